This design comes from an exercise in tuning for small area, a short achievable clock period and few clock cycles on the open sky130 flow, not from production work.
In this exercise RTL edits were held to simulation tests only and were not proved equivalent to the original.
Runs are listed by start time; runs that overlapped did not see each other's results, and the first one shown may already differ from the original design.
Not every run is shown, and edits may drop behaviour that the tests do not exercise.

**flow/config.mk**
```make
export PLATFORM = sky130hd
export DESIGN_NAME = MSDAP
export DESIGN_NICKNAME = MSDAP
export VERILOG_FILES = /design/flow/design.v
export SDC_FILE = /design/flow/constraint.sdc
export NUM_CORES = 4
export LEC_CHECK = 0
export CAP_MARGIN = 20
export CORE_MARGIN = 2
export CORE_UTILIZATION = 40
export PLACE_DENSITY = 0.6
export SLEW_MARGIN = 20
```
**flow/constraint.sdc**
```tcl
create_clock -name core_clock -period 12.0 [get_ports {Sclk}]
set_input_delay 2.4000 -clock core_clock [delete_from_list [all_inputs] [get_ports {Sclk}]]
set_output_delay 2.4000 -clock core_clock [all_outputs]
set_load 0.01 [all_outputs]
```
**flow/design.v**
```verilog
module msdap_piso (
	input         clk,
	input         clear,
	input         load,
	input  [39:0] dinL,
	input  [39:0] dinR,
	output        free,
	output        OutReady,
	output        OutputL,
	output        OutputR
);
	reg [5:0]  cnt;
	reg [39:0] shL, shR;
	always @(posedge clk) begin
		if (clear) begin
			cnt <= 6'd0;
		end else if (load) begin
			cnt <= 6'd40;
			shL <= dinL;
			shR <= dinR;
		end else if (cnt != 6'd0) begin
			cnt <= cnt - 6'd1;
			shL <= {shL[38:0], 1'b0};
			shR <= {shR[38:0], 1'b0};
		end
	end
	assign free     = (cnt <= 6'd1);
	assign OutReady = (cnt != 6'd0);
	assign OutputL  = shL[39];
	assign OutputR  = shR[39];
endmodule
module msdap_channel (
	input             clk,
	input             rj_we,
	input             co_we,
	input             x_we,
	input      [6:0]  load_addr,
	input      [15:0] din,
	input      [5:0]  wp_next,
	input      [5:0]  wp,
	input      [6:0]  nsamp,
	input             go,
	output reg        done,
	output     [39:0] acc_out
);
	reg [7:0]  rj_mem [0:15];
	reg [6:0]  co_mem [0:127];    
	reg [15:0] x_mem  [0:63];
	reg [3:0]  j;
	reg [7:0]  k;
	reg [6:0]  caddr;
	reg [39:0] acc;
	always @(posedge clk) begin
		if (rj_we)
			rj_mem[load_addr[3:0]] <= din[7:0];
		if (co_we)
			co_mem[load_addr] <= {din[8], din[5:0]};
		if (x_we)
			x_mem[wp_next] <= din;
	end
	wire [7:0]  rj    = rj_mem[j];
	wire [6:0]  coef  = co_mem[caddr];
	wire [5:0]  idx   = coef[5:0];
	wire        neg   = coef[6];
	wire [15:0] x     = x_mem[wp - idx];
	wire        valid = {1'b0, idx} < nsamp;
	wire [39:0] xe    = {{8{x[15]}}, x, 16'h0000};
	wire [39:0] sum   = neg ? acc - xe : acc + xe;
	always @(posedge clk) begin
		if (go) begin
			j     <= 4'd0;
			k     <= 8'd0;
			caddr <= 7'd0;
			acc   <= 40'd0;
			done  <= 1'b0;
		end else if (!done) begin
			if (k == rj) begin
				acc <= {acc[39], acc[39:1]};
				k   <= 8'd0;
				j   <= j + 4'd1;
				if (j == 4'd15)
					done <= 1'b1;
			end else begin
				if (valid)
					acc <= sum;
				k     <= k + 8'd1;
				caddr <= caddr + 7'd1;
			end
		end
	end
	assign acc_out = acc;
endmodule
module MSDAP (
	input         Sclk,
	input         Start,
	input         Reset_n,
	input         Frame,
	input  [15:0] InputL,
	input  [15:0] InputR,
	output        InReady,
	output        OutReady,
	output        OutputL,
	output        OutputR
);
	localparam [2:0] LOAD_RJ = 3'd0, LOAD_CO = 3'd1, IDLE = 3'd2,
	                 COMPUTE = 3'd3, WAIT_OUT = 3'd4;
	reg [2:0] state;
	reg [6:0] load_cnt;
	reg [5:0] wp;
	reg [6:0] nsamp;
	reg       go;
	wire rj_we    = (state == LOAD_RJ) && Frame;
	wire co_we    = (state == LOAD_CO) && Frame;
	wire x_we     = (state == IDLE) && Frame && Reset_n;
	wire data_ph  = (state == IDLE) || (state == COMPUTE) || (state == WAIT_OUT);
	wire soft_rst = data_ph && !Reset_n;
	wire        doneL, doneR;
	wire [39:0] yL, yR;
	wire        piso_free;
	wire        both_done = doneL && doneR;
	wire        load_out  = (state == COMPUTE || state == WAIT_OUT) && both_done && piso_free;
	assign InReady = (state == LOAD_RJ) || (state == LOAD_CO) || (state == IDLE);
	always @(posedge Sclk) begin
		go <= 1'b0;
		if (!Start) begin
			state    <= LOAD_RJ;
			load_cnt <= 7'd0;
			nsamp    <= 7'd0;
		end else if (soft_rst) begin
			state <= IDLE;
			nsamp <= 7'd0;
		end else begin
			case (state)
			LOAD_RJ: if (Frame) begin
				load_cnt <= load_cnt + 7'd1;
				if (load_cnt[3:0] == 4'd15) begin
					state    <= LOAD_CO;
					load_cnt <= 7'd0;
				end
			end
			LOAD_CO: if (Frame) begin
				load_cnt <= load_cnt + 7'd1;
				if (load_cnt == 7'd127)
					state <= IDLE;
			end
			IDLE: if (Frame) begin
				wp    <= wp + 6'd1;
				if (nsamp != 7'd64)
					nsamp <= nsamp + 7'd1;
				go    <= 1'b1;
				state <= COMPUTE;
			end
			COMPUTE, WAIT_OUT: begin
				if (!go && both_done) begin
					if (piso_free)
						state <= IDLE;
					else
						state <= WAIT_OUT;
				end
			end
			default: state <= LOAD_RJ;
			endcase
		end
	end
	msdap_channel chL (
		.clk(Sclk), .rj_we(rj_we), .co_we(co_we), .x_we(x_we),
		.load_addr(load_cnt), .din(InputL), .wp_next(wp + 6'd1),
		.wp(wp), .nsamp(nsamp), .go(go), .done(doneL), .acc_out(yL)
	);
	msdap_channel chR (
		.clk(Sclk), .rj_we(rj_we), .co_we(co_we), .x_we(x_we),
		.load_addr(load_cnt), .din(InputR), .wp_next(wp + 6'd1),
		.wp(wp), .nsamp(nsamp), .go(go), .done(doneR), .acc_out(yR)
	);
	msdap_piso out (
		.clk(Sclk), .clear(!Start || soft_rst), .load(load_out && !go),
		.dinL(yL), .dinR(yR), .free(piso_free),
		.OutReady(OutReady), .OutputL(OutputL), .OutputR(OutputR)
	);
endmodule
```
**flow/run.sh**
```bash
#!/bin/bash
# synth_recipe.tcl (not shown) runs the flow's synth.tcl, then flattens the netlist and writes it again
# the make line also repeats each setting of config.mk as NAME=value (left out here)
make -C /OpenROAD-flow-scripts/flow DESIGN_CONFIG=/design/flow/config.mk WORK_HOME=/design/flow/orfs CLKGATE_MAP_FILE= SYNTH_SCRIPT=/design/flow/synth_recipe.tcl finish
```
==> results.cfg, run 1 <==
[outcome]
status = complete, no violations

[timing]
tightest_slew_ps = 1170
hold_viol_final = 0
fin_tns_setup_ps = 0
min_period_over_period = 0.965
setup_ws_ps = 419
finalSetupViolCount = 0
layout_min_cycle_time_ps = 11580
slew_headroom = 0.216
rsz0062_at_grt = no
finClkSkew_ps = 111
drv_slew = 0
fmax_mhz = 86.3

[clock_tree]
cts_tree = yes
cts_max_path_buffers = 4
htree_levels = 5
cts_setup_buffers = 0
cts.reportedPaths.clkPinSlew_ps = 60
cts-buffers-inserted = 434
root_buffer = clkbuf_16
clkLatencyLatePin_ps = 1040
cts.sinks = 4348
hold_buffers = 0
cts-resized-gates = 0

[placed_design]
port_buffers = 39
dp_cells = 13700
dp_slack_ps = 676
hpwl_um = 257000
gp_congestion = 0.870

[synthesis]
synthCells = 7985
ys_ff_latch = 4348
yosysTopAreaCell = edfxtp_1
ys_seq_area_frac = 0.752
synth_top_area_share = 0.733
syn-num-nets = 8111
synth.top_cells.by_area = edfxtp_1 73%, mux4_2 16%, dfxtp_1 1.9%
synth_most_common_cell = edfxtp_1
ys.flop_type = edfxtp_1
synthArstFlopShare = 0
synth_edf_count = 4182
syn_avg_cell_area_um2 = 21.5
yosys-top-cells-count = 4182 x edfxtp_1, 1217 x mux4_2, 469 x nor2_1
yosys_warnings = 3
syn_area_mm2 = 0.171
synth_cell_types = 85

[worst_setup_path]
worstPathRequired_ps = 12820
crit_fanout = 39
crit_slowest_cell = fa_4
end_kind = flip-flop
max_stage_delay_ps = 1150
worstSetupPathType = reg2reg
arrival_ps = 12400
cpMostUsedCell = mux4_2
crit_path_start_kind = flip-flop

[finish]
ff_latch_area_mm2 = 0.129
syn_to_final_growth_pct = 14.2
fin_cells = 14500
layout-drive-gt1-share = 0.291
multi_input_area_mm2 = 0.0415
fin_nets = 8552
final.fill_count = 35100

[route]
dr.first_iter.drc_count = 10200
vias = 84000
wl_per_cell_um = 30.8
drc_errors = 0
via_per_inst = 5.80
routed_wl_um = 447000
postRouteAntennaNets = 0
first_pass_iters = 6

[floorplan]
core_area_mm2 = 0.427
die_w_um = 659
ioPinCount = 40
start_util = 0.401
fp-row-count = 240
die_y_um = 659
die_area_mm2 = 0.434

[grt]
grt_start_max_net_pins = 130
antenna_found_initial = 25
grt_pass1_wl_um = 632000
grt-ovfl-total = 0
grt_pass1_vias = 84100
track_usage = 0.203

[worst_hold_path]
hold_path.class = reg2reg

[job]
drv_cap = 0
registers in the layout (all words and copies together) (netlist names), 3 cells and up, named ones only:
| signal | cells |
|---|---|
| chL.j | 4 |
| wp | 6 |
| chR.acc | 40 |
| state | 3 |
| chR.co_mem | 896 |
| chR.j | 4 |
| out.cnt | 6 |
| chL.co_mem | 896 |
| chL.x_mem | 1024 |
| chR.caddr | 7 |
| chL.caddr | 7 |
| chR.x_mem | 1024 |
| chL.k | 8 |
| out.shR | 40 |
| chR.k | 8 |
| nsamp | 7 |
| chR.rj_mem | 128 |
| out.shL | 40 |
| chL.rj_mem | 128 |
| chL.acc | 40 |
| load_cnt | 7 |
critical path: cells and delay by family (launching register included):
| family | cells | cell delay, ps |
|---|---|---|
| xor+xnor | 1 | 510 |
| simple gates | 4 | 1090 |
| compound gates | 8 | 1590 |
| buf+inv | 6 | 1760 |
| fa+ha+maj | 2 | 1510 |
| flops | 1 | 760 |
| mux | 9 | 4090 |
metrics by stage:
stage | utilization | hold WS (ps) | area (um^2)
floorplan | - | 460 | 171000
global placement | 0.424 | 474 | 181000
detailed placement | 0.424 | 488 | 181000
CTS | 0.458 | 492 | 196000
global route | 0.458 | 508 | 196000
finish | 0.458 | 499 | 196000
worst paths after layout:
kind	start	endpoint	slack (ps)	depth (start not counted)
worst min register to register	chL.j[3]	chL.done	500	2
worst min-delay path	chL.j[3]	chL.done	500	2
worst max register to register	flip-flop	chR.acc[39]	420	30
worst max-delay path	flip-flop	chR.acc[39]	420	30
area by class of cell:
class	instances	share of cell area
diodes	11	0.000141
clock buffers	526	0.0585
clock inverters	279	0.0147
inverters	46	0.000882
multi-input cells	3192	0.212
flip-flops and latches	4348	0.659
well taps	5687	0.0364
repair buffers	404	0.0184
placed cells by master (no fill, tap or decap), types with 69 or more instances in the layout:
master,count
clkbuf_16,438
nand2_1,199
dfxtp_1,153
xnor2_1,73
ha_1,84
mux2_2,123
buf_4,328
mux2i_1,238
edfxtp_1,4182
nor2_4,79
o21ai_0,69
mux4_2,1217
clkinv_1,98
nand3_1,85
clkinv_2,88
a21oi_1,103
clkbuf_1,72
nor2_1,340
metal layers:
metal / up-vias / GRT usage / part of all wire
li1: 34300 / - / -
met1: 45600 / 0.285 / 0.41
met2: 3536 / 0.332 / 0.49
met3: 648 / 0.0324 / 0.077
met4: 2 / 0.0513 / 0.027
met5: - / 0 / 0.000020
cell families after synthesis:
group,after synthesis,synth area share
DFF,4348,0.752
muxes,1582,0.182
and+or+nand+nor,1012,0.0268
buffers and inverters,445,0.0112
AOI/OAI and AO/OA,378,0.0144
xor gates and xnor gates,130,0.00669
adders and majority gates,90,0.00675
Testbench counts, summed over its fixed seeds: cycles 94,392.
Power of run 1 is not shown: the default activity estimate is doubtful for this run.
--- run 2: outline of the changes from run 1 ---
flow/design.v: 180 -> 2879 lines; modules unchanged: 0
  msdap_piso: edited, 31 -> 21 lines
  msdap_channel: edited, 61 -> 141 lines
  msdap_tree: new, 2638 lines, shown in part
  MSDAP: edited, 88 -> 79 lines
==> module msdap_piso as of run 2 <==
module msdap_piso (
	input        clk,
	input        clear,      
	input        kill,       
	input        ycap,       
	output       pload,      
	output [5:0] ocnt_n,     
	output       yfull_n,
	output reg   OutReady
);
	reg [5:0] ocnt;
	reg       yfull;
	assign pload   = yfull && (ocnt <= 6'd1);
	assign ocnt_n  = clear ? 6'd0 : pload ? 6'd40 : (ocnt != 6'd0) ? ocnt - 6'd1 : 6'd0;
	assign yfull_n = !clear && (ycap || (yfull && !pload));
	always @(posedge clk) begin
		ocnt     <= ocnt_n;
		yfull    <= yfull_n;
		OutReady <= (ocnt_n != 6'd0) && !kill;
	end
endmodule
==> module msdap_channel as of run 2 <==
module msdap_channel (
	input             clk,
	input      [5:0]  t,         
	input      [15:0] din,       
	input             ins,       
	input             wclr,      
	input             tap_go,    
	input             tap_start, 
	input             rst,       
	input             va_n,      
	input             vb_n,      
	input             first,     
	input             cpa,       
	input             pload,     
	output            pend_n,    
	output            obit
);
	reg [15:0] X [0:63];
	integer i;
	always @(posedge clk) begin
		for (i = 0; i < 64; i = i + 1)
			if (!ins)
				X[i] <= X[(i + 1) % 64];
		if (ins && t[5])
			X[0] <= din;
		if (ins && !t[5])
			X[32] <= din;
	end
	wire [15:0] xa_n = ins ? (t[5] ? din : X[0]) : X[1];
	wire [15:0] xb_n = ins ? (t[5] ? X[32] : din) : X[33];
	reg  [4:0] j;         
	reg  [7:0] rc;        
	reg        needr;     
	reg        sdone;     
	reg        pend;
	reg  [5:0] pd;
	reg        ps;
	wire [3:0] rj_idx  = 4'd15 - (j[3:0] - 4'd1);
	wire       rj_here = needr && (t[4:0] == {1'b0, rj_idx});
	wire [7:0] rj_val  = t[5] ? X[32][7:0] : X[0][7:0];
	wire       upd     = pend && !needr && !sdone && (t[4:0] == pd[4:0]);
	wire       upd_b   = t[5] ^ pd[5];
	assign pend_n = tap_go || (pend && !upd && !sdone);
	always @(posedge clk) begin
		if (rst) begin
			pend  <= 1'b0;
			needr <= 1'b0;
			sdone <= 1'b1;
		end else begin
			if (tap_start) begin
				j     <= 5'd1;
				needr <= 1'b1;
				sdone <= 1'b0;
			end else if (rj_here) begin
				if (rj_val != 8'd0) begin
					rc    <= rj_val;
					needr <= 1'b0;
				end else if (j == 5'd16) begin
					needr <= 1'b0;
					sdone <= 1'b1;
				end else
					j <= j + 5'd1;
			end else if (upd) begin
				rc <= rc - 8'd1;
				if (rc == 8'd1) begin
					if (j == 5'd16)
						sdone <= 1'b1;
					else begin
						j     <= j + 5'd1;
						needr <= 1'b1;
					end
				end
			end
			pend <= pend_n;
			if (tap_go) begin
				pd <= din[5:0];
				ps <= din[8];
			end
		end
	end
	reg  [23:0] W [0:63];
	wire [15:0] onehot = 16'd1 << (j[3:0] - 4'd1);
	wire [23:0] dlt    = {8'd0, onehot} ^ {24{ps}};
	wire [23:0] wsum   = (upd_b ? W[32] : W[0]) + dlt + {23'd0, ps};
	always @(posedge clk) begin
		for (i = 0; i < 64; i = i + 1)
			if (i != 31 && i != 63)
				W[i] <= W[i + 1];
		W[63] <= wclr ? 24'd0 : (upd && !upd_b) ? wsum : W[0];
		W[31] <= wclr ? 24'd0 : (upd &&  upd_b) ? wsum : W[32];
	end
	function [23:0] booth;    
		input [15:0] x;
		input        v;
		integer k;
		reg b2, b1, b0;
		begin
			booth = 24'd0;
			for (k = 0; k < 8; k = k + 1) begin
				b2 = x[2*k+1];
				b1 = x[2*k];
				b0 = (k == 0) ? 1'b0 : x[2*k-1];
				booth[16+k] = v & (b1 ^ b0);
				booth[8+k]  = v & ((b2 & ~b1 & ~b0) | (~b2 & b1 & b0));
				booth[k]    = v & b2 & ~(b1 & b0);
			end
		end
	endfunction
	reg [23:0] bda, bdb;
	always @(posedge clk) begin
		bda <= booth(xa_n, va_n);
		bdb <= booth(xb_n, vb_n);
	end
	reg  [39:0] a0, a1, a2;
	wire [39:0] r0, r1, r2;
	wire [39:0] g0 = first ? 40'd0 : a0;
	wire [39:0] g1 = first ? 40'd0 : a1;
	wire [39:0] g2 = first ? 40'd0 : a2;
	msdap_tree tree (
		.ha(W[0]), .hb(W[32]),
		.oa(bda[23:16]), .ta(bda[15:8]), .na(bda[7:0]),
		.ob(bdb[23:16]), .tb(bdb[15:8]), .nb(bdb[7:0]),
		.a0(g0), .a1(g1), .a2(g2), .r0(r0), .r1(r1), .r2(r2)
	);
	reg  [6:0]  nc;
	always @(posedge clk) begin
		a0 <= r0;
		a1 <= r1;
		a2 <= r2;
		nc <= (first ? 7'd0 : nc) + {6'd0, bda[7]} + {6'd0, bdb[7]};
	end
	localparam [39:0] CORR = 40'd0 - (40'd1 << 31) - (40'd1 << 33)
	                         - (40'd1 << 35) - (40'd1 << 37) - (40'd1 << 39);
	reg  [39:0] y, sh;
	always @(posedge clk) begin
		if (cpa)
			y <= a0 + a1 + a2 + {19'd0, nc, 14'd0} + CORR;
		sh <= pload ? y : {sh[38:0], 1'b0};
	end
	assign obit = sh[39];
endmodule
==> module msdap_tree as of run 2, first 139 of 2638 lines <==
module msdap_tree (
	input  [23:0] ha, hb,
	input  [7:0] oa, ta, na, ob, tb, nb,
	input  [39:0] a0,
	input  [39:0] a1,
	input  [39:0] a2,
	output [39:0] r0, output [39:0] r1, output [39:0] r2
);
	wire pp1;
	wire pp2;
	wire pp3;
	wire pp4;
	wire pp5;
	wire pp6;
	wire pp7;
	wire pp8;
	wire pp9;
	wire pp10;
	wire pp11;
	wire pp12;
	wire pp13;
	wire pp14;
	wire pp15;
	wire pp16;
	wire pp17;
	wire pp18;
	wire pp19;
	wire pp20;
	wire pp21;
	wire pp22;
	wire pp23;
	wire pp24;
	wire pp25;
	wire pp26;
	wire pp27;
	wire pp28;
	wire pp29;
	wire pp30;
	wire pp31;
	wire pp32;
	wire pp33;
	wire pp34;
	wire pp35;
	wire pp36;
	wire pp37;
	wire pp38;
	wire pp39;
	wire pp40;
	wire pp41;
	wire pp42;
	wire pp43;
	wire pp44;
	wire pp45;
	wire pp46;
	wire pp47;
	wire pp48;
	wire pp49;
	wire pp50;
	wire pp51;
	wire pp52;
	wire pp53;
	wire pp54;
	wire pp55;
	wire pp56;
	wire pp57;
	wire pp58;
	wire pp59;
	wire pp60;
	wire pp61;
	wire pp62;
	wire pp63;
	wire pp64;
	wire pp65;
	wire pp66;
	wire pp67;
	wire pp68;
	wire pp69;
	wire pp70;
	wire pp71;
	wire pp72;
	wire pp73;
	wire pp74;
	wire pp75;
	wire pp76;
	wire pp77;
	wire pp78;
	wire pp79;
	wire pp80;
	wire pp81;
	wire pp82;
	wire pp83;
	wire pp84;
	wire pp85;
	wire pp86;
	wire pp87;
	wire pp88;
	wire pp89;
	wire pp90;
	wire pp91;
	wire pp92;
	wire pp93;
	wire pp94;
	wire pp95;
	wire pp96;
	wire pp97;
	wire pp98;
	wire pp99;
	wire pp100;
	wire pp101;
	wire pp102;
	wire pp103;
	wire pp104;
	wire pp105;
	wire pp106;
	wire pp107;
	wire pp108;
	wire pp109;
	wire pp110;
	wire pp111;
	wire pp112;
	wire pp113;
	wire pp114;
	wire pp115;
	wire pp116;
	wire pp117;
	wire pp118;
	wire pp119;
	wire pp120;
	wire pp121;
	wire pp122;
	wire pp123;
	wire pp124;
	wire pp125;
	wire pp126;
	wire pp127;
	wire pp128;
	wire pp129;
	wire pp130;
	wire pp131;
==> module MSDAP as of run 2 <==
module MSDAP (
	input         Sclk,
	input         Start,
	input         Reset_n,
	input         Frame,
	input  [15:0] InputL,
	input  [15:0] InputR,
	output        InReady,
	output        OutReady,
	output        OutputL,
	output        OutputR
);
	reg  [15:0] inl, inr;
	reg         rdy;
	reg         fr;           
	reg         dph;          
	reg         st_q, sr_q;   
	reg  [7:0]  wcnt;         
	reg  [5:0]  t;
	reg  [6:0]  nsamp;
	reg         comp;         
	reg         cpa;          
	wire xfer = Frame && rdy;
	wire kill = !Start || (dph && !Reset_n);
	wire clr  = st_q || sr_q;
	wire w_r   = (wcnt < 8'd16);
	wire w_s   = (wcnt == 8'd144);
	wire ins   = fr && (w_r || w_s);
	wire ins_s = fr && w_s;
	wire tap_go    = fr && !w_r && !w_s;
	wire tap_start = fr && (wcnt == 8'd15);
	wire lap_end   = (t[4:0] == 5'd31);
	wire [5:0] t_n     = st_q ? 6'd0 : t + 6'd1;
	wire [7:0] wcnt_n  = st_q ? 8'd0 : (fr && !w_s) ? wcnt + 8'd1 : wcnt;
	wire [6:0] nsamp_n = clr ? 7'd0 : (ins_s && nsamp != 7'd64) ? nsamp + 7'd1 : nsamp;
	wire       comp_n  = !clr && (lap_end ? ins_s : comp);
	wire       pendL_n, pendR_n;
	wire       pload, yfull_n;
	wire [5:0] ocnt_n;
	wire outok = !(yfull_n && comp_n) && (ocnt_n <= 6'd35 || (!yfull_n && !comp_n));
	wire free  = !pendL_n && !pendR_n;
	wire rdy_n = (wcnt_n < 8'd16) ? (t_n[4:0] == 5'd30) :
	             (wcnt_n < 8'd144) ? (free && !xfer) :
	             (t_n[4:0] == 5'd30) && free && outok;
	always @(posedge Sclk) begin
		inl   <= InputL;
		inr   <= InputR;
		fr    <= xfer;
		st_q  <= !Start;
		sr_q  <= Start && dph && !Reset_n;
		rdy   <= rdy_n && !kill && !clr;
		t     <= t_n;
		wcnt  <= wcnt_n;
		nsamp <= nsamp_n;
		comp  <= comp_n;
		cpa   <= !clr && lap_end && comp;
		dph   <= !st_q && (dph || (xfer && wcnt == 8'd143));
	end
	wire va_n = {1'b0, t_n} < nsamp_n;
	wire vb_n = {1'b0, ~t_n[5], t_n[4:0]} < nsamp_n;
	wire wclr = (wcnt == 8'd0);
	msdap_channel chL (
		.clk(Sclk), .t(t), .din(inl), .ins(ins), .wclr(wclr),
		.tap_go(tap_go), .tap_start(tap_start), .rst(st_q),
		.va_n(va_n), .vb_n(vb_n), .first(t[4:0] == 5'd0), .cpa(cpa),
		.pload(pload), .pend_n(pendL_n), .obit(OutputL)
	);
	msdap_channel chR (
		.clk(Sclk), .t(t), .din(inr), .ins(ins), .wclr(wclr),
		.tap_go(tap_go), .tap_start(tap_start), .rst(st_q),
		.va_n(va_n), .vb_n(vb_n), .first(t[4:0] == 5'd0), .cpa(cpa),
		.pload(pload), .pend_n(pendR_n), .obit(OutputR)
	);
	msdap_piso out (
		.clk(Sclk), .clear(clr), .kill(kill), .ycap(cpa),
		.pload(pload), .ocnt_n(ocnt_n), .yfull_n(yfull_n), .OutReady(OutReady)
	);
	assign InReady = rdy;
endmodule
==> run 2 against run 1 <==
Against the previous run:
- fmax increased by 120%
- core utilization is essentially flat
- first-iteration DRC count decreased by 21%
- clock skew is 10 ps higher
- synthesized area is 12% higher
- non-clock buffer count fell by 162
- worst setup slack better by 6400 ps
- highest routed layer unchanged
==> results.cfg, run 2 <==
[timing]
rsz0062_at_grt = no
slew_headroom = 0.158
tightest_slew_ps = 1260
min_period_over_period = 0.432
drv_slew = 0
fin_tns_setup_ps = 0
finalSetupViolCount = 0
finClkSkew_ps = 121
layout_min_cycle_time_ps = 5180
fmax_mhz = 193
hold_viol_final = 0

[grt]
track_usage = 0.162
grt_pass1_wl_um = 592000
grt_start_max_net_pins = 200
grt-ovfl-total = 0
antenna_found_initial = 28
grt_pass1_vias = 93400

[finish]
final.fill_count = 41300
layout_common_cells = 3522 x dfxtp_1, 2168 x edfxtp_1, 926 x fa_1, 904 x inv_1, 775 x nand2_1
fin_nets = 13900
multi_input_area_mm2 = 0.0489
reg_top3 = chL.W: 1536 flops, chR.W: 1536 flops
mostFrequentLayoutCell = dfxtp_1
ff_latch_area_mm2 = 0.137
layout-drive-gt1-share = 0.0943
syn_to_final_growth_pct = 13.9

[synthesis]
synth_cell_types = 84
synth_edf_count = 2168
synth_most_common_cell = dfxtp_1
synth.top_cells.by_area = dfxtp_1 37%, edfxtp_1 34%, fa_1 9.7%
synthCells = 12500
syn_avg_cell_area_um2 = 15.3
yosysTopAreaCell = dfxtp_1
yosys_warnings = 7
yosys-top-cells-count = 3576 x dfxtp_1, 2168 x edfxtp_1, 926 x fa_1
ys_seq_area_frac = 0.715
synthArstFlopShare = 0
ys.flop_type = dfxtp_1
syn-num-nets = 13700
synth_top_area_share = 0.374
ys_ff_latch = 5744
syn_area_mm2 = 0.191

[clock_tree]
htree_levels = 6
hold_buffers = 0
cts.sinks = 5744
clkLatencyLatePin_ps = 1060
cts_setup_buffers = 0
cts-resized-gates = 0
cts_tree = yes
cts.reportedPaths.clkPinSlew_ps = 60
cts-buffers-inserted = 558
root_buffer = clkbuf_16
cts_max_path_buffers = 4

[route]
drc_errors = 0
first_pass_iters = 8
postRouteAntennaNets = 0
dr.first_iter.drc_count = 8009
vias = 93200
routed_wl_um = 395000
wl_per_cell_um = 20.3
via_per_inst = 4.78

[worst_setup_path]
timing.rr.start = t[0]
rr_worst_depth = 11
crit_path_start_kind = flip-flop
rrSetupSlack_ps = 6820
r2r-end = chR.a2[28]
worstPathRequired_ps = 12910
worstSetupStartpoint = t[0]
end_kind = flip-flop
arrival_ps = 6100
crit_fanout = 69
worstSetupPathType = reg2reg
cp-endpoint = chR.a2[28]

[floorplan]
core_area_mm2 = 0.475
die_area_mm2 = 0.484
die_w_um = 695
die_y_um = 695
ioPinCount = 40
fp-row-count = 253
start_util = 0.402

[outcome]
status = complete, no violations

[job]
drv_cap = 0

[worst_hold_path]
hold_path.class = reg2reg
worstHoldStart = chL.W[5][14]

[placed_design]
gp_congestion = 0.865
hpwl_um = 243000
port_buffers = 39
[run 2: cell count changes after synthesis, moves of 722 or more]
cell | previous run | this run
inv_1 | 45 | 905
fa_1 | 4 | 926
mux4_2 | 1217 | 0
dfxtp_1 | 166 | 3576
edfxtp_1 | 4182 | 2168
a22oi_1 | 17 | 739
[run 2: kinds of logic after synthesis]
logic type / synth area share
xor+xnor: 0.0473
buf+inv: 0.0297
compound gates: 0.0492
simple gates: 0.0336
flops: 0.715
fa+ha+maj: 0.116
mux: 0.00949
[run 2: worst min path at each step]
stage	slack, ps	to	depth (start not counted)
global route	260	chL.W[0][11]	0
floorplan	310	chL.W[0][0]	0
global placement	310	chL.W[26][0]	0
CTS	220	chL.W[59][22]	0
detailed placement	310	chL.W[15][18]	0
finish	230	chL.W[4][14]	0
[run 2: critical path, cell delays in order (launching register included)]
cell     delay [ps]
dfxtp_1         730
inv_1           100
ha_1            220
or4b_4          610
buf_4           760
nand2_1         170
fa_1            470
fa_1            470
fa_1            560
inv_1            60
fa_1            420
fa_1            460
[run 2: cell type report]
class                   count  area share
diodes                     20    0.000230
clock buffers             762      0.0721
inverters                 909      0.0157
repair buffers            242     0.00922
clock inverters           239      0.0133
well taps                6375      0.0366
flip-flops and latches   5744       0.628
multi-input cells        5235       0.225
[run 2: per-stage QoR]
stage | setup slack, ps | instance area, um^2 | hold slack [ps] | cells | utilization
2_1_floorplan | 1030 | 191000 | 310 | 12500 | -
3_3_place_gp | 5850 | 199000 | 310 | 18500 | 0.419
3_5_place_dp | 6830 | 199000 | 312 | 18500 | 0.419
4_1_cts | 6790 | 218000 | 223 | 19500 | 0.458
5_1_grt | 6570 | 218000 | 255 | 19500 | 0.458
6_report | 6820 | 218000 | 228 | 19500 | 0.458
[run 2: metal layers]
metal  wire (um)  up-vias  global-route usage
met5          34        -            0.000800
met4       16200        6              0.0639
met1      181000    46500               0.232
met2      167000     3409               0.235
li1            -    42300                   -
met3       32000     1029              0.0421
Testbench counts for the RTL of run 2, summed over its fixed seeds: cycles 26,129.
Power of run 2 is not shown: the default activity estimate is doubtful for this run.
==> run 3, diff against run 2 <==
--- a/flow/design.v
+++ b/flow/design.v
@@ -132,9 +132,11 @@
 		bda <= booth(xa_n, va_n);
 		bdb <= booth(xb_n, vb_n);
 	end
+	localparam [39:0] CORR = 40'd0 - (40'd1 << 31) - (40'd1 << 33)
+	                         - (40'd1 << 35) - (40'd1 << 37) - (40'd1 << 39);
 	reg  [39:0] a0, a1, a2;
 	wire [39:0] r0, r1, r2;
-	wire [39:0] g0 = first ? 40'd0 : a0;
+	wire [39:0] g0 = first ? CORR : a0;
 	wire [39:0] g1 = first ? 40'd0 : a1;
 	wire [39:0] g2 = first ? 40'd0 : a2;
 	msdap_tree tree (
@@ -150,12 +152,12 @@
 		a2 <= r2;
 		nc <= (first ? 7'd0 : nc) + {6'd0, bda[7]} + {6'd0, bdb[7]};
 	end
-	localparam [39:0] CORR = 40'd0 - (40'd1 << 31) - (40'd1 << 33)
-	                         - (40'd1 << 35) - (40'd1 << 37) - (40'd1 << 39);
+	wire [39:0] f0, f1;
+	msdap_fin fin (.nc(nc), .a0(a0), .a1(a1), .a2(a2), .r0(f0), .r1(f1));
 	reg  [39:0] y, sh;
 	always @(posedge clk) begin
 		if (cpa)
-			y <= a0 + a1 + a2 + {19'd0, nc, 14'd0} + CORR;
+			y <= f0 + f1;
 		sh <= pload ? y : {sh[38:0], 1'b0};
 	end
 	assign obit = sh[39];
@@ -166,7 +168,9 @@
 	input  [39:0] a0,
 	input  [39:0] a1,
 	input  [39:0] a2,
-	output [39:0] r0, output [39:0] r1, output [39:0] r2
+	output [39:0] r0,
+	output [39:0] r1,
+	output [39:0] r2
 );
 	wire pp1;
 	wire pp2;
@@ -2798,6 +2802,277 @@
 	assign r1 = {c1312, c1310, c1308, c1306, c1304, c1302, c1300, c1298, c1296, c1294, c1292, c1290, c1288, c1286, c1284, c1282, c1280, c1278, c1276, c1274, c1272, c1270, c1268, c1266, c1264, c1262, c1260, c1258, c1256, c1254, c1252, c1250, c1248, c1246, c1244, c1242, c1240, c1238, c1236, s1079};
 	assign r2 = {s1313, s1311, s1309, s1307, s1305, s1303, s1301, s1299, s1297, s1295, s1293, s1291, s1289, s1287, s1285, s1283, s1281, s1279, s1277, s1275, s1273, s1271, s1269, s1267, s1265, s1263, s1261, s1259, s1257, s1255, s1253, s1251, s1249, s1247, s1245, s1243, s1241, s1239, s1237, s1235};
 endmodule
+module msdap_fin (
+	input  [6:0] nc,
+	input  [39:0] a0,
+	input  [39:0] a1,
+	input  [39:0] a2,
+	output [39:0] r0,
+	output [39:0] r1
+);
+	wire s1;
+	wire c2;
+	wire s3;
+	wire c4;
+	wire s5;
+	wire c6;
+	wire s7;
+	wire c8;
+	wire s9;
+	wire c10;
+	wire s11;
+	wire c12;
+	wire s13;
+	wire c14;
+	wire s15;
+	wire c16;
+	wire s17;
+	wire c18;
+	wire s19;
+	wire c20;
+	wire s21;
+	wire c22;
+	wire s23;
+	wire c24;
+	wire s25;
+	wire c26;
+	wire s27;
+	wire c28;
+	wire s29;
+	wire c30;
+	wire s31;
+	wire c32;
+	wire s33;
+	wire c34;
+	wire s35;
+	wire c36;
+	wire s37;
+	wire c38;
+	wire s39;
+	wire c40;
+	wire s41;
+	wire c42;
+	wire s43;
+	wire c44;
+	wire s45;
+	wire c46;
+	wire s47;
+	wire c48;
+	wire s49;
+	wire c50;
+	wire s51;
+	wire s52;
+	wire c53;
+	wire s54;
+	wire c55;
+	wire s56;
+	wire c57;
+	wire s58;
+	wire c59;
+	wire s60;
+	wire c61;
+	wire s62;
+	wire c63;
+	wire s64;
+	wire c65;
+	wire s66;
+	wire c67;
+	wire s68;
+	wire c69;
+	wire s70;
+	wire c71;
+	wire s72;
+	wire c73;
+	wire s74;
+	wire c75;
+	wire s76;
+	wire c77;
+	wire s78;
+	wire c79;
+	wire s80;
+	wire c81;
+	wire s82;
+	wire c83;
+	wire s84;
+	wire c85;
+	wire s86;
+	wire c87;
+	wire s88;
+	wire c89;
+	wire s90;
+	wire c91;
+	wire s92;
+	wire c93;
+	wire s94;
+	wire c95;
+	wire s96;
+	wire c97;
+	wire s98;
+	wire c99;
+	wire s100;
+	wire c101;
+	wire s102;
+	wire c103;
+	wire s104;
+	wire c105;
+	wire s106;
+	wire c107;
+	wire s108;
+	wire c109;
+	wire s110;
+	wire c111;
+	wire s112;
+	wire c113;
+	wire s114;
+	wire c115;
+	wire s116;
+	wire c117;
+	wire s118;
+	wire c119;
+	wire s120;
+	wire c121;
+	wire s122;
+	wire c123;
+	wire s124;
+	wire c125;
+	wire s126;
+	wire c127;
+	wire s128;
+	wire c129;
+	wire s130;
+	assign s1 = a0[14] ^ a1[14];
+	assign c2 = a0[14] & a1[14];
+	assign s3 = a0[15] ^ a1[15] ^ a2[15];
+	assign c4 = (a0[15] & a1[15]) | (a0[15] & a2[15]) | (a1[15] & a2[15]);
+	assign s5 = a0[16] ^ a1[16] ^ a2[16];
+	assign c6 = (a0[16] & a1[16]) | (a0[16] & a2[16]) | (a1[16] & a2[16]);
+	assign s7 = a0[17] ^ a1[17] ^ a2[17];
+	assign c8 = (a0[17] & a1[17]) | (a0[17] & a2[17]) | (a1[17] & a2[17]);
+	assign s9 = a0[18] ^ a1[18] ^ a2[18];
+	assign c10 = (a0[18] & a1[18]) | (a0[18] & a2[18]) | (a1[18] & a2[18]);
+	assign s11 = a0[19] ^ a1[19] ^ a2[19];
+	assign c12 = (a0[19] & a1[19]) | (a0[19] & a2[19]) | (a1[19] & a2[19]);
+	assign s13 = a0[20] ^ a1[20] ^ a2[20];
+	assign c14 = (a0[20] & a1[20]) | (a0[20] & a2[20]) | (a1[20] & a2[20]);
+	assign s15 = a0[21] ^ a1[21];
+	assign c16 = a0[21] & a1[21];
+	assign s17 = a0[22] ^ a1[22];
+	assign c18 = a0[22] & a1[22];
+	assign s19 = a0[23] ^ a1[23];
+	assign c20 = a0[23] & a1[23];
+	assign s21 = a0[24] ^ a1[24];
+	assign c22 = a0[24] & a1[24];
+	assign s23 = a0[25] ^ a1[25];
+	assign c24 = a0[25] & a1[25];
+	assign s25 = a0[26] ^ a1[26];
+	assign c26 = a0[26] & a1[26];
+	assign s27 = a0[27] ^ a1[27];
+	assign c28 = a0[27] & a1[27];
+	assign s29 = a0[28] ^ a1[28];
+	assign c30 = a0[28] & a1[28];
+	assign s31 = a0[29] ^ a1[29];
+	assign c32 = a0[29] & a1[29];
+	assign s33 = a0[30] ^ a1[30];
+	assign c34 = a0[30] & a1[30];
+	assign s35 = a0[31] ^ a1[31];
+	assign c36 = a0[31] & a1[31];
+	assign s37 = a0[32] ^ a1[32];
+	assign c38 = a0[32] & a1[32];
+	assign s39 = a0[33] ^ a1[33];
+	assign c40 = a0[33] & a1[33];
+	assign s41 = a0[34] ^ a1[34];
+	assign c42 = a0[34] & a1[34];
+	assign s43 = a0[35] ^ a1[35];
+	assign c44 = a0[35] & a1[35];
+	assign s45 = a0[36] ^ a1[36];
+	assign c46 = a0[36] & a1[36];
+	assign s47 = a0[37] ^ a1[37];
+	assign c48 = a0[37] & a1[37];
+	assign s49 = a0[38] ^ a1[38];
+	assign c50 = a0[38] & a1[38];
+	assign s51 = a0[39] ^ a1[39];
+	assign s52 = a0[0] ^ a1[0];
+	assign c53 = a0[0] & a1[0];
+	assign s54 = a0[1] ^ a1[1] ^ a2[1];
+	assign c55 = (a0[1] & a1[1]) | (a0[1] & a2[1]) | (a1[1] & a2[1]);
+	assign s56 = a0[2] ^ a1[2] ^ a2[2];
+	assign c57 = (a0[2] & a1[2]) | (a0[2] & a2[2]) | (a1[2] & a2[2]);
+	assign s58 = a0[3] ^ a1[3] ^ a2[3];
+	assign c59 = (a0[3] & a1[3]) | (a0[3] & a2[3]) | (a1[3] & a2[3]);
+	assign s60 = a0[4] ^ a1[4] ^ a2[4];
+	assign c61 = (a0[4] & a1[4]) | (a0[4] & a2[4]) | (a1[4] & a2[4]);
+	assign s62 = a0[5] ^ a1[5] ^ a2[5];
+	assign c63 = (a0[5] & a1[5]) | (a0[5] & a2[5]) | (a1[5] & a2[5]);
+	assign s64 = a0[6] ^ a1[6] ^ a2[6];
+	assign c65 = (a0[6] & a1[6]) | (a0[6] & a2[6]) | (a1[6] & a2[6]);
+	assign s66 = a0[7] ^ a1[7] ^ a2[7];
+	assign c67 = (a0[7] & a1[7]) | (a0[7] & a2[7]) | (a1[7] & a2[7]);
+	assign s68 = a0[8] ^ a1[8] ^ a2[8];
+	assign c69 = (a0[8] & a1[8]) | (a0[8] & a2[8]) | (a1[8] & a2[8]);
+	assign s70 = a0[9] ^ a1[9] ^ a2[9];
+	assign c71 = (a0[9] & a1[9]) | (a0[9] & a2[9]) | (a1[9] & a2[9]);
+	assign s72 = a0[10] ^ a1[10] ^ a2[10];
+	assign c73 = (a0[10] & a1[10]) | (a0[10] & a2[10]) | (a1[10] & a2[10]);
+	assign s74 = a0[11] ^ a1[11] ^ a2[11];
+	assign c75 = (a0[11] & a1[11]) | (a0[11] & a2[11]) | (a1[11] & a2[11]);
+	assign s76 = a0[12] ^ a1[12] ^ a2[12];
+	assign c77 = (a0[12] & a1[12]) | (a0[12] & a2[12]) | (a1[12] & a2[12]);
+	assign s78 = a0[13] ^ a1[13] ^ a2[13];
+	assign c79 = (a0[13] & a1[13]) | (a0[13] & a2[13]) | (a1[13] & a2[13]);
+	assign s80 = a2[14] ^ nc[0] ^ s1;
+	assign c81 = (a2[14] & nc[0]) | (a2[14] & s1) | (nc[0] & s1);
+	assign s82 = nc[1] ^ c2 ^ s3;
+	assign c83 = (nc[1] & c2) | (nc[1] & s3) | (c2 & s3);
+	assign s84 = nc[2] ^ c4 ^ s5;
+	assign c85 = (nc[2] & c4) | (nc[2] & s5) | (c4 & s5);
+	assign s86 = nc[3] ^ c6 ^ s7;
+	assign c87 = (nc[3] & c6) | (nc[3] & s7) | (c6 & s7);
+	assign s88 = nc[4] ^ c8 ^ s9;
+	assign c89 = (nc[4] & c8) | (nc[4] & s9) | (c8 & s9);
+	assign s90 = nc[5] ^ c10 ^ s11;
+	assign c91 = (nc[5] & c10) | (nc[5] & s11) | (c10 & s11);
+	assign s92 = nc[6] ^ c12 ^ s13;
+	assign c93 = (nc[6] & c12) | (nc[6] & s13) | (c12 & s13);
+	assign s94 = a2[21] ^ c14 ^ s15;
+	assign c95 = (a2[21] & c14) | (a2[21] & s15) | (c14 & s15);
+	assign s96 = a2[22] ^ c16 ^ s17;
+	assign c97 = (a2[22] & c16) | (a2[22] & s17) | (c16 & s17);
+	assign s98 = a2[23] ^ c18 ^ s19;
+	assign c99 = (a2[23] & c18) | (a2[23] & s19) | (c18 & s19);
+	assign s100 = a2[24] ^ c20 ^ s21;
+	assign c101 = (a2[24] & c20) | (a2[24] & s21) | (c20 & s21);
+	assign s102 = a2[25] ^ c22 ^ s23;
+	assign c103 = (a2[25] & c22) | (a2[25] & s23) | (c22 & s23);
+	assign s104 = a2[26] ^ c24 ^ s25;
+	assign c105 = (a2[26] & c24) | (a2[26] & s25) | (c24 & s25);
+	assign s106 = a2[27] ^ c26 ^ s27;
+	assign c107 = (a2[27] & c26) | (a2[27] & s27) | (c26 & s27);
+	assign s108 = a2[28] ^ c28 ^ s29;
+	assign c109 = (a2[28] & c28) | (a2[28] & s29) | (c28 & s29);
+	assign s110 = a2[29] ^ c30 ^ s31;
+	assign c111 = (a2[29] & c30) | (a2[29] & s31) | (c30 & s31);
+	assign s112 = a2[30] ^ c32 ^ s33;
+	assign c113 = (a2[30] & c32) | (a2[30] & s33) | (c32 & s33);
+	assign s114 = a2[31] ^ c34 ^ s35;
+	assign c115 = (a2[31] & c34) | (a2[31] & s35) | (c34 & s35);
+	assign s116 = a2[32] ^ c36 ^ s37;
+	assign c117 = (a2[32] & c36) | (a2[32] & s37) | (c36 & s37);
+	assign s118 = a2[33] ^ c38 ^ s39;
+	assign c119 = (a2[33] & c38) | (a2[33] & s39) | (c38 & s39);
+	assign s120 = a2[34] ^ c40 ^ s41;
+	assign c121 = (a2[34] & c40) | (a2[34] & s41) | (c40 & s41);
+	assign s122 = a2[35] ^ c42 ^ s43;
+	assign c123 = (a2[35] & c42) | (a2[35] & s43) | (c42 & s43);
+	assign s124 = a2[36] ^ c44 ^ s45;
+	assign c125 = (a2[36] & c44) | (a2[36] & s45) | (c44 & s45);
+	assign s126 = a2[37] ^ c46 ^ s47;
+	assign c127 = (a2[37] & c46) | (a2[37] & s47) | (c46 & s47);
+	assign s128 = a2[38] ^ c48 ^ s49;
+	assign c129 = (a2[38] & c48) | (a2[38] & s49) | (c48 & s49);
+	assign s130 = a2[39] ^ c50 ^ s51;
+	assign r0 = {c129, c127, c125, c123, c121, c119, c117, c115, c113, c111, c109, c107, c105, c103, c101, c99, c97, c95, c93, c91, c89, c87, c85, c83, c81, c79, c77, c75, c73, c71, c69, c67, c65, c63, c61, c59, c57, c55, c53, a2[0]};
+	assign r1 = {s130, s128, s126, s124, s122, s120, s118, s116, s114, s112, s110, s108, s106, s104, s102, s100, s98, s96, s94, s92, s90, s88, s86, s84, s82, s80, s78, s76, s74, s72, s70, s68, s66, s64, s62, s60, s58, s56, s54, s52};
+endmodule
 module MSDAP (
 	input         Sclk,
 	input         Start,
@@ -2825,7 +3100,9 @@
 	wire clr  = st_q || sr_q;
 	wire w_r   = (wcnt < 8'd16);
 	wire w_s   = (wcnt == 8'd144);
-	wire ins   = fr && (w_r || w_s);
+	reg  ins;                 
+	reg  rdy_ins;             
+	reg  first;
 	wire ins_s = fr && w_s;
 	wire tap_go    = fr && !w_r && !w_s;
 	wire tap_start = fr && (wcnt == 8'd15);
@@ -2849,6 +3126,9 @@
 		st_q  <= !Start;
 		sr_q  <= Start && dph && !Reset_n;
 		rdy   <= rdy_n && !kill && !clr;
+		rdy_ins <= (wcnt_n < 8'd16) || (wcnt_n >= 8'd144);
+		ins   <= xfer && rdy_ins;
+		first <= (t_n[4:0] == 5'd0);
 		t     <= t_n;
 		wcnt  <= wcnt_n;
 		nsamp <= nsamp_n;
@@ -2862,13 +3142,13 @@
 	msdap_channel chL (
 		.clk(Sclk), .t(t), .din(inl), .ins(ins), .wclr(wclr),
 		.tap_go(tap_go), .tap_start(tap_start), .rst(st_q),
-		.va_n(va_n), .vb_n(vb_n), .first(t[4:0] == 5'd0), .cpa(cpa),
+		.va_n(va_n), .vb_n(vb_n), .first(first), .cpa(cpa),
 		.pload(pload), .pend_n(pendL_n), .obit(OutputL)
 	);
 	msdap_channel chR (
 		.clk(Sclk), .t(t), .din(inr), .ins(ins), .wclr(wclr),
 		.tap_go(tap_go), .tap_start(tap_start), .rst(st_q),
-		.va_n(va_n), .vb_n(vb_n), .first(t[4:0] == 5'd0), .cpa(cpa),
+		.va_n(va_n), .vb_n(vb_n), .first(first), .cpa(cpa),
 		.pload(pload), .pend_n(pendR_n), .obit(OutputR)
 	);
 	msdap_piso out (
==> run 3 against run 2 <==
Against the previous run:
- still clean
- worst setup slack better by 88 ps
- sequential cell count up 3
- global-route usage down 0.75 points
- via count down 1.9%
- count of clock-buffer cells in the layout up 1
- die area up 0.27%
- largest cell class unchanged
- highest routed layer is now met4
==> results.cfg, run 3 <==
[synthesis]
synth_most_common_cell = dfxtp_1
yosys-top-cells-count = 3579 x dfxtp_1, 2168 x edfxtp_1, 984 x inv_1
syn-num-nets = 13600
yosysTopAreaCell = dfxtp_1
ys.flop_type = dfxtp_1
synth_cell_types = 81
ys_seq_area_frac = 0.713
syn_area_mm2 = 0.192
yosys_warnings = 7
synth_top_area_share = 0.374
ys_ff_latch = 5747
synth.top_cells.by_area = dfxtp_1 37%, edfxtp_1 34%, fa_1 9.6%
synth_edf_count = 2168
synthArstFlopShare = 0
synthCells = 12400
syn_avg_cell_area_um2 = 15.5

[timing]
tightest_slew_ps = 1180
min_period_over_period = 0.425
drv_slew = 0
hold_viol_final = 0
slew_headroom = 0.210
fin_tns_setup_ps = 0
finClkSkew_ps = 108
rsz0062_at_grt = no
layout_min_cycle_time_ps = 5100
fmax_mhz = 196
finalSetupViolCount = 0

[finish]
mostFrequentLayoutCell = dfxtp_1
fin_nets = 13800
layout_common_cells = 3541 x dfxtp_1, 2168 x edfxtp_1, 984 x inv_1, 922 x fa_1, 738 x a22oi_1
syn_to_final_growth_pct = 14.1
fin_cells = 19500
layout-drive-gt1-share = 0.104
reg_top3 = chL.W: 1536 flops, chR.W: 1536 flops
final.fill_count = 41600
utilization = 0.458
stdcell_area_mm2 = 0.219

[clock_tree]
root_buffer = clkbuf_16
cts.reportedPaths.clkPinSlew_ps = 60
cts_max_path_buffers = 4
cts_tree = yes
hold_buffers = 0
htree_levels = 6
cts_setup_buffers = 0
cts.sinks = 5747
clkLatencyLatePin_ps = 1060
cts-buffers-inserted = 560
cts-resized-gates = 0

[route]
wl_per_cell_um = 19.4
via_per_inst = 4.70
routed_wl_um = 378000
first_pass_iters = 6
postRouteAntennaNets = 0
vias = 91500
dr.first_iter.drc_count = 8152
drc_errors = 0

[grt]
antenna_found_initial = 19
track_usage = 0.155
grt_pass1_wl_um = 573000
grt-ovfl-total = 0
grt_pass1_vias = 92500
grt_start_max_net_pins = 198

[worst_setup_path]
arrival_ps = 5970
r2r-end = chL.W[63][22]
end_kind = flip-flop
path_cells = inv_1, ha_1, nor2_1, a21oi_1, o21ai_0, nand2_1, xnor2_1, ha_1, nor2b_1, o21ai_1, a21boi_0, o21ai_1, a21oi_1, o21ai_1, a211oi_1, or4_1, nand3_1, a21oi_1
crit_path_start_kind = flip-flop
rr_worst_depth = 18
timing.rr.start = chL.j[0]
rrSetupSlack_ps = 6900
worstPathRequired_ps = 12870
crit_slowest_cell = o21ai_0
worstSetupPathType = reg2reg
max_stage_delay_ps = 840
crit_fanout = 8

[placed_design]
port_buffers = 39
hpwl_um = 235000
dp_cells = 18400
placed_area_mm2 = 0.200
gp_congestion = 0.855

[floorplan]
fp-row-count = 254
die_y_um = 696
ioPinCount = 40
die_w_um = 696
core_area_mm2 = 0.478
die_area_mm2 = 0.485
start_util = 0.401

[worst_hold_path]
min_path_cells = 0
hold_path.class = reg2reg
worstHoldStart = chL.W[11][6]
hold_end = chL.W[10][6]

[outcome]
status = complete, no violations

[job]
drv_cap = 0
-- run 3: metal layers --
layer	GRT usage	vias to the layer above	share of wire
met2	0.231	2866	0.43
met1	0.221	45700	0.46
li1	-	42000	-
met3	0.0352	894	0.074
met5	0	-	0
met4	0.0565	0	0.036
-- run 3: stage by stage --
step                      worst slack, ps  hold WS, ps
after global routing                 6510          289
after detailed placement             7050          312
after CTS                            6940          278
final                                6900          282
after floorplan                      4080          310
after global placement               7040          310
-- run 3: worst max-delay path: cells and delay by family (launching register included) --
family	cells	cell delay, ps
compound gates	9	2280
xor+xnor	1	170
fa+ha+maj	2	630
buf+inv	1	170
flops	1	500
simple gates	5	1140
-- run 3: worst max-delay path by stage --
stage / start / end / slack [ps] / cells after the start
detailed placement: chL.j[0] / chL.W[63][22] / 7050 / 18
finish: chL.j[0] / chL.W[63][22] / 6900 / 18
floorplan: ins / chL.X[10][0] / 4080 / 3
global route: chL.j[0] / chL.W[63][22] / 6510 / 19
CTS: chL.j[0] / chL.W[63][22] / 6940 / 18
global placement: chL.j[0] / chL.W[63][22] / 7040 / 18
-- run 3: layout make-up --
class / instances / area (um^2) / area share
clock buffer: 763 / 15900 / 0.0728
timing repair buffer: 243 / 2020 / 0.00922
clock inverter: 264 / 3140 / 0.0143
multi-input combinational: 5040 / 49100 / 0.224
tap: 6400 / 8010 / 0.0366
sequential: 5747 / 137000 / 0.625
inverter: 989 / 3740 / 0.0171
antenna: 10 / 25.0 / 0.000114
-- run 3: cell families after synthesis --
group / Yosys count / synth area share
buffers and inverters: 1576 / 0.0311
AO/OA/AOI/OAI: 1331 / 0.0481
flip-flops: 5747 / 0.713
AND/OR/NAND/NOR: 1201 / 0.0303
XOR/XNOR: 1027 / 0.0470
adder cells (fa/ha/maj): 1189 / 0.114
multiplexers: 292 / 0.0164
Testbench counts for the RTL of run 3, summed over its fixed seeds: cycles 26,129.
Power of run 3 is not shown: the default activity estimate is doubtful for this run.
==> run 4, diff against run 3 <==
--- a/flow/design.v
+++ b/flow/design.v
@@ -24,6 +24,7 @@
 	input      [5:0]  t,         
 	input      [15:0] din,       
 	input             ins,       
+	input             insb,      
 	input             wclr,      
 	input             tap_go,    
 	input             tap_start, 
@@ -32,6 +33,7 @@
 	input             vb_n,      
 	input             first,     
 	input             cpa,       
+	input             cpa2,      
 	input             pload,     
 	output            pend_n,    
 	output            obit
@@ -47,8 +49,8 @@
 		if (ins && !t[5])
 			X[32] <= din;
 	end
-	wire [15:0] xa_n = ins ? (t[5] ? din : X[0]) : X[1];
-	wire [15:0] xb_n = ins ? (t[5] ? X[32] : din) : X[33];
+	wire [15:0] xa_n = insb ? (t[5] ? din : X[0]) : X[1];
+	wire [15:0] xb_n = insb ? (t[5] ? X[32] : din) : X[33];
 	reg  [4:0] j;         
 	reg  [7:0] rc;        
 	reg        needr;     
@@ -62,48 +64,60 @@
 	wire       upd     = pend && !needr && !sdone && (t[4:0] == pd[4:0]);
 	wire       upd_b   = t[5] ^ pd[5];
 	assign pend_n = tap_go || (pend && !upd && !sdone);
-	always @(posedge clk) begin
+	reg  [4:0] j_n;
+	reg  [7:0] rc_n;
+	reg        needr_n, sdone_n;
+	always @* begin
+		j_n     = j;
+		rc_n    = rc;
+		needr_n = needr;
+		sdone_n = sdone;
 		if (rst) begin
-			pend  <= 1'b0;
-			needr <= 1'b0;
-			sdone <= 1'b1;
-		end else begin
-			if (tap_start) begin
-				j     <= 5'd1;
-				needr <= 1'b1;
-				sdone <= 1'b0;
-			end else if (rj_here) begin
-				if (rj_val != 8'd0) begin
-					rc    <= rj_val;
-					needr <= 1'b0;
-				end else if (j == 5'd16) begin
-					needr <= 1'b0;
-					sdone <= 1'b1;
-				end else
-					j <= j + 5'd1;
-			end else if (upd) begin
-				rc <= rc - 8'd1;
-				if (rc == 8'd1) begin
-					if (j == 5'd16)
-						sdone <= 1'b1;
-					else begin
-						j     <= j + 5'd1;
-						needr <= 1'b1;
-					end
+			needr_n = 1'b0;
+			sdone_n = 1'b1;
+		end else if (tap_start) begin
+			j_n     = 5'd1;
+			needr_n = 1'b1;
+			sdone_n = 1'b0;
+		end else if (rj_here) begin
+			if (rj_val != 8'd0) begin
+				rc_n    = rj_val;
+				needr_n = 1'b0;
+			end else if (j == 5'd16) begin
+				needr_n = 1'b0;
+				sdone_n = 1'b1;
+			end else
+				j_n = j + 5'd1;
+		end else if (upd) begin
+			rc_n = rc - 8'd1;
+			if (rc == 8'd1) begin
+				if (j == 5'd16)
+					sdone_n = 1'b1;
+				else begin
+					j_n     = j + 5'd1;
+					needr_n = 1'b1;
 				end
 			end
-			pend <= pend_n;
-			if (tap_go) begin
-				pd <= din[5:0];
-				ps <= din[8];
-			end
 		end
 	end
+	wire ps_n = tap_go ? din[8] : ps;
+	always @(posedge clk) begin
+		j     <= j_n;
+		rc    <= rc_n;
+		needr <= needr_n;
+		sdone <= sdone_n;
+		pend  <= pend_n && !rst;
+		ps    <= ps_n;
+		if (tap_go)
+			pd <= din[5:0];
+	end
 	reg  [23:0] W [0:63];
-	wire [15:0] onehot = 16'd1 << (j[3:0] - 4'd1);
-	wire [23:0] dlt    = {8'd0, onehot} ^ {24{ps}};
-	wire [23:0] wsum   = (upd_b ? W[32] : W[0]) + dlt + {23'd0, ps};
+	reg  [23:0] dlt;
+	reg         dneg;
+	wire [23:0] wsum   = (upd_b ? W[32] : W[0]) + dlt + {23'd0, dneg};
 	always @(posedge clk) begin
+		dlt  <= {8'd0, 16'd1 << (j_n[3:0] - 4'd1)} ^ {24{ps_n}};
+		dneg <= ps_n;
 		for (i = 0; i < 64; i = i + 1)
 			if (i != 31 && i != 63)
 				W[i] <= W[i + 1];
@@ -155,9 +169,17 @@
 	wire [39:0] f0, f1;
 	msdap_fin fin (.nc(nc), .a0(a0), .a1(a1), .a2(a2), .r0(f0), .r1(f1));
 	reg  [39:0] y, sh;
+	reg  [19:0] h0, h1;
+	reg         hc;
+	wire [20:0] lo = {1'b0, f0[19:0]} + {1'b0, f1[19:0]};
 	always @(posedge clk) begin
+		h0 <= f0[39:20];
+		h1 <= f1[39:20];
+		hc <= lo[20];
 		if (cpa)
-			y <= f0 + f1;
+			y[19:0] <= lo[19:0];
+		if (cpa2)
+			y[39:20] <= h0 + h1 + {19'd0, hc};
 		sh <= pload ? y : {sh[38:0], 1'b0};
 	end
 	assign obit = sh[39];
@@ -3095,6 +3117,7 @@
 	reg  [6:0]  nsamp;
 	reg         comp;         
 	reg         cpa;          
+	reg         cpa2;         
 	wire xfer = Frame && rdy;
 	wire kill = !Start || (dph && !Reset_n);
 	wire clr  = st_q || sr_q;
@@ -3103,7 +3126,9 @@
 	reg  ins;                 
 	reg  rdy_ins;             
 	reg  first;
-	wire ins_s = fr && w_s;
+	reg  rdy_ins_q;
+	wire insb  = fr && rdy_ins_q;     
+	wire ins_s = ins && dph;
 	wire tap_go    = fr && !w_r && !w_s;
 	wire tap_start = fr && (wcnt == 8'd15);
 	wire lap_end   = (t[4:0] == 5'd31);
@@ -3128,6 +3153,8 @@
 		rdy   <= rdy_n && !kill && !clr;
 		rdy_ins <= (wcnt_n < 8'd16) || (wcnt_n >= 8'd144);
 		ins   <= xfer && rdy_ins;
+		rdy_ins_q <= rdy_ins;
+		cpa2  <= cpa && !clr;
 		first <= (t_n[4:0] == 5'd0);
 		t     <= t_n;
 		wcnt  <= wcnt_n;
@@ -3140,19 +3167,19 @@
 	wire vb_n = {1'b0, ~t_n[5], t_n[4:0]} < nsamp_n;
 	wire wclr = (wcnt == 8'd0);
 	msdap_channel chL (
-		.clk(Sclk), .t(t), .din(inl), .ins(ins), .wclr(wclr),
+		.clk(Sclk), .t(t), .din(inl), .ins(ins), .insb(insb), .wclr(wclr),
 		.tap_go(tap_go), .tap_start(tap_start), .rst(st_q),
-		.va_n(va_n), .vb_n(vb_n), .first(first), .cpa(cpa),
+		.va_n(va_n), .vb_n(vb_n), .first(first), .cpa(cpa), .cpa2(cpa2),
 		.pload(pload), .pend_n(pendL_n), .obit(OutputL)
 	);
 	msdap_channel chR (
-		.clk(Sclk), .t(t), .din(inr), .ins(ins), .wclr(wclr),
+		.clk(Sclk), .t(t), .din(inr), .ins(ins), .insb(insb), .wclr(wclr),
 		.tap_go(tap_go), .tap_start(tap_start), .rst(st_q),
-		.va_n(va_n), .vb_n(vb_n), .first(first), .cpa(cpa),
+		.va_n(va_n), .vb_n(vb_n), .first(first), .cpa(cpa), .cpa2(cpa2),
 		.pload(pload), .pend_n(pendR_n), .obit(OutputR)
 	);
 	msdap_piso out (
-		.clk(Sclk), .clear(clr), .kill(kill), .ycap(cpa),
+		.clk(Sclk), .clear(clr), .kill(kill), .ycap(cpa2),
 		.pload(pload), .ocnt_n(ocnt_n), .yfull_n(yfull_n), .OutReady(OutReady)
 	);
 	assign InReady = rdy;
==> run 4 against run 3 <==
Against the previous run:
- highest routed layer is now met5
- first-iteration DRC count is 3.5% lower
- synthesized area is 0.95% higher
- critical path depth is 2 lower
- still clean
- sequential share of layout area is 0.68 points higher
- sequential cell count is 116 higher
- fmax is 3.2% lower
- global-route usage is 0.28 points lower
- routed wire length is 0.23% lower
- register-to-register slack worse by 170 ps
==> results.cfg, run 4 <==
[worst_hold_path]
hold_end = chL.W[0][3]
hold_path.class = reg2reg
worstHoldStart = chL.W[1][3]
min_path_cells = 0

[synthesis]
synthCells = 12400
syn_avg_cell_area_um2 = 15.6
synthArstFlopShare = 0
synth_top_area_share = 0.383
yosys_warnings = 7
syn_area_mm2 = 0.194
yosysTopAreaCell = dfxtp_1
synth.top_cells.by_area = dfxtp_1 38%, edfxtp_1 33%, fa_1 9.6%
ys_ff_latch = 5863
synth_edf_count = 2158
synth_most_common_cell = dfxtp_1
synth_cell_types = 82
yosys-top-cells-count = 3705 x dfxtp_1, 2158 x edfxtp_1, 973 x inv_1
syn-num-nets = 13700
ys_seq_area_frac = 0.718
ys.flop_type = dfxtp_1

[clock_tree]
cts_setup_buffers = 0
clkLatencyLatePin_ps = 1070
cts_max_path_buffers = 4
htree_levels = 6
cts.sinks = 5863
cts-resized-gates = 0
hold_buffers = 0
cts_tree = yes
root_buffer = clkbuf_16
cts.reportedPaths.clkPinSlew_ps = 60
cts-buffers-inserted = 549

[route]
postRouteAntennaNets = 0
drc_errors = 0
dr.first_iter.drc_count = 7868
routed_wl_um = 377000
first_pass_iters = 6
vias = 92100
wl_per_cell_um = 19.3
via_per_inst = 4.72

[placed_design]
hpwl_um = 233000
port_buffers = 39
gp_congestion = 0.842
placed_area_mm2 = 0.202

[floorplan]
die_y_um = 700
core_area_mm2 = 0.482
ioPinCount = 40
fp-row-count = 255
die_w_um = 700
start_util = 0.401
die_area_mm2 = 0.489

[timing]
min_period_over_period = 0.439
hold_viol_final = 0
drv_slew = 0
layout_min_cycle_time_ps = 5270
finClkSkew_ps = 64.5
fin_tns_setup_ps = 0
fmax_mhz = 190
hold_slack_ps = 285
finalSetupViolCount = 0
rsz0062_at_grt = no
tightest_slew_ps = 1270
slew_headroom = 0.156

[grt]
grt-ovfl-total = 0
grt_start_max_net_pins = 208
grt_pass1_vias = 92000
antenna_found_initial = 31
track_usage = 0.152
grt_pass1_wl_um = 569000

[worst_setup_path]
cpMostUsedCell = nand2_1
r2r-end = chL.W[63][16]
timing.rr.start = t[5]
cp.depth = 16
end_kind = flip-flop
crit_path_start_kind = flip-flop
worstPathRequired_ps = 12940
cp_num_buf_inv = 3
arrival_ps = 6210
rrSetupSlack_ps = 6730
crit_fanout = 27
path_delay_family = compound AO/OA/AOI/OAI gates
rr_worst_depth = 16
path_cells = xor2_2, buf_4, clkinv_1, nand2_1, nand2_1, fa_1, inv_1, fa_1, nor2b_1, o31a_1, o32ai_1, o21ai_0, a21boi_0, o21ai_0, mux2i_1, nand2_1
crit_slowest_cell = clkinv_1
max_stage_delay_ps = 650
worstSetupPathType = reg2reg

[finish]
layout_common_cells = 3681 x dfxtp_1, 2158 x edfxtp_1, 972 x inv_1, 928 x fa_1, 736 x a22oi_1
mostFrequentLayoutCell = dfxtp_1
reg_top3 = chL.W: 1536 flops, chR.W: 1536 flops
syn_to_final_growth_pct = 13.6
multi_input_area_mm2 = 0.0487
ff_latch_area_mm2 = 0.139
final.fill_count = 41700
fin_nets = 13900
layout-drive-gt1-share = 0.0998
stdcell_area_mm2 = 0.220

[outcome]
status = complete, no violations

[job]
drv_cap = 0
-- run 4: per-stage QoR --
step           std cells  utilization  setup WS [ps]
3_5_place_dp       18500        0.418           6760
3_3_place_gp       18500        0.418           6570
2_1_floorplan      12400            -         -18650
5_1_grt            19500        0.456           6220
6_report           19500        0.456           6730
4_1_cts            19500        0.456           6740
-- run 4: logic make-up (layout without fill, tap and decap cells) --
kind of cell,count (synthesis),after routing,share of synthesized area
buffers and inverters,1573,2237,0.0306
multiplexers,251,251,0.0141
AO/OA/AOI/OAI,1348,1348,0.0481
adder cells (fa/ha/maj),1185,1185,0.113
XOR/XNOR,1011,1011,0.0458
other,0,14,0
flip-flops,5863,5863,0.718
AND/OR/NAND/NOR,1206,1206,0.0307
-- run 4: routing by layer --
metal / vias up / part of all wire / track usage
met5: - / 0.000034 / 0
met2: 3000 / 0.43 / 0.225
met1: 46000 / 0.46 / 0.219
met4: 2 / 0.040 / 0.0610
li1: 42200 / - / -
met3: 904 / 0.070 / 0.0305
-- run 4: worst max path at each step --
stage	to	slack, ps	start
6_report	chL.W[63][16]	6730	t[5]
5_1_grt	chL.W[63][16]	6220	t[5]
4_1_cts	chL.W[63][16]	6740	t[5]
3_5_place_dp	chL.W[63][16]	6760	t[5]
3_3_place_gp	chL.W[31][16]	6570	t[5]
2_1_floorplan	chL.X[10][0]	-18650	ins
-- run 4: final cells by class --
cell class	count	share of cell area
sequential	5863	0.632
multi-input combinational	5001	0.222
clock buffer	743	0.0694
tap	6425	0.0366
inverter	985	0.0168
clock inverter	247	0.0134
timing repair buffer	262	0.00976
antenna	14	0.000159
Testbench counts for the RTL of run 4, summed over its fixed seeds: cycles 26,137.
Power of run 4 is not shown: the default activity estimate is doubtful for this run.
==> run 5, diff against run 4 <==
--- a/flow/design.v
+++ b/flow/design.v
@@ -112,17 +112,27 @@
 			pd <= din[5:0];
 	end
 	reg  [23:0] W [0:63];
-	reg  [23:0] dlt;
+	reg  [23:0] dlt;      
 	reg         dneg;
-	wire [23:0] wsum   = (upd_b ? W[32] : W[0]) + dlt + {23'd0, dneg};
+	reg         upd2, upd2_b, cy;
+	reg  [11:0] dhi;
+	wire [23:0] wsel = upd_b ? W[32] : W[0];
+	wire [12:0] wlo  = {1'b0, wsel[11:0]} + {1'b0, dlt[11:0]} + {12'd0, dneg};
+	wire [11:0] whi  = (upd2_b ? W[31][23:12] : W[63][23:12]) + dhi + {11'd0, cy};
 	always @(posedge clk) begin
-		dlt  <= {8'd0, 16'd1 << (j_n[3:0] - 4'd1)} ^ {24{ps_n}};
-		dneg <= ps_n;
+		dlt    <= {8'd0, 16'd1 << (j_n[3:0] - 4'd1)} ^ {24{ps_n}};
+		dneg   <= ps_n;
+		upd2   <= upd;
+		upd2_b <= upd_b;
+		cy     <= wlo[12];
+		dhi    <= dlt[23:12];
 		for (i = 0; i < 64; i = i + 1)
-			if (i != 31 && i != 63)
+			if (i != 30 && i != 31 && i != 62 && i != 63)
 				W[i] <= W[i + 1];
-		W[63] <= wclr ? 24'd0 : (upd && !upd_b) ? wsum : W[0];
-		W[31] <= wclr ? 24'd0 : (upd &&  upd_b) ? wsum : W[32];
+		W[63] <= wclr ? 24'd0 : (upd && !upd_b) ? {W[0][23:12], wlo[11:0]} : W[0];
+		W[31] <= wclr ? 24'd0 : (upd &&  upd_b) ? {W[32][23:12], wlo[11:0]} : W[32];
+		W[62] <= (upd2 && !upd2_b) ? {whi, W[63][11:0]} : W[63];
+		W[30] <= (upd2 &&  upd2_b) ? {whi, W[31][11:0]} : W[31];
 	end
 	function [23:0] booth;    
 		input [15:0] x;
==> flow/flow/run.sh (new file) <==
#!/bin/bash
# Layout flow: the standard flow (standard.sh, unchanged synthesis and
# steps), with timing repair aimed well past the 12 ns clock: repair_timing
# works until the setup slack reaches SETUP_SLACK_MARGIN and may resize cells
# to any footprint.  The constraints (constraint.sdc) are not changed.
set -euo pipefail
cd "$(dirname "$0")/.."
bash standard.sh SETUP_SLACK_MARGIN=8.2 MATCH_CELL_FOOTPRINT=0 finish > flow_standard.log 2>&1
==> flow/standard.sh (new file) <==
#!/bin/bash
# synth_recipe.tcl (not shown) runs the flow's synth.tcl, then flattens the netlist and writes it again
# the make line also repeats each setting of config.mk as NAME=value (left out here)
make -C /OpenROAD-flow-scripts/flow DESIGN_CONFIG=/design/flow/config.mk WORK_HOME=/design/flow/orfs CLKGATE_MAP_FILE= SYNTH_SCRIPT=/design/flow/synth_recipe.tcl "${@:-finish}"
removed: flow/run.sh
==> run 5 against run 4 <==
Against the previous run:
- count of clock-buffer cells in the layout up 44
- critical path depth shrank 15
- via count increased by 0.53%
- worst hold slack got worse by 46 ps
- synthesized cell count up 1.0%
==> results.cfg, run 5 <==
[outcome]
status = complete, no violations

[synthesis]
synth_cell_types = 84
syn_avg_cell_area_um2 = 15.4
ys_ff_latch = 5879
synth.top_cells.by_area = dfxtp_1 38%, edfxtp_1 33%, fa_1 9.6%
ys_seq_area_frac = 0.719
synth_edf_count = 2158
yosys_warnings = 7
yosysTopAreaCell = dfxtp_1
synthCells = 12600
ys.flop_type = dfxtp_1
syn_area_mm2 = 0.194
yosys-top-cells-count = 3721 x dfxtp_1, 2158 x edfxtp_1, 980 x inv_1
synth_most_common_cell = dfxtp_1
synth_top_area_share = 0.385
synthArstFlopShare = 0
syn-num-nets = 13800

[clock_tree]
hold_buffers = 0
cts.reportedPaths.clkPinSlew_ps = 60
htree_levels = 6
clkLatencyLatePin_ps = 1100
cts_tree = yes
cts.sinks = 5879
cts-buffers-inserted = 569
root_buffer = clkbuf_16
cts_max_path_buffers = 4

[finish]
ff_latch_area_mm2 = 0.140
syn_to_final_growth_pct = 15.1
mostFrequentLayoutCell = dfxtp_1
layout_common_cells = 3656 x dfxtp_1, 2158 x edfxtp_1, 976 x inv_1, 932 x fa_1, 735 x a22oi_1
reg_top3 = chL.W: 1536 flops, chR.W: 1536 flops
fin_cells = 19800
final.fill_count = 41600
multi_input_area_mm2 = 0.0489
fin_nets = 14100
utilization = 0.462
stdcell_area_mm2 = 0.223
layout-drive-gt1-share = 0.105

[route]
vias = 92600
wl_per_cell_um = 19.5
drc_errors = 0
postRouteAntennaNets = 0
first_pass_iters = 6
via_per_inst = 4.69
routed_wl_um = 385000
dr.first_iter.drc_count = 8406

[placed_design]
placed_area_mm2 = 0.202
gp_congestion = 0.832
port_buffers = 39
hpwl_um = 231000
dp_cells = 18600

[worst_setup_path]
worstSetupStartpoint = rdy
crit_path_start_kind = flip-flop
arrival_ps = 1600
max_stage_delay_ps = 360
path_cells = buf_12
crit_slowest_cell = dfxtp_2
worstSetupPathType = reg2out
path_delay_family = flip-flops
end_kind = primary output
cp_num_buf_inv = 1
worstPathRequired_ps = 9600
timing.rr.start = chR.W[0][18]
crit_fanout = 2

[floorplan]
die_y_um = 700
start_util = 0.402
core_area_mm2 = 0.482
ioPinCount = 40
die_w_um = 700
fp-row-count = 255
die_area_mm2 = 0.490

[timing]
min_period_over_period = 0.334
slew_headroom = 0.296
layout_min_cycle_time_ps = 4000
tightest_slew_ps = 1060
finClkSkew_ps = 121
finalSetupViolCount = 0
hold_viol_final = 0
fin_tns_setup_ps = 0
fmax_mhz = 250
drv_slew = 0
rsz0062_at_grt = yes

[grt]
grt-ovfl-total = 0
grt_pass1_wl_um = 573000
track_usage = 0.154
grt_start_max_net_pins = 214
grt_pass1_vias = 91900
antenna_found_initial = 39

[worst_hold_path]
worstHoldStart = chR.W[23][21]
hold_path.class = reg2reg

[job]
drv_cap = 0
run 5: cell count changes after synthesis, moves of 8 or more:
cell / delta
nand2_1: +205
mux2_2: -72
and2_1: +52
a21oi_1: -32
buf_1: -29
o21ai_0: +21
dfxtp_1: +16
a31oi_1: -14
clkbuf_1: +12
nor4_1: -11
o21a_1: -10
buf_2: +9
o211ai_1: -8
run 5: cell families after synthesis:
kind of cell / Yosys count / share of synthesized area
AO/OA/AOI/OAI: 1286 / 0.0459
XOR/XNOR: 1012 / 0.0458
adder cells (fa/ha/maj): 1188 / 0.113
buffers and inverters: 1568 / 0.0306
flip-flops: 5879 / 0.719
multiplexers: 178 / 0.00989
AND/OR/NAND/NOR: 1456 / 0.0361
run 5: final timing paths:
kind	endpoint	slack, ps	cells past startpoint
min	chR.W[22][21]	240	0
max	InReady	8000	1
max reg2reg	chR.a2[22]	8250	9
min reg2reg	chR.W[22][21]	240	0
run 5: repair_timing:
| item | CTS | global route |
|---|---|---|
| gates cloned | 5 | 2 |
| setup endpoints to repair | 1152 | 132 |
| buffers inserted | 14 | 41 |
| pin swaps | 2 | 11 |
| resized for setup | 148 | 162 |
run 5: routing by layer:
layer | vias up | share of wire | wire length [um] | track usage
met2 | 3171 | 0.42 | 160000 | 0.220
met3 | 893 | 0.080 | 30600 | 0.0357
met5 | - | 0.000034 | 13 | 0
met4 | 2 | 0.041 | 15600 | 0.0602
li1 | 42500 | - | - | -
met1 | 46000 | 0.46 | 179000 | 0.226
run 5: final cells by class:
| type | instances | area share |
|---|---|---|
| tap | 6425 | 0.0360 |
| clock buffer | 787 | 0.0723 |
| antenna | 29 | 0.000325 |
| sequential | 5879 | 0.626 |
| timing repair inverter | 2 | 0.0000449 |
| timing repair buffer | 280 | 0.0147 |
| inverter | 987 | 0.0168 |
| multi-input combinational | 5122 | 0.219 |
| clock inverter | 244 | 0.0151 |
run 5: metrics by stage:
step	hold slack (ps)	setup WS (ps)
floorplan	310	-21030
global placement	310	6030
detailed placement	312	5940
CTS	253	7880
global route	273	7900
finish	239	8000
Testbench counts for the RTL of run 5, summed over its fixed seeds: cycles 26,137.
Power of run 5 is not shown: the default activity estimate is doubtful for this run.
==> run 6, diff against run 5 <==
--- a/flow/design.v
+++ b/flow/design.v
@@ -32,8 +32,8 @@
 	input             va_n,      
 	input             vb_n,      
 	input             first,     
+	input      [13:0] corr,      
 	input             cpa,       
-	input             cpa2,      
 	input             pload,     
 	output            pend_n,    
 	output            obit
@@ -156,11 +156,9 @@
 		bda <= booth(xa_n, va_n);
 		bdb <= booth(xb_n, vb_n);
 	end
-	localparam [39:0] CORR = 40'd0 - (40'd1 << 31) - (40'd1 << 33)
-	                         - (40'd1 << 35) - (40'd1 << 37) - (40'd1 << 39);
 	reg  [39:0] a0, a1, a2;
 	wire [39:0] r0, r1, r2;
-	wire [39:0] g0 = first ? CORR : a0;
+	wire [39:0] g0 = first ? 40'd0 : a0;
 	wire [39:0] g1 = first ? 40'd0 : a1;
 	wire [39:0] g2 = first ? 40'd0 : a2;
 	msdap_tree tree (
@@ -177,19 +175,11 @@
 		nc <= (first ? 7'd0 : nc) + {6'd0, bda[7]} + {6'd0, bdb[7]};
 	end
 	wire [39:0] f0, f1;
-	msdap_fin fin (.nc(nc), .a0(a0), .a1(a1), .a2(a2), .r0(f0), .r1(f1));
+	msdap_fin fin (.nc(nc), .corr(corr), .a0(a0), .a1(a1), .a2(a2), .r0(f0), .r1(f1));
 	reg  [39:0] y, sh;
-	reg  [19:0] h0, h1;
-	reg         hc;
-	wire [20:0] lo = {1'b0, f0[19:0]} + {1'b0, f1[19:0]};
 	always @(posedge clk) begin
-		h0 <= f0[39:20];
-		h1 <= f1[39:20];
-		hc <= lo[20];
 		if (cpa)
-			y[19:0] <= lo[19:0];
-		if (cpa2)
-			y[39:20] <= h0 + h1 + {19'd0, hc};
+			y <= f0 + f1;
 		sh <= pload ? y : {sh[38:0], 1'b0};
 	end
 	assign obit = sh[39];
@@ -2836,6 +2826,7 @@
 endmodule
 module msdap_fin (
 	input  [6:0] nc,
+	input  [13:0] corr,
 	input  [39:0] a0,
 	input  [39:0] a1,
 	input  [39:0] a2,
@@ -2996,33 +2987,33 @@
 	assign c22 = a0[24] & a1[24];
 	assign s23 = a0[25] ^ a1[25];
 	assign c24 = a0[25] & a1[25];
-	assign s25 = a0[26] ^ a1[26];
-	assign c26 = a0[26] & a1[26];
-	assign s27 = a0[27] ^ a1[27];
-	assign c28 = a0[27] & a1[27];
-	assign s29 = a0[28] ^ a1[28];
-	assign c30 = a0[28] & a1[28];
-	assign s31 = a0[29] ^ a1[29];
-	assign c32 = a0[29] & a1[29];
-	assign s33 = a0[30] ^ a1[30];
-	assign c34 = a0[30] & a1[30];
-	assign s35 = a0[31] ^ a1[31];
-	assign c36 = a0[31] & a1[31];
-	assign s37 = a0[32] ^ a1[32];
-	assign c38 = a0[32] & a1[32];
-	assign s39 = a0[33] ^ a1[33];
-	assign c40 = a0[33] & a1[33];
-	assign s41 = a0[34] ^ a1[34];
-	assign c42 = a0[34] & a1[34];
-	assign s43 = a0[35] ^ a1[35];
-	assign c44 = a0[35] & a1[35];
-	assign s45 = a0[36] ^ a1[36];
-	assign c46 = a0[36] & a1[36];
-	assign s47 = a0[37] ^ a1[37];
-	assign c48 = a0[37] & a1[37];
-	assign s49 = a0[38] ^ a1[38];
-	assign c50 = a0[38] & a1[38];
-	assign s51 = a0[39] ^ a1[39];
+	assign s25 = a0[26] ^ a1[26] ^ a2[26];
+	assign c26 = (a0[26] & a1[26]) | (a0[26] & a2[26]) | (a1[26] & a2[26]);
+	assign s27 = a0[27] ^ a1[27] ^ a2[27];
+	assign c28 = (a0[27] & a1[27]) | (a0[27] & a2[27]) | (a1[27] & a2[27]);
+	assign s29 = a0[28] ^ a1[28] ^ a2[28];
+	assign c30 = (a0[28] & a1[28]) | (a0[28] & a2[28]) | (a1[28] & a2[28]);
+	assign s31 = a0[29] ^ a1[29] ^ a2[29];
+	assign c32 = (a0[29] & a1[29]) | (a0[29] & a2[29]) | (a1[29] & a2[29]);
+	assign s33 = a0[30] ^ a1[30] ^ a2[30];
+	assign c34 = (a0[30] & a1[30]) | (a0[30] & a2[30]) | (a1[30] & a2[30]);
+	assign s35 = a0[31] ^ a1[31] ^ a2[31];
+	assign c36 = (a0[31] & a1[31]) | (a0[31] & a2[31]) | (a1[31] & a2[31]);
+	assign s37 = a0[32] ^ a1[32] ^ a2[32];
+	assign c38 = (a0[32] & a1[32]) | (a0[32] & a2[32]) | (a1[32] & a2[32]);
+	assign s39 = a0[33] ^ a1[33] ^ a2[33];
+	assign c40 = (a0[33] & a1[33]) | (a0[33] & a2[33]) | (a1[33] & a2[33]);
+	assign s41 = a0[34] ^ a1[34] ^ a2[34];
+	assign c42 = (a0[34] & a1[34]) | (a0[34] & a2[34]) | (a1[34] & a2[34]);
+	assign s43 = a0[35] ^ a1[35] ^ a2[35];
+	assign c44 = (a0[35] & a1[35]) | (a0[35] & a2[35]) | (a1[35] & a2[35]);
+	assign s45 = a0[36] ^ a1[36] ^ a2[36];
+	assign c46 = (a0[36] & a1[36]) | (a0[36] & a2[36]) | (a1[36] & a2[36]);
+	assign s47 = a0[37] ^ a1[37] ^ a2[37];
+	assign c48 = (a0[37] & a1[37]) | (a0[37] & a2[37]) | (a1[37] & a2[37]);
+	assign s49 = a0[38] ^ a1[38] ^ a2[38];
+	assign c50 = (a0[38] & a1[38]) | (a0[38] & a2[38]) | (a1[38] & a2[38]);
+	assign s51 = a0[39] ^ a1[39] ^ a2[39];
 	assign s52 = a0[0] ^ a1[0];
 	assign c53 = a0[0] & a1[0];
 	assign s54 = a0[1] ^ a1[1] ^ a2[1];
@@ -3075,33 +3066,33 @@
 	assign c101 = (a2[24] & c20) | (a2[24] & s21) | (c20 & s21);
 	assign s102 = a2[25] ^ c22 ^ s23;
 	assign c103 = (a2[25] & c22) | (a2[25] & s23) | (c22 & s23);
-	assign s104 = a2[26] ^ c24 ^ s25;
-	assign c105 = (a2[26] & c24) | (a2[26] & s25) | (c24 & s25);
-	assign s106 = a2[27] ^ c26 ^ s27;
-	assign c107 = (a2[27] & c26) | (a2[27] & s27) | (c26 & s27);
-	assign s108 = a2[28] ^ c28 ^ s29;
-	assign c109 = (a2[28] & c28) | (a2[28] & s29) | (c28 & s29);
-	assign s110 = a2[29] ^ c30 ^ s31;
-	assign c111 = (a2[29] & c30) | (a2[29] & s31) | (c30 & s31);
-	assign s112 = a2[30] ^ c32 ^ s33;
-	assign c113 = (a2[30] & c32) | (a2[30] & s33) | (c32 & s33);
-	assign s114 = a2[31] ^ c34 ^ s35;
-	assign c115 = (a2[31] & c34) | (a2[31] & s35) | (c34 & s35);
-	assign s116 = a2[32] ^ c36 ^ s37;
-	assign c117 = (a2[32] & c36) | (a2[32] & s37) | (c36 & s37);
-	assign s118 = a2[33] ^ c38 ^ s39;
-	assign c119 = (a2[33] & c38) | (a2[33] & s39) | (c38 & s39);
-	assign s120 = a2[34] ^ c40 ^ s41;
-	assign c121 = (a2[34] & c40) | (a2[34] & s41) | (c40 & s41);
-	assign s122 = a2[35] ^ c42 ^ s43;
-	assign c123 = (a2[35] & c42) | (a2[35] & s43) | (c42 & s43);
-	assign s124 = a2[36] ^ c44 ^ s45;
-	assign c125 = (a2[36] & c44) | (a2[36] & s45) | (c44 & s45);
-	assign s126 = a2[37] ^ c46 ^ s47;
-	assign c127 = (a2[37] & c46) | (a2[37] & s47) | (c46 & s47);
-	assign s128 = a2[38] ^ c48 ^ s49;
-	assign c129 = (a2[38] & c48) | (a2[38] & s49) | (c48 & s49);
-	assign s130 = a2[39] ^ c50 ^ s51;
+	assign s104 = corr[0] ^ c24 ^ s25;
+	assign c105 = (corr[0] & c24) | (corr[0] & s25) | (c24 & s25);
+	assign s106 = corr[1] ^ c26 ^ s27;
+	assign c107 = (corr[1] & c26) | (corr[1] & s27) | (c26 & s27);
+	assign s108 = corr[2] ^ c28 ^ s29;
+	assign c109 = (corr[2] & c28) | (corr[2] & s29) | (c28 & s29);
+	assign s110 = corr[3] ^ c30 ^ s31;
+	assign c111 = (corr[3] & c30) | (corr[3] & s31) | (c30 & s31);
+	assign s112 = corr[4] ^ c32 ^ s33;
+	assign c113 = (corr[4] & c32) | (corr[4] & s33) | (c32 & s33);
+	assign s114 = corr[5] ^ c34 ^ s35;
+	assign c115 = (corr[5] & c34) | (corr[5] & s35) | (c34 & s35);
+	assign s116 = corr[6] ^ c36 ^ s37;
+	assign c117 = (corr[6] & c36) | (corr[6] & s37) | (c36 & s37);
+	assign s118 = corr[7] ^ c38 ^ s39;
+	assign c119 = (corr[7] & c38) | (corr[7] & s39) | (c38 & s39);
+	assign s120 = corr[8] ^ c40 ^ s41;
+	assign c121 = (corr[8] & c40) | (corr[8] & s41) | (c40 & s41);
+	assign s122 = corr[9] ^ c42 ^ s43;
+	assign c123 = (corr[9] & c42) | (corr[9] & s43) | (c42 & s43);
+	assign s124 = corr[10] ^ c44 ^ s45;
+	assign c125 = (corr[10] & c44) | (corr[10] & s45) | (c44 & s45);
+	assign s126 = corr[11] ^ c46 ^ s47;
+	assign c127 = (corr[11] & c46) | (corr[11] & s47) | (c46 & s47);
+	assign s128 = corr[12] ^ c48 ^ s49;
+	assign c129 = (corr[12] & c48) | (corr[12] & s49) | (c48 & s49);
+	assign s130 = corr[13] ^ c50 ^ s51;
 	assign r0 = {c129, c127, c125, c123, c121, c119, c117, c115, c113, c111, c109, c107, c105, c103, c101, c99, c97, c95, c93, c91, c89, c87, c85, c83, c81, c79, c77, c75, c73, c71, c69, c67, c65, c63, c61, c59, c57, c55, c53, a2[0]};
 	assign r1 = {s130, s128, s126, s124, s122, s120, s118, s116, s114, s112, s110, s108, s106, s104, s102, s100, s98, s96, s94, s92, s90, s88, s86, s84, s82, s80, s78, s76, s74, s72, s70, s68, s66, s64, s62, s60, s58, s56, s54, s52};
 endmodule
@@ -3127,7 +3118,6 @@
 	reg  [6:0]  nsamp;
 	reg         comp;         
 	reg         cpa;          
-	reg         cpa2;         
 	wire xfer = Frame && rdy;
 	wire kill = !Start || (dph && !Reset_n);
 	wire clr  = st_q || sr_q;
@@ -3145,11 +3135,18 @@
 	wire [5:0] t_n     = st_q ? 6'd0 : t + 6'd1;
 	wire [7:0] wcnt_n  = st_q ? 8'd0 : (fr && !w_s) ? wcnt + 8'd1 : wcnt;
 	wire [6:0] nsamp_n = clr ? 7'd0 : (ins_s && nsamp != 7'd64) ? nsamp + 7'd1 : nsamp;
-	wire       comp_n  = !clr && (lap_end ? ins_s : comp);
 	wire       pendL_n, pendR_n;
 	wire       pload, yfull_n;
 	wire [5:0] ocnt_n;
-	wire outok = !(yfull_n && comp_n) && (ocnt_n <= 6'd35 || (!yfull_n && !comp_n));
+	wire       early_n = comp && !lap_end && !cpa && ({2'b0, t_n[4:0]} >= nsamp) &&
+	                     (!yfull_n || ocnt_n <= 6'd1);
+	wire       comp_n  = !clr && (lap_end ? ins_s : (comp && !early_n));
+	wire       cpa_n   = !clr && ((lap_end && comp) || early_n);
+	wire [5:0]  kk     = (t_n[4:0] == 5'd0) ? 6'd32 : {1'b0, t_n[4:0]};
+	wire [13:0] kmul   = kk * 14'd21845;
+	reg  [13:0] corr;
+	wire [1:0] ahead = {1'b0, yfull_n} + {1'b0, cpa_n} + {1'b0, comp_n};
+	wire outok = (ahead == 2'd0) || (ahead == 2'd1 && ocnt_n <= 6'd35);
 	wire free  = !pendL_n && !pendR_n;
 	wire rdy_n = (wcnt_n < 8'd16) ? (t_n[4:0] == 5'd30) :
 	             (wcnt_n < 8'd144) ? (free && !xfer) :
@@ -3164,13 +3161,13 @@
 		rdy_ins <= (wcnt_n < 8'd16) || (wcnt_n >= 8'd144);
 		ins   <= xfer && rdy_ins;
 		rdy_ins_q <= rdy_ins;
-		cpa2  <= cpa && !clr;
 		first <= (t_n[4:0] == 5'd0);
 		t     <= t_n;
 		wcnt  <= wcnt_n;
 		nsamp <= nsamp_n;
 		comp  <= comp_n;
-		cpa   <= !clr && lap_end && comp;
+		cpa   <= cpa_n;
+		corr  <= 14'd0 - kmul;
 		dph   <= !st_q && (dph || (xfer && wcnt == 8'd143));
 	end
 	wire va_n = {1'b0, t_n} < nsamp_n;
@@ -3179,17 +3176,17 @@
 	msdap_channel chL (
 		.clk(Sclk), .t(t), .din(inl), .ins(ins), .insb(insb), .wclr(wclr),
 		.tap_go(tap_go), .tap_start(tap_start), .rst(st_q),
-		.va_n(va_n), .vb_n(vb_n), .first(first), .cpa(cpa), .cpa2(cpa2),
+		.va_n(va_n), .vb_n(vb_n), .first(first), .corr(corr), .cpa(cpa),
 		.pload(pload), .pend_n(pendL_n), .obit(OutputL)
 	);
 	msdap_channel chR (
 		.clk(Sclk), .t(t), .din(inr), .ins(ins), .insb(insb), .wclr(wclr),
 		.tap_go(tap_go), .tap_start(tap_start), .rst(st_q),
-		.va_n(va_n), .vb_n(vb_n), .first(first), .cpa(cpa), .cpa2(cpa2),
+		.va_n(va_n), .vb_n(vb_n), .first(first), .corr(corr), .cpa(cpa),
 		.pload(pload), .pend_n(pendR_n), .obit(OutputR)
 	);
 	msdap_piso out (
-		.clk(Sclk), .clear(clr), .kill(kill), .ycap(cpa2),
+		.clk(Sclk), .clear(clr), .kill(kill), .ycap(cpa),
 		.pload(pload), .ocnt_n(ocnt_n), .yfull_n(yfull_n), .OutReady(OutReady)
 	);
 	assign InReady = rdy;
==> flow/flow/run.sh (replaced) <==
#!/bin/bash
# Layout flow: the standard flow (standard.sh: unchanged synthesis and
# steps) with other knob values.  Timing repair aims well past the 12 ns
# clock (repair_timing works until the setup slack reaches
# SETUP_SLACK_MARGIN) and may resize cells to any footprint; the die is
# denser and the clock tree clusters more sinks per buffer.  The
# constraints (constraint.sdc) are not changed.
set -euo pipefail
cd "$(dirname "$0")/.."
bash standard.sh SETUP_SLACK_MARGIN=8.2 MATCH_CELL_FOOTPRINT=0 \
	CORE_UTILIZATION=55 PLACE_DENSITY=0.68 \
	CTS_CLUSTER_SIZE=25 CTS_CLUSTER_DIAMETER=60 \
	finish > flow_standard.log 2>&1
==> run 6 against run 5 <==
Against the previous run:
- design area decreased by 3.7%
- core utilization rose by 15 points
- still clean on timing, DRC and antenna
- worst hold slack improved by 64 ps
- via count grew 1.0%
- sequential share of layout area up 1.8 points
- synthesized cell count decreased by 1.2%
- routed wire length up 5.9%
- clock skew down 67 ps
- critical endpoint is now chL.y[39]
- fmax decreased by 2.4%
- sequential cell count fell by 70
- worst setup slack worse by 97 ps
==> results.cfg, run 6 <==
[worst_setup_path]
rr_worst_depth = 13
r2r-end = chL.y[39]
cp-endpoint = chL.y[39]
crit_fanout = 4
rrSetupSlack_ps = 7900
end_kind = flip-flop
worstSetupStartpoint = chL.a2[20]
crit_path_start_kind = flip-flop
worstSetupPathType = reg2reg
arrival_ps = 4780
worstPathRequired_ps = 12680
timing.rr.start = chL.a2[20]

[floorplan]
die_w_um = 597
die_y_um = 597
fp-row-count = 217
ioPinCount = 40
start_util = 0.553
core_area_mm2 = 0.350
die_area_mm2 = 0.356

[route]
first_pass_iters = 8
drc_errors = 0
vias = 93600
wl_per_cell_um = 23.4
dr.first_iter.drc_count = 9643
routed_wl_um = 408000
postRouteAntennaNets = 0
via_per_inst = 5.38

[synthesis]
synthSimpleGateAreaFrac = 0.0323
ys_ff_latch = 5809
synthCells = 12400
synth_fa_ha_area_frac = 0.116
synth_most_common_cell = dfxtp_1
synth_top_area_share = 0.378
synth_cell_types = 97
synth_compound_area_frac = 0.0482
syn_area_mm2 = 0.193
syn_avg_cell_area_um2 = 15.6
synth_edf_count = 2158
ys_seq_area_frac = 0.713
synthMuxAreaShare = 0.0148
yosysTopAreaCell = dfxtp_1
ys.flop_type = dfxtp_1
syn-num-nets = 13700
synth_top_family_by_area = adder cells
synthArstFlopShare = 0
synth_xor_area_frac = 0.0465
yosys_warnings = 8
yosys-top-cells-count = 3651 x dfxtp_1, 2158 x edfxtp_1, 959 x fa_1
synth.top_cells.by_area = dfxtp_1 38%, edfxtp_1 34%, fa_1 9.9%

[clock_tree]
htree_levels = 5
clkLatencyLatePin_ps = 980
cts.sinks = 5809
cts_max_path_buffers = 4
cts.reportedPaths.clkPinSlew_ps = 90
cts_tree = yes
root_buffer = clkbuf_16
cts-buffers-inserted = 350

[grt]
track_usage = 0.223
grt_pass1_vias = 95600
grt_use_met1 = 0.330
grt_start_max_net_pins = 232
grt_pass1_wl_um = 596000
grtUsageMet2 = 0.326
antenna_found_initial = 36
grtUsageMet3 = 0.0481
top_usage_layer = met1
grt-ovfl-total = 0

[timing]
fin_tns_setup_ps = 0
hold_viol_final = 0
finalSetupViolCount = 0
min_period_over_period = 0.342
fmax_mhz = 244
rsz0062_at_grt = yes
drv_slew = 0
tightest_slew_ps = 1040
finClkSkew_ps = 54.5
slew_headroom = 0.297
layout_min_cycle_time_ps = 4100

[finish]
syn_to_final_growth_pct = 11.0
layout_common_cells = 3568 x dfxtp_1, 2158 x edfxtp_1, 942 x fa_1, 912 x inv_1, 716 x a22oi_1
multi_input_area_mm2 = 0.0509
layout-drive-gt1-share = 0.107
ff_latch_area_mm2 = 0.138
reg_top3 = chL.W: 1536 flops, chR.W: 1536 flops
fin_cells = 17400
final.fill_count = 25400
fin_nets = 13800
mostFrequentLayoutCell = dfxtp_1

[placed_design]
port_buffers = 39
dp_cells = 16700
gp_congestion = 0.904
hpwl_um = 250000

[job]
drv_cap = 0

[worst_hold_path]
hold_path.class = reg2reg
worstHoldStart = chR.W[63][11]

[outcome]
status = complete, no violations
## run 6: changes by cell type after synthesis, moves of 24 or more
cell,change
nand2_1,-201
mux2_2,+71
dfxtp_1,-70
inv_1,-60
nor2b_1,+28
fa_1,+27
o21ai_0,+24
## run 6: final cells by class
class | count | share of cell area
Antenna cell | 10 | 0.000117
Clock buffer | 402 | 0.0431
Clock inverter | 175 | 0.0115
Inverter | 927 | 0.0163
Multi-Input combinational cell | 5099 | 0.237
Sequential cell | 5809 | 0.643
Tap cell | 4599 | 0.0268
Timing Repair Buffer | 378 | 0.0219
## run 6: stage by stage
step / area (um^2) / setup WS (ps) / utilization / hold WS (ps)
after detailed placement: 199000 / 7320 / 0.569 / 312
after global placement: 199000 / 7390 / 0.569 / 309
final: 215000 / 7900 / 0.614 / 303
after floorplan: 193000 / -18640 / - / 310
after global routing: 215000 / 7840 / 0.614 / 301
after CTS: 212000 / 7930 / 0.606 / 292
## run 6: repair_timing
item,4_1_cts,5_1_grt
pin swaps,40,72
cloned,3,11
hold endpoints to repair,0,0
setup buffers,40,88
setup endpoints to repair,904,643
gates resized for setup,298,324
hold buffers,0,0
## run 6: worst min-delay path by stage
stage                                to  slack [ps]  cells after the start
after floorplan             chL.W[0][0]         310                      0
final                     chR.W[62][11]         300                      0
after global placement    chL.W[19][22]         310                      0
after CTS                 chR.W[62][11]         290                      0
after detailed placement  chL.W[15][23]         310                      0
after global routing      chR.W[62][11]         300                      0
## run 6: layer usage
metal / routed length (um) / up-vias / part of all wire
met2: 174000 / 3738 / 0.43
met5: 72 / - / 0.00018
li1: - / 41800 / -
met3: 35600 / 1025 / 0.087
met1: 181000 / 47100 / 0.44
met4: 16600 / 2 / 0.041
## run 6: cells by family (layout without fill, tap and decap cells)
kind of cell | count (synthesis) | count (layout)
AO/OA/AOI/OAI | 1359 | 1359
XOR/XNOR | 1023 | 1023
adder cells (fa/ha/maj) | 1215 | 1215
buffers and inverters | 1506 | 1882
flip-flops | 5809 | 5809
multiplexers | 261 | 261
other | 0 | 10
AND/OR/NAND/NOR | 1241 | 1241
## run 6: worst max-delay path, stage by stage, from the launching register on
cell and delay, ps:
dfxtp_2 330, fa_1 500, fa_1 580, ha_4 220, buf_4 130, and4_1 190, a221o_1 440, a221o_1 390
o21a_1 200, o21a_1 200, nor2_4 160, o21ai_2 90, a31o_2 250, xnor2_2 150
Testbench counts for the RTL of run 6, summed over its fixed seeds: cycles 25,881.
Power of run 6 is not shown: the default activity estimate is doubtful for this run.
==> run 7, diff against run 6 <==
--- a/flow/flow/run.sh
+++ b/flow/flow/run.sh
@@ -9,5 +9,5 @@
 cd "$(dirname "$0")/.."
 bash standard.sh SETUP_SLACK_MARGIN=8.2 MATCH_CELL_FOOTPRINT=0 \
 	CORE_UTILIZATION=55 PLACE_DENSITY=0.68 \
-	CTS_CLUSTER_SIZE=25 CTS_CLUSTER_DIAMETER=60 \
+	CTS_CLUSTER_SIZE=30 CTS_CLUSTER_DIAMETER=80 \
 	finish > flow_standard.log 2>&1
==> run 7 against run 6 <==
Against the previous run:
- worst setup slack worse by 5.9 ps
- register-to-register slack about the same
- final cell count down 1.1%
- count of clock-buffer cells in the layout down 81
- core utilization down 1.2 points
- via count down 1.1%
- fmax down 0.14%
- critical path depth unchanged
- still clean on timing, DRC and antenna
- critical path type unchanged
- design area down 2.0%
- die area unchanged
- sequential share of layout area up 1.3 points
==> results.cfg, run 7 <==
[synthesis]
synth_edf_count = 2158
synth_compound_area_frac = 0.0482
synth_most_common_cell = dfxtp_1
syn_avg_cell_area_um2 = 15.6
yosysTopAreaCell = dfxtp_1
yosys_warnings = 8
synth_top_area_share = 0.378
synth_top_family_by_area = adder cells
ys.flop_type = dfxtp_1
syn-num-nets = 13700
synthCells = 12400
synthSimpleGateAreaFrac = 0.0323
synth_fa_ha_area_frac = 0.116
yosys-top-cells-count = 3651 x dfxtp_1, 2158 x edfxtp_1, 959 x fa_1
synth_xor_area_frac = 0.0465
syn_area_mm2 = 0.193
ys_ff_latch = 5809
synthArstFlopShare = 0
ys_seq_area_frac = 0.713
synthMuxAreaShare = 0.0148
synth_cell_types = 97
synth.top_cells.by_area = dfxtp_1 38%, edfxtp_1 34%, fa_1 9.9%

[finish]
final.fill_count = 25800
fin_nets = 13700
layout-drive-gt1-share = 0.0884
layout_common_cells = 3565 x dfxtp_1, 2158 x edfxtp_1, 953 x fa_1, 911 x inv_1, 732 x a22oi_1
multi_input_area_mm2 = 0.0509
syn_to_final_growth_pct = 8.85
ff_latch_area_mm2 = 0.138
reg_top3 = chL.W: 1536 flops, chR.W: 1536 flops
mostFrequentLayoutCell = dfxtp_1

[worst_setup_path]
crit_slowest_cell = fa_1
cp_num_buf_inv = 0
rr_worst_depth = 13
r2r-end = chL.y[39]
crit_path_start_kind = flip-flop
arrival_ps = 4840
worstSetupPathType = reg2reg
path_cells = fa_1, fa_1, ha_4, a21o_1, a21o_1, a221o_1, a221o_1, o21a_1, o21a_1, nor2_4, o21ai_2, a31o_2, xnor2_2
path_delay_family = compound AO/OA/AOI/OAI gates
crit_fanout = 4
end_kind = flip-flop
rrSetupSlack_ps = 7890
max_stage_delay_ps = 550
timing.rr.start = chL.a2[20]
worstPathRequired_ps = 12740

[outcome]
status = complete, no violations

[worst_hold_path]
min_path_cells = 0
hold_path.class = reg2reg
hold_end = chL.W[1][1]
worstHoldStart = chL.W[2][1]

[timing]
min_period_over_period = 0.342
finalSetupViolCount = 0
drv_slew = 0
setup_ws_ps = 7890
layout_min_cycle_time_ps = 4110
hold_viol_final = 0
tightest_slew_ps = 1030
fmax_mhz = 244
rsz0062_at_grt = yes
fin_tns_setup_ps = 0
finClkSkew_ps = 73.9
slew_headroom = 0.314

[clock_tree]
cts.reportedPaths.clkPinSlew_ps = 110
cts_max_path_buffers = 4
root_buffer = clkbuf_16
clkLatencyLatePin_ps = 990
cts-buffers-inserted = 243
hold_buffers = 0
cts_tree = yes
cts.sinks = 5809
htree_levels = 4

[route]
via_per_inst = 5.38
routed_wl_um = 402000
dr.first_iter.drc_count = 9129
postRouteAntennaNets = 0
first_pass_iters = 9
vias = 92500
drc_errors = 0
wl_per_cell_um = 23.3

[grt]
grt-ovfl-total = 0
grt_start_max_net_pins = 232
grtUsageMet3 = 0.0461
track_usage = 0.220
grt_use_met1 = 0.327
grt_pass1_vias = 93900
antenna_found_initial = 35
grtUsageMet2 = 0.322
grt_pass1_wl_um = 589000
top_usage_layer = met1

[placed_design]
gp_congestion = 0.904
hpwl_um = 250000
dp_slack_ps = 7320
port_buffers = 39

[floorplan]
core_area_mm2 = 0.350
fp-row-count = 217
ioPinCount = 40
die_area_mm2 = 0.356
die_w_um = 597
start_util = 0.553
die_y_um = 597

[job]
drv_cap = 0
run 7: cell type report:
| cell class | count | area share |
|---|---|---|
| inverter | 927 | 0.0166 |
| multi-input combinational | 5099 | 0.242 |
| clock inverter | 65 | 0.00607 |
| timing repair buffer | 365 | 0.0214 |
| clock buffer | 321 | 0.0305 |
| sequential | 5809 | 0.656 |
| antenna | 14 | 0.000166 |
| tap | 4599 | 0.0273 |
run 7: metal layers:
metal | share of wire | up-vias
met3 | 0.087 | 967
li1 | - | 41400
met5 | 0.00011 | -
met2 | 0.43 | 3552
met1 | 0.45 | 46600
met4 | 0.041 | 6
run 7: metrics by stage:
step                 util  instances  area [um^2]  hold slack, ps
finish              0.602      17200       211000             274
global route        0.602      17200       210000             299
CTS                 0.595      17100       208000             285
detailed placement  0.569      16700       199000             312
global placement    0.569      16700       199000             309
floorplan               -      12400       193000             310
run 7: worst max-delay path by stage:
stage,startpoint,end,cells past startpoint,slack [ps]
2_1_floorplan,ins,chL.X[10][0],1,-18640
3_3_place_gp,first,chL.a2[18],10,7390
3_5_place_dp,first,chL.a2[18],10,7320
4_1_cts,chL.a1[20],chL.y[39],13,7930
5_1_grt,chL.a2[20],chL.y[39],13,7850
6_report,chL.a2[20],chL.y[39],13,7890
run 7: cell families after synthesis:
logic type | after synthesis
multiplexers | 261
buffers and inverters | 1506
AND/OR/NAND/NOR | 1241
AO/OA/AOI/OAI | 1359
XOR/XNOR | 1023
flip-flops | 5809
adder cells (fa/ha/maj) | 1215
run 7: repair_timing:
| action | 4_1_cts | 5_1_grt |
|---|---|---|
| pin swaps | 43 | 90 |
| setup endpoints to repair | 904 | 707 |
| gates resized for setup | 293 | 312 |
| gates cloned | 2 | 8 |
| buffers inserted | 45 | 73 |
Power of run 7 is not shown: the default activity estimate is doubtful for this run.
==> run 8, diff against run 7 <==
--- a/flow/design.v
+++ b/flow/design.v
@@ -34,6 +34,7 @@
 	input             first,     
 	input      [13:0] corr,      
 	input             cpa,       
+	input             cpa2,      
 	input             pload,     
 	output            pend_n,    
 	output            obit
@@ -177,9 +178,17 @@
 	wire [39:0] f0, f1;
 	msdap_fin fin (.nc(nc), .corr(corr), .a0(a0), .a1(a1), .a2(a2), .r0(f0), .r1(f1));
 	reg  [39:0] y, sh;
+	reg  [19:0] h0, h1;
+	reg         hc;
+	wire [20:0] lo = {1'b0, f0[19:0]} + {1'b0, f1[19:0]};
 	always @(posedge clk) begin
+		h0 <= f0[39:20];
+		h1 <= f1[39:20];
+		hc <= lo[20];
 		if (cpa)
-			y <= f0 + f1;
+			y[19:0] <= lo[19:0];
+		if (cpa2)
+			y[39:20] <= h0 + h1 + {19'd0, hc};
 		sh <= pload ? y : {sh[38:0], 1'b0};
 	end
 	assign obit = sh[39];
@@ -3118,6 +3127,7 @@
 	reg  [6:0]  nsamp;
 	reg         comp;         
 	reg         cpa;          
+	reg         cpa2;         
 	wire xfer = Frame && rdy;
 	wire kill = !Start || (dph && !Reset_n);
 	wire clr  = st_q || sr_q;
@@ -3145,7 +3155,7 @@
 	wire [5:0]  kk     = (t_n[4:0] == 5'd0) ? 6'd32 : {1'b0, t_n[4:0]};
 	wire [13:0] kmul   = kk * 14'd21845;
 	reg  [13:0] corr;
-	wire [1:0] ahead = {1'b0, yfull_n} + {1'b0, cpa_n} + {1'b0, comp_n};
+	wire [1:0] ahead = {1'b0, yfull_n} + {1'b0, cpa_n || cpa} + {1'b0, comp_n};
 	wire outok = (ahead == 2'd0) || (ahead == 2'd1 && ocnt_n <= 6'd35);
 	wire free  = !pendL_n && !pendR_n;
 	wire rdy_n = (wcnt_n < 8'd16) ? (t_n[4:0] == 5'd30) :
@@ -3161,6 +3171,7 @@
 		rdy_ins <= (wcnt_n < 8'd16) || (wcnt_n >= 8'd144);
 		ins   <= xfer && rdy_ins;
 		rdy_ins_q <= rdy_ins;
+		cpa2  <= cpa && !clr;
 		first <= (t_n[4:0] == 5'd0);
 		t     <= t_n;
 		wcnt  <= wcnt_n;
@@ -3176,17 +3187,17 @@
 	msdap_channel chL (
 		.clk(Sclk), .t(t), .din(inl), .ins(ins), .insb(insb), .wclr(wclr),
 		.tap_go(tap_go), .tap_start(tap_start), .rst(st_q),
-		.va_n(va_n), .vb_n(vb_n), .first(first), .corr(corr), .cpa(cpa),
+		.va_n(va_n), .vb_n(vb_n), .first(first), .corr(corr), .cpa(cpa), .cpa2(cpa2),
 		.pload(pload), .pend_n(pendL_n), .obit(OutputL)
 	);
 	msdap_channel chR (
 		.clk(Sclk), .t(t), .din(inr), .ins(ins), .insb(insb), .wclr(wclr),
 		.tap_go(tap_go), .tap_start(tap_start), .rst(st_q),
-		.va_n(va_n), .vb_n(vb_n), .first(first), .corr(corr), .cpa(cpa),
+		.va_n(va_n), .vb_n(vb_n), .first(first), .corr(corr), .cpa(cpa), .cpa2(cpa2),
 		.pload(pload), .pend_n(pendR_n), .obit(OutputR)
 	);
 	msdap_piso out (
-		.clk(Sclk), .clear(clr), .kill(kill), .ycap(cpa),
+		.clk(Sclk), .clear(clr), .kill(kill), .ycap(cpa2),
 		.pload(pload), .ocnt_n(ocnt_n), .yfull_n(yfull_n), .OutReady(OutReady)
 	);
 	assign InReady = rdy;
==> run 8 against run 7 <==
Against the previous run:
- via count fell by 0.57%
- final cell count rose by 1.3%
- die area rose by 0.51%
- clock skew fell by 19 ps
- sequential cell count up 83
- global-route usage is 0.24 points lower
- still clean
- count of clock-buffer cells in the layout grew 8
- fmax up 3.1%
- worst hold slack better by 36 ps
- routed wire length down 1.0%
- synthesized cell count rose by 0.89%
==> results.cfg, run 8 <==
[floorplan]
die_area_mm2 = 0.358
core_area_mm2 = 0.352
start_util = 0.552
fp-row-count = 218
ioPinCount = 40
die_y_um = 599
die_w_um = 599

[placed_design]
gp_congestion = 0.901
hpwl_um = 244000
port_buffers = 39

[timing]
finClkSkew_ps = 54.8
fmax_mhz = 251
slew_headroom = 0.223
drv_slew = 0
tightest_slew_ps = 1150
fin_tns_setup_ps = 0
layout_min_cycle_time_ps = 3980
rsz0062_at_grt = yes
hold_viol_final = 0
min_period_over_period = 0.332
finalSetupViolCount = 0

[worst_setup_path]
cp.depth = 1
rr_worst_depth = 8
worstPathRequired_ps = 9600
end_kind = primary output
crit_slowest_cell = dfxtp_4
path_cells = buf_6
crit_fanout = 1
cp_num_buf_inv = 1
max_stage_delay_ps = 480
path_delay_family = flip-flops
crit_path_start_kind = flip-flop
arrival_ps = 1580
worstSetupPathType = reg2out

[finish]
final.fill_count = 26000
layout-drive-gt1-share = 0.0742
mostFrequentLayoutCell = dfxtp_1
fin_nets = 13800
reg_top3 = chL.W: 1536 flops, chR.W: 1536 flops
layout_common_cells = 3651 x dfxtp_1, 2158 x edfxtp_1, 961 x fa_1, 915 x inv_1, 736 x a22oi_1
syn_to_final_growth_pct = 8.69

[route]
postRouteAntennaNets = 0
wl_per_cell_um = 22.8
via_per_inst = 5.28
first_pass_iters = 7
vias = 92000
dr.first_iter.drc_count = 9081
routed_wl_um = 397000
drc_errors = 0

[grt]
track_usage = 0.218
antenna_found_initial = 27
grt_pass1_wl_um = 583000
grt-ovfl-total = 0
grt_start_max_net_pins = 177
grt_pass1_vias = 93300

[clock_tree]
cts_max_path_buffers = 4
root_buffer = clkbuf_16
clkLatencyLatePin_ps = 950
cts.sinks = 5892
htree_levels = 5
cts_tree = yes
cts-buffers-inserted = 262
cts.reportedPaths.clkPinSlew_ps = 110

[synthesis]
yosys_warnings = 8
synth_most_common_cell = dfxtp_1
yosys-top-cells-count = 3734 x dfxtp_1, 2158 x edfxtp_1, 963 x fa_1
syn-num-nets = 13800
synth_top_area_share = 0.385
synthCells = 12500
yosysTopAreaCell = dfxtp_1
ys.flop_type = dfxtp_1
ys_seq_area_frac = 0.718
ys_ff_latch = 5892
synth_edf_count = 2158
synthArstFlopShare = 0
synth.top_cells.by_area = dfxtp_1 38%, edfxtp_1 33%, fa_1 9.9%
syn_avg_cell_area_um2 = 15.5
syn_area_mm2 = 0.194
synth_cell_types = 80

[worst_hold_path]
hold_path.class = reg2reg
min_path_cells = 0

[outcome]
status = complete, no violations

[job]
drv_cap = 0
run 8: cell count changes in the layout (fill, tap and decap cells not counted), sizes merged, moves of 8 or more:
cell    change
xnor2       -8
o21bai      -8
and2       +13
nor3       -13
clkbuf      +8
buf        -28
o21a       -10
nand2     +147
a21oi      -13
a31oi      -11
nand3      +18
o21ai      -20
mux2       -66
dfxtp      +83
run 8: through the flow:
step | util | setup WS, ps | cell area (um^2) | hold WS, ps | std cells
6_report | 0.600 | 8020 | 211000 | 309 | 17400
5_1_grt | 0.600 | 7960 | 211000 | 300 | 17400
3_5_place_dp | 0.568 | 6750 | 200000 | 312 | 16900
2_1_floorplan | - | -20160 | 194000 | 310 | 12500
3_3_place_gp | 0.568 | 6970 | 200000 | 309 | 16900
4_1_cts | 0.594 | 7950 | 209000 | 310 | 17300
run 8: final timing paths:
check             slack [ps]           end         start
setup / recovery        8020      OutReady  out.OutReady
hold / removal           310  chR.W[30][0]  chR.W[31][0]
setup reg to reg        8220    chL.a2[25]    chL.bda[7]
hold reg to reg          310  chR.W[30][0]  chR.W[31][0]
run 8: cells by family after synthesis:
| family | after synthesis | synth area share |
|---|---|---|
| DFF | 5892 | 0.718 |
| and+or+nand+nor | 1406 | 0.0353 |
| adders and majority gates | 1217 | 0.116 |
| AOI/OAI and AO/OA | 1295 | 0.0456 |
| buffers and inverters | 1501 | 0.0291 |
| muxes | 191 | 0.0105 |
| xor gates and xnor gates | 1022 | 0.0461 |
run 8: layout make-up:
type	instances	area [um^2]	area share
inverter	923	3480	0.0165
clock inverter	74	1310	0.00621
sequential	5892	140000	0.662
clock buffer	329	6960	0.0329
antenna	10	25.0	0.000118
timing repair inverter	2	10.0	0.0000474
timing repair buffer	337	4180	0.0198
multi-input combinational	5132	49600	0.235
tap	4730	5920	0.0280
run 8: layer usage:
| layer | share of wire | up-vias | global-route usage |
|---|---|---|---|
| met1 | 0.45 | 46400 | 0.320 |
| li1 | - | 41500 | - |
| met2 | 0.43 | 3315 | 0.321 |
| met5 | 0.00022 | - | 0 |
| met3 | 0.086 | 796 | 0.0513 |
| met4 | 0.037 | 4 | 0.0702 |
run 8: what timing repair did:
item / CTS / global route
hold buffers: 0 / 0
buffers inserted: 26 / 80
resized for setup: 210 / 207
endpoints found under the setup margin: 1042 / 613
pin swaps: 14 / 25
cloned: 4 / 11
Testbench counts for the RTL of run 8, summed over its fixed seeds: cycles 25,889.
Power of run 8 is not shown: the default activity estimate is doubtful for this run.

## afterwards: timing with drivers on the ports
The results above use ideal ports. As a check the final layouts listed here were re-extracted and re-timed, cells and wires unchanged.
Step 1, drivers: a clkbuf_16 drives Sclk and a buf_2 each remaining input, both assumed.
Step 2 moves the port delays by t, midway between the first and last clock arrival at a register: inputs arrive t later, outputs are due t later. That takes back most of the time a late clock gives input paths.
Three values: ideal, step 1, step 2; two values: the first two.
| run | t (ns) | setup slack, ns | worst setup path at the end | slew at the worst register clock pin (ns) | worst slew at a driven data input, ns |
|---|---|---|---|---|---|
| run 1 | 1.094 | 0.419 / 0.419 / 0.419 | register to register | 0.07 / 0.07 | 0.23 |
| run 2 | 1.108 | 6.815 / 6.815 / 6.815 | register to register | 0.07 / 0.07 | 0.07 |
| run 3 | 1.135 | 6.903 / 6.903 / 6.903 | register to register | 0.08 / 0.08 | 0.05 |
| run 4 | 1.135 | 6.732 / 6.732 / 6.732 | register to register | 0.09 / 0.09 | 0.09 |
| run 5 | 1.154 | 7.997 / 7.882 / 7.805 | input to register | 0.07 / 0.07 | 0.32 |
| run 6 | 1.057 | 7.900 / 7.900 / 7.900 | register to register | 0.10 / 0.10 | 0.26 |
| run 7 | 1.059 | 7.894 / 7.894 / 7.894 | register to register | 0.12 / 0.12 | 0.19 |
| run 8 | 1.028 | 8.017 / 7.915 / 8.221 | input to register | 0.12 / 0.12 | 0.17 |
After both steps setup and hold are still met in every run listed. For run 5, which loses most, drivers alone change the setup slack by -0.115 ns; drivers and shift together by -0.192 ns.
